This design comes from an exercise in tuning for small area on the open sky130 flow, not from production work.
At most, simulation tests tie the RTL to the original design; equivalence was not proved.
The runs stand in the order in which they began. Some may have run side by side, so a run need not build on the results above it, and the first need not be the original design.
The series may have gaps, and a smaller design here may also do less where the tests do not look.
No functional check of the RTL was part of run 1.
The clock cells of runs 5 to 13 come from the design's own scripts or RTL, not from TritonCTS.
The flow treats the clock pin as an ideal source. Dropping or thinning the clock tree relies on that and would not hold on a real chip.
Power figures rest on the tool's default switching activity, not on a simulated workload.

**flow/design.v**
```verilog
module some_registers
  (
   input wire        pclk,
   input wire        preset_n,
   input wire        penable,
   input wire [7:0]  paddr,
   input wire        pwrite,
   input wire [31:0] pwdata,
   input wire [3:0]  pstrb,
   input wire [2:0]  pprot,
   input wire        psel,
   output reg [31:0] prdata,
   output reg        pready
);
   wire [1:0]        wordaddr;
   reg [31:0]        registers[3:0];  
   assign wordaddr = paddr[3:2];
   always @(posedge pclk or negedge preset_n)
     if(!preset_n) begin
        pready <= 1'b0;
     end else begin
        if (psel & !penable) begin
           pready <= 1'b1;
        end else begin 
           pready <= 1'b0;
        end
     end
   always @(posedge pclk)
     if (preset_n & psel & !penable) begin
        if (pwrite) begin
           if (pstrb[0]) registers[wordaddr][7:0] <= pwdata[7:0];
           if (pstrb[1]) registers[wordaddr][15:8] <= pwdata[15:8];
           if (pstrb[2]) registers[wordaddr][23:16] <= pwdata[23:16];
           if (pstrb[3]) registers[wordaddr][31:24] <= pwdata[31:24];
        end else begin
           prdata <= registers[wordaddr];
        end
     end
endmodule
module pwm_controller
  #(parameter WIDTH = 16)
  (
   input wire        pclk,
   input wire        preset_n,
   input wire        penable,
   input wire [7:0]  paddr,
   input wire        pwrite,
   input wire [31:0] pwdata,
   input wire [3:0]  pstrb,
   input wire [2:0]  pprot,
   input wire        psel,
   output reg [31:0] prdata,
   output reg        pready,
   output wire       pwm_out
);
   reg [WIDTH-1:0]   counter;
   reg [WIDTH-1:0]   counter_limit;  
   reg [WIDTH-1:0]   on_limit;       
   assign pwm_out = counter < on_limit;
   always @(posedge pclk or negedge preset_n)
     if(!preset_n) begin
        pready <= 1'b0;
        counter <= {WIDTH{1'b0}};
        counter_limit <= {WIDTH{1'b0}};
        on_limit <= {WIDTH{1'b0}};
     end else begin
        if (psel & !penable) begin
           if (pwrite) begin
              if (paddr == 8'h0)
                counter_limit <= pwdata[WIDTH-1:0];
              else
                on_limit <= pwdata[WIDTH-1:0];
           end
           pready <= 1'b1;
        end else begin 
           pready <= 1'b0;
        end
        if (counter >= counter_limit)
          counter <= {WIDTH{1'b0}};
        else
          counter <= counter + 1'b1;
     end
   always @(posedge pclk)
     if (preset_n & psel & !penable & !pwrite) begin
        if (paddr == 8'h0)
          prdata <= {{(32-WIDTH){1'b0}}, counter_limit};
        else
          prdata <= {{(32-WIDTH){1'b0}}, on_limit};
     end
endmodule
module apb_periph
  (
   input wire        pclk,
   input wire        preset_n,
   input wire        penable,
   input wire [7:0]  paddr,
   input wire        pwrite,
   input wire [31:0] pwdata,
   input wire [3:0]  pstrb,
   input wire [2:0]  pprot,
   input wire        psel1,
   output wire [31:0] prdata1,
   output wire       pready1,
   input wire        psel2,
   output wire [31:0] prdata2,
   output wire       pready2,
   output wire       led
);
   some_registers some_registers0
     (
      .pclk(pclk),
      .preset_n(preset_n),
      .penable(penable),
      .paddr(paddr),
      .pwrite(pwrite),
      .pwdata(pwdata),
      .pstrb(pstrb),
      .pprot(pprot),
      .psel(psel1),
      .prdata(prdata1),
      .pready(pready1)
      );
   pwm_controller pwm_controller0
     (
      .pclk(pclk),
      .preset_n(preset_n),
      .penable(penable),
      .paddr(paddr),
      .pwrite(pwrite),
      .pwdata(pwdata),
      .pstrb(pstrb),
      .pprot(pprot),
      .psel(psel2),
      .prdata(prdata2),
      .pready(pready2),
      .pwm_out(led)
      );
endmodule
```
**flow/run.sh**
```bash
#!/bin/bash
# synth_recipe.tcl (not shown) runs the flow's synth.tcl, then flattens the netlist and writes it again
# the make line also repeats each setting of config.mk as NAME=value (left out here)
make -C /OpenROAD-flow-scripts/flow DESIGN_CONFIG=/design/flow/config.mk WORK_HOME=/design/flow/orfs CLKGATE_MAP_FILE= SYNTH_SCRIPT=/design/flow/synth_recipe.tcl finish
```
**flow/config.mk**
```make
export PLATFORM = sky130hd
export DESIGN_NAME = apb_periph
export DESIGN_NICKNAME = apb_periph
export VERILOG_FILES = /design/flow/design.v
export SDC_FILE = /design/flow/constraint.sdc
export NUM_CORES = 4
export LEC_CHECK = 0
export CAP_MARGIN = 20
export CORE_MARGIN = 2
export CORE_UTILIZATION = 40
export SLEW_MARGIN = 20
```
**flow/constraint.sdc**
```tcl
create_clock -name core_clock -period 5.0 [get_ports {pclk}]
set_input_delay 1.0000 -clock core_clock [delete_from_list [all_inputs] [get_ports {pclk}]]
set_output_delay 1.0000 -clock core_clock [all_outputs]
set_load 0.01 [all_outputs]
```
==> results of run 1 <==
[layout by cell type, fill, tap and decap left out, types with 3 or more instances in the layout]
cell and n:
a21o_1 3, a21oi_1 9, and3_1 3, buf_2 3, buf_4 10, clkbuf_1 6, clkbuf_16 25, clkdlybuf4s50_1 97
clkinv_1 9, clkinv_2 3, conb_1 16, dfrtp_1 50, edfxtp_1 176, ha_1 32, inv_1 35, mux2_2 18
mux4_2 32, nand2_1 49, nand2b_1 3, nand3_1 9, nand4_1 6, nor2_1 34, nor3_1 7, o21ai_0 35
xnor2_1 4, xor2_1 10
[cell type report]
type / instances / area (um^2)
clock buffers: 31 / 648
clock inverters: 13 / 78.8
repair buffers: 110 / 1060
multi-input cells: 287 / 2370
inverters: 35 / 131
flip-flops and latches: 226 / 6540
well taps: 285 / 357
fillers: 1909 / 11400
[sequential cells by signal, indices dropped and copies added (netlist names)]
| register | cells |
|---|---|
| some_registers0.registers | 128 |
| some_registers0.prdata | 32 |
| pwm_controller0.counter | 16 |
| pwm_controller0.counter_limit | 16 |
| pwm_controller0.on_limit | 16 |
| pwm_controller0.prdata | 16 |
| pwm_controller0.pready | 1 |
| some_registers0.pready | 1 |
[metal layers]
metal  global-route usage [%]  vias up  part of all wire, %
met1                     19.1     2449                   43
met5                        0        -                    0
met3                     2.72       28                  5.0
li1                         -     2319                    -
met2                     26.5      131                   50
met4                     4.19        0                  2.0
[worst register-to-register path, stage by stage (launching register included)]
cell and delay, ns:
dfrtp_1 0.43, ha_1 0.34, nand4_1 0.17, or3_1 0.44, a221oi_1 0.41, or3_1 0.55, nor2_1 0.12
[power breakdown]
group | leakage [nW] | internal (mW) | switching, mW
Combinational | 1.49 | 0.111 | 0.150
Clock | 0.355 | 0.959 | 0.676
Sequential | 2.26 | 2.08 | 0.0221
Total | 4.10 | 3.15 | 0.848
[per-stage QoR]
step / total power, mW / setup slack (ns) / std cells / util [%] / cell area, um^2
final: 3.99 / 0.988 / 987 / 49.5 / 11200
after detailed placement: 2.40 / 1.57 / 943 / 46.3 / 10500
after global routing: 4.14 / 0.755 / 987 / 49.5 / 11200
after CTS: 4.04 / 0.983 / 987 / 49.5 / 11200
after global placement: 2.39 / 1.52 / 943 / 46.3 / 10500
after floorplan: 2.29 / 2.23 / 582 / - / 9240
[worst max-delay path by stage]
| stage | endpoint | slack [ns] |
|---|---|---|
| CTS | led | 0.98 |
| floorplan | led | 2.23 |
| detailed placement | led | 1.57 |
| global route | led | 0.76 |
| global placement | led | 1.52 |
| finish | led | 0.99 |
[cell families (layout without fill, tap and decap cells)]
logic type	count (synthesis)	after routing	share of synthesized area, %
AND/OR/NAND/NOR	122	122	6.14
buffers and inverters	69	189	3.68
AO/OA/AOI/OAI	53	53	3.25
XOR/XNOR	14	14	1.33
flip-flops	226	226	71.1
other	1	16	0.0408
adder cells (fa/ha/maj)	32	32	4.36
multiplexers	50	50	10.1
==> results.json, run 1 <==
{
  "run_status": "complete, no violations",
  "post_cts_resize_count": 0,
  "worst_path_class_setup": "reg2out",
  "crit_buf_inv": 1,
  "routed-via-count": 4927,
  "final.setup_skew_ns": 0.00494,
  "num_antenna_cells": 0,
  "cpMaxStageDelayCell": "clkdlybuf4s50_1",
  "syn_inst": 567,
  "final-hold-violation-count": 0,
  "ant_nets": 0,
  "post_drt_wl_per_cell_um": 18.1,
  "worst_r2r_endpoint": "pwm_controller0.counter[15]",
  "startpoint_type": "flip-flop",
  "post_synth_instance_area_mm2": 0.00919,
  "yosysMostFrequentCell": "edfxtp_1",
  "grt_setup_unrepaired": "false",
  "timing.critical_path.from": "pwm_controller0.counter[9]",
  "synth-edff-count": 176,
  "clock_sinks": 226,
  "critical_path_required_ns": 4.00,
  "critPathMaxFanout": 5,
  "clock_path_buffers": 3,
  "leakage_nw": 4.10,
  "syn_avg_cell_area_um2": 16.2,
  "cts_hold_buffers": 0,
  "core_area_mm2": 0.0226,
  "wire_length_of_the_first_global_routing_pass_mm": 27.8,
  "track_usage_pct": 15.0,
  "final_max_tran_viols": 0,
  "chipWidth_um": 156,
  "timing.critical_path.cells": "ha_1 -> a21oi_1 -> nor2_1 -> a211oi_1 -> o21ai_0 -> a2111oi_0 -> clkdlybuf4s50_1",
  "warnings_from_yosys": 2,
  "cpPeakStageDelay_ns": 0.65,
  "place.gp.congestion": 0.821,
  "yosysUniqueCellTypes": 36,
  "cap_viol_max_count": 0,
  "die_area_mm2": 0.0242,
  "synth_top_cell_by_area": "edfxtp_1",
  "route.final.wire_length_mm": 17.9,
  "area.growth.synth_to_final_pct": 21.7,
  "num-nets-final": 769,
  "number_of_design_rule_violations_left_after_detail_routing": 0,
  "yosys_register_bits": 226,
  "cts_htree_levels": 1,
  "cts_buffers": 24,
  "synth_sequential_area_ratio_pct": 71.1,
  "worst_pin_slew_ns": 0.932,
  "worst_r2r_path_depth": 6,
  "path_clk_slew_ns": 0.06,
  "initial_antenna_violation_count": 0,
  "setup_violations": 0,
  "crit_family": "compound AO/OA/AOI/OAI gates",
  "fin_crit_sh_pct": 80.2,
  "root_cell_of_the_clock_tree": "clkbuf_16",
  "first_global_vias": 5188,
  "synth_top_area_share_pct": 57.5,
  "ios": 120,
  "die-height_um": 156,
  "crit_cells": 7,
  "tritoncts_clock_tree": "yes",
  "vias_per_instance": 4.99,
  "endpoint_kind": "output port",
  "detailedRoute.firstPassIterationCount": 4,
  "std_cell_rows": 55,
  "min_path_type": "in2async",
  "cp.arrival_ns": 3.01,
  "final.min_clock_period_ns": 4.01,
  "place_hpwl_mm": 12.2,
  "largest_net_degree_at_the_start_of_global_routing": 40,
  "synth.area.top_cells": "edfxtp_1 58%, dfrtp_1 14%, mux4_2 7.8%, ha_1 4.4%, mux2_2 2.2%",
  "clock_insertion_delay_at_the_later_pin_of_the_skew_report_ns": 0.50,
  "tns_ns": 0,
  "r2r_start": "pwm_controller0.counter[14]",
  "max_slew_margin_pct": 37.9,
  "synth.top_cells.by_count": "176 x edfxtp_1, 50 x dfrtp_1, 49 x nand2_1",
  "finalHoldWorstSlack_ns": 0.431,
  "globalRouteOverflowTotal": 0,
  "power.density_cell_area_mw_per_mm2": 357,
  "cts_setup_buffers": 0,
  "yosys_most_used_dff": "edfxtp_1",
  "maximum_vdd_drop_mv": 0.205,
  "drive_gt1_share_pct": 13.7,
  "number_of_drc_violations_after_detailed_routing_iteration_0": 277,
  "initial_util_pct": 40.7,
  "number_of_port_buffers": 100,
  "fmax_ghz": 0.249,
  "worst-r2r-setup-slack_ns": 2.40,
  "synthArstFlopShare_pct": 22.1
}
==> run 2: changes to the inputs <==
--- a/flow/design.v
+++ b/flow/design.v
@@ -11,4 +11,4 @@
    input wire        psel,
-   output reg [31:0] prdata,
-   output reg        pready
+   output wire [31:0] prdata,
+   output wire       pready
 );
@@ -17,22 +17,10 @@
    assign wordaddr = paddr[3:2];
-   always @(posedge pclk or negedge preset_n)
-     if(!preset_n) begin
-        pready <= 1'b0;
-     end else begin
-        if (psel & !penable) begin
-           pready <= 1'b1;
-        end else begin 
-           pready <= 1'b0;
-        end
-     end
+   assign pready = penable;
+   assign prdata = registers[wordaddr];
    always @(posedge pclk)
-     if (preset_n & psel & !penable) begin
-        if (pwrite) begin
-           if (pstrb[0]) registers[wordaddr][7:0] <= pwdata[7:0];
-           if (pstrb[1]) registers[wordaddr][15:8] <= pwdata[15:8];
-           if (pstrb[2]) registers[wordaddr][23:16] <= pwdata[23:16];
-           if (pstrb[3]) registers[wordaddr][31:24] <= pwdata[31:24];
-        end else begin
-           prdata <= registers[wordaddr];
-        end
+     if (preset_n & psel & !penable & pwrite) begin
+        if (pstrb[0]) registers[wordaddr][7:0] <= pwdata[7:0];
+        if (pstrb[1]) registers[wordaddr][15:8] <= pwdata[15:8];
+        if (pstrb[2]) registers[wordaddr][23:16] <= pwdata[23:16];
+        if (pstrb[3]) registers[wordaddr][31:24] <= pwdata[31:24];
      end
@@ -51,4 +39,4 @@
    input wire        psel,
-   output reg [31:0] prdata,
-   output reg        pready,
+   output wire [31:0] prdata,
+   output wire       pready,
    output wire       pwm_out
@@ -58,6 +46,8 @@
    reg [WIDTH-1:0]   on_limit;       
+   wire              addr0 = (paddr == 8'h0);
    assign pwm_out = counter < on_limit;
+   assign pready = penable;
+   assign prdata = {{(32-WIDTH){1'b0}}, addr0 ? counter_limit : on_limit};
    always @(posedge pclk or negedge preset_n)
      if(!preset_n) begin
-        pready <= 1'b0;
         counter <= {WIDTH{1'b0}};
@@ -66,12 +56,7 @@
      end else begin
-        if (psel & !penable) begin
-           if (pwrite) begin
-              if (paddr == 8'h0)
-                counter_limit <= pwdata[WIDTH-1:0];
-              else
-                on_limit <= pwdata[WIDTH-1:0];
-           end
-           pready <= 1'b1;
-        end else begin 
-           pready <= 1'b0;
+        if (psel & !penable & pwrite) begin
+           if (addr0)
+             counter_limit <= pwdata[WIDTH-1:0];
+           else
+             on_limit <= pwdata[WIDTH-1:0];
         end
@@ -81,9 +66,2 @@
           counter <= counter + 1'b1;
-     end
-   always @(posedge pclk)
-     if (preset_n & psel & !penable & !pwrite) begin
-        if (paddr == 8'h0)
-          prdata <= {{(32-WIDTH){1'b0}}, counter_limit};
-        else
-          prdata <= {{(32-WIDTH){1'b0}}, on_limit};
      end
==> run 2 against run 1 <==
Cell count down 12%. Register-to-register slack worse by 0.05 ns. Count of clock-buffer cells in the layout down 14. Sequential power shrank 23%. Clock power shrank 24%. Via count decreased by 11%. Non-clock buffer count up 1. Clock skew is 0.0036 ns higher. Sequential cell count down 50. First-iteration DRC count fell by 10%. Synthesized cell count decreased by 8.8%. Highest routed layer unchanged. Still clean.
==> results.json, run 2 <==
{
  "run_status": "complete, no violations",
  "globalRouteOverflowTotal": 0,
  "placed_cells_incl_taps": 841,
  "min_path_type": "reg2reg",
  "min_path_cells": 1,
  "worst_r2r_path_depth": 6,
  "chipWidth_um": 143,
  "drive_gt1_share_pct": 15.0,
  "finalNonFillerCells": 873,
  "worst_pin_slew_ns": 1.03,
  "post_synth_instance_area_mm2": 0.00768,
  "warnings_from_yosys": 2,
  "syn_inst": 517,
  "ant_nets": 0,
  "cts_hold_buffers": 0,
  "met2_length_mm": 7.78,
  "multi_input_comb_area_mm2": 0.00234,
  "power.density_cell_area_mw_per_mm2": 340,
  "clock_insertion_delay_at_the_later_pin_of_the_skew_report_ns": 0.42,
  "timing.hold.worst_endpoint": "pwm_controller0.counter_limit[3]",
  "synth-edff-count": 128,
  "met3RoutedLength_um": 642,
  "post_drt_wl_per_cell_um": 17.6,
  "track_usage_pct": 15.9,
  "initial_util_pct": 40.9,
  "final.setup_skew_ns": 0.00850,
  "synth_sequential_area_ratio_pct": 65.7,
  "largest_register": "some_registers0.registers",
  "r2r_start": "pwm_controller0.counter[13]",
  "synth_top_cell_by_area": "edfxtp_1",
  "setup_violations": 0,
  "final.min_clock_period_ns": 4.07,
  "yosysUniqueCellTypes": 38,
  "final-hold-violation-count": 0,
  "endpoint_kind": "output port",
  "cts_setup_buffers": 0,
  "route.final.wire_length_mm": 15.4,
  "yosys_register_bits": 176,
  "yosys_most_used_dff": "edfxtp_1",
  "final_common_cell": "edfxtp_1",
  "max_slew_margin_pct": 31.2,
  "fillCellCount": 1613,
  "place_hpwl_mm": 10.7,
  "ios": 120,
  "grt_setup_unrepaired": "false",
  "core_area_mm2": 0.0188,
  "number_of_design_rule_violations_left_after_detail_routing": 0,
  "final_max_tran_viols": 0,
  "yosysMostFrequentCell": "edfxtp_1",
  "path_clk_slew_ns": 0.07,
  "most-common-layout-cells": "128 x edfxtp_1, 97 x clkdlybuf4s50_1, 48 x dfrtp_1, 47 x nand2_1, 37 x inv_1",
  "num_antenna_cells": 0,
  "clock_sinks": 176,
  "wire_length_of_the_first_global_routing_pass_mm": 24.3,
  "cap_viol_max_count": 0,
  "largest_net_degree_at_the_start_of_global_routing": 49,
  "vias_per_instance": 5.04,
  "syn_avg_cell_area_um2": 14.9,
  "detailedRoute.firstPassIterationCount": 4,
  "maximum_vdd_drop_mv": 0.234,
  "largest_register_ffs": 128,
  "synth.top_cells.by_count": "128 x edfxtp_1, 48 x dfrtp_1, 47 x nand2_1",
  "post_cts_resize_count": 0,
  "cpMaxStageDelayCell": "clkdlybuf4s50_1",
  "clock_path_buffers": 2,
  "fin_crit_sh_pct": 81.5,
  "timing.critical_path.cells": "clkdlybuf4s50_1 -> nor4_1 -> buf_4 -> nand2_1 -> buf_4 -> o21ai_0 -> clkdlybuf4s50_1",
  "initial_antenna_violation_count": 0,
  "tritoncts_clock_tree": "yes",
  "worst-r2r-setup-slack_ns": 2.35,
  "cp.arrival_ns": 3.07,
  "top_layer": "met4",
  "die_area_mm2": 0.0203,
  "synth.area.top_cells": "edfxtp_1 50%, dfrtp_1 16%, mux4_2 9.4%, ha_1 5.2%, mux2_2 2.6%",
  "number_of_drc_violations_after_detailed_routing_iteration_0": 248,
  "first_global_vias": 4698,
  "area.growth.synth_to_final_pct": 23.0,
  "routed-via-count": 4398,
  "cts_buffers": 17,
  "crit_family": "buffers and inverters",
  "cts_htree_levels": 4,
  "num-nets-final": 711,
  "worst_r2r_endpoint": "pwm_controller0.counter[5]",
  "leakage_nw": 3.53,
  "die-height_um": 143,
  "worst_path_class_setup": "in2out",
  "synthArstFlopShare_pct": 27.3,
  "tns_ns": 0,
  "std_cell_rows": 50,
  "crit_buf_inv": 4,
  "number_of_port_buffers": 100,
  "synth_top_area_share_pct": 50.1,
  "routedLengthMet1_mm": 6.83,
  "layout.area.seq_mm2": 0.00504,
  "root_cell_of_the_clock_tree": "clkbuf_16",
  "critical_path_required_ns": 4.00,
  "hold_start": "pwm_controller0.counter_limit[3]",
  "critPathMaxFanout": 15,
  "cpPeakStageDelay_ns": 0.61,
  "startpoint_type": "primary input",
  "fmax_ghz": 0.246,
  "place.gp.congestion": 0.837
}
-- run 2: changes by cell type in the layout (fill, tap and decap cells not counted), moves of 3 or more --
cell       before  now
edfxtp_1      176  128
clkbuf_16      25   17
clkbuf_1        6    0
clkinv_1        9    3
xor2_1         10    4
clkinv_4        0    5
xnor2_1         4    9
inv_6           0    4
clkinv_2        3    0
nand3_1         9    6
-- run 2: kinds of logic (layout without fill, tap and decap cells) --
family | after synthesis | in the layout | synth area share (%)
flip-flops | 176 | 176 | 65.7
AND/OR/NAND/NOR | 116 | 116 | 6.75
buffers and inverters | 73 | 180 | 4.61
AO/OA/AOI/OAI | 56 | 56 | 4.17
multiplexers | 50 | 50 | 12.0
adder cells (fa/ha/maj) | 32 | 32 | 5.21
XOR/XNOR | 13 | 13 | 1.48
other | 1 | 16 | 0.0488
-- run 2: worst register-to-register path, delay by kind of cell (launching register included) --
kind,cells,cell delay (ns)
compound gates,1,0.57
fa+ha+maj,1,0.33
flops,1,0.44
simple gates,4,1.18
-- run 2: how the worst max path moves through the flow --
stage               slack, ns      from     endpoint  cells past startpoint
floorplan                1.83  paddr[2]  prdata1[18]                      3
detailed placement       0.95  paddr[7]   prdata2[6]                      7
global route             0.76  paddr[7]   prdata2[6]                      7
global placement         0.93  paddr[7]   prdata2[5]                      7
CTS                      0.92  paddr[7]   prdata2[6]                      7
finish                   0.93  paddr[7]   prdata2[6]                      7
-- run 2: stage by stage --
step / instance area [um^2] / worst slack (ns) / util (%) / hold slack [ns] / power, mW
after global routing: 9440 / 0.760 / 50.3 / 0.521 / 3.34
after floorplan: 7730 / 1.83 / - / 0.479 / 1.83
after CTS: 9440 / 0.919 / 50.3 / 0.509 / 3.25
after global placement: 8880 / 0.929 / 47.3 / 0.488 / 1.99
final: 9440 / 0.927 / 50.3 / 0.508 / 3.21
after detailed placement: 8880 / 0.949 / 47.3 / 0.494 / 1.99
-- run 2: layer usage --
layer	vias to the layer above	global-route usage, %
met5	-	0
li1	2091	-
met3	12	3.70
met1	2196	20.0
met4	0	4.06
met2	99	27.8
-- run 2: final cells by class --
type | count | share of cell area [%]
sequential | 176 | 53.4
tap | 234 | 3.10
clock inverter | 15 | 1.43
timing repair buffer | 111 | 11.3
clock buffer | 17 | 4.51
inverter | 37 | 1.47
multi-input combinational | 283 | 24.7
-- run 2: report_power, final --
group          switching, mW  internal (mW)
registers             0.0212           1.60
logic                  0.169          0.166
clock network          0.557          0.690
==> run 3: changes to the inputs <==
--- a/flow/design.v
+++ b/flow/design.v
@@ -15,13 +15,29 @@
    wire [1:0]        wordaddr;
-   reg [31:0]        registers[3:0];  
+   reg               phase;            
+   reg [31:0]        slot0 [1:0];      
+   reg [31:0]        slot1 [1:0];      
    assign wordaddr = paddr[3:2];
-   assign pready = penable;
-   assign prdata = registers[wordaddr];
-   always @(posedge pclk)
-     if (preset_n & psel & !penable & pwrite) begin
-        if (pstrb[0]) registers[wordaddr][7:0] <= pwdata[7:0];
-        if (pstrb[1]) registers[wordaddr][15:8] <= pwdata[15:8];
-        if (pstrb[2]) registers[wordaddr][23:16] <= pwdata[23:16];
-        if (pstrb[3]) registers[wordaddr][31:24] <= pwdata[31:24];
-     end
+   assign pready = 1'b1;
+   wire              rslot = wordaddr[0] ^ phase;
+   assign prdata = rslot ? slot1[wordaddr[1]] : slot0[wordaddr[1]];
+   wire              wr = psel & pwrite & rslot;
+   always @(posedge pclk or negedge preset_n)
+     if (!preset_n)
+       phase <= 1'b0;
+     else
+       phase <= !phase;
+   genvar            p, b;
+   generate
+      for (p = 0; p < 2; p = p + 1) begin : pair
+         for (b = 0; b < 4; b = b + 1) begin : lane
+            always @(posedge pclk) begin
+               if (wr & (wordaddr[1] == p) & pstrb[b])
+                 slot0[p][8*b +: 8] <= pwdata[8*b +: 8];
+               else
+                 slot0[p][8*b +: 8] <= slot1[p][8*b +: 8];
+               slot1[p][8*b +: 8] <= slot0[p][8*b +: 8];
+            end
+         end
+      end
+   endgenerate
 endmodule
@@ -44,8 +60,26 @@
    reg [WIDTH-1:0]   counter;
-   reg [WIDTH-1:0]   counter_limit;  
-   reg [WIDTH-1:0]   on_limit;       
+   reg [WIDTH-1:0]   climit_n;       
+   reg [WIDTH-1:0]   onlimit_n;      
+   reg               climit_set;
+   reg               onlimit_set;
    wire              addr0 = (paddr == 8'h0);
-   assign pwm_out = counter < on_limit;
-   assign pready = penable;
-   assign prdata = {{(32-WIDTH){1'b0}}, addr0 ? counter_limit : on_limit};
+   wire              wr = psel & !penable & pwrite;
+   function automatic ge_n;
+      input [WIDTH-1:0] a;
+      input [WIDTH-1:0] b_n;
+      integer i;
+      reg c;
+      begin
+         c = 1'b1;
+         for (i = 0; i < WIDTH; i = i + 1)
+           c = (a[i] & b_n[i]) | (a[i] & c) | (b_n[i] & c);
+         ge_n = c;
+      end
+   endfunction
+   assign pwm_out = onlimit_set & !ge_n(counter, onlimit_n);
+   assign pready = 1'b1;
+   wire              rd_c = addr0 & climit_set;
+   wire              rd_o = !addr0 & onlimit_set;
+   assign prdata = {{(32-WIDTH){1'b0}},
+                    ~(({WIDTH{!rd_c}} | climit_n) & ({WIDTH{!rd_o}} | onlimit_n))};
    always @(posedge pclk or negedge preset_n)
@@ -53,12 +87,12 @@
         counter <= {WIDTH{1'b0}};
-        counter_limit <= {WIDTH{1'b0}};
-        on_limit <= {WIDTH{1'b0}};
+        climit_set <= 1'b0;
+        onlimit_set <= 1'b0;
      end else begin
-        if (psel & !penable & pwrite) begin
+        if (wr) begin
            if (addr0)
-             counter_limit <= pwdata[WIDTH-1:0];
+             climit_set <= 1'b1;
            else
-             on_limit <= pwdata[WIDTH-1:0];
+             onlimit_set <= 1'b1;
         end
-        if (counter >= counter_limit)
+        if (!climit_set || ge_n(counter, climit_n))
           counter <= {WIDTH{1'b0}};
@@ -66,2 +100,9 @@
           counter <= counter + 1'b1;
+     end
+   always @(posedge pclk)
+     if (wr) begin
+        if (addr0)
+          climit_n <= ~pwdata[WIDTH-1:0];
+        else
+          onlimit_n <= ~pwdata[WIDTH-1:0];
      end
==> flow/flow/run.sh (new file) <==
#!/bin/bash
# Standard ORFS layout with these changes:
#  - synthesis maps logic with an area-oriented ABC script (flow/abc.script)
#    in place of ORFS's speed script; everything else in synthesis, and so
#    every register, is as the standard synthesis makes it;
#  - ports are buffered with the smallest buffer (buf_1);
#  - clock tree synthesis uses clkbuf_8 and inserts no dummy loads.
set -euo pipefail
W=$(pwd)
rm -rf "$W/scripts_abc"
cp -r "$FLOW_HOME/scripts" "$W/scripts_abc"
cp "$W/flow/abc.script" "$W/scripts_abc/abc_speed.script"
bash standard.sh "SCRIPTS_DIR=$W/scripts_abc" synth > synth.log 2>&1
bash standard.sh \
  "BUFFER_PORTS_ARGS=-buffer_cell sky130_fd_sc_hd__buf_1" \
  "CTS_ARGS=-sink_clustering_enable -repair_clock_nets -dont_use_dummy_load -buf_list sky130_fd_sc_hd__clkbuf_8" \
  finish > layout.log 2>&1
==> flow/flow/abc.script (new file) <==
strash
&get -n
&st
&synch2
&dch -f
&nf -R 1000
&put
==> flow/standard.sh (new file) <==
#!/bin/bash
# synth_recipe.tcl (not shown) runs the flow's synth.tcl, then flattens the netlist and writes it again
# the make line also repeats each setting of config.mk as NAME=value (left out here)
make -C /OpenROAD-flow-scripts/flow DESIGN_CONFIG=/design/flow/config.mk WORK_HOME=/design/flow/orfs CLKGATE_MAP_FILE= SYNTH_SCRIPT=/design/flow/synth_recipe.tcl "${@:-finish}"
removed: flow/run.sh
==> run 3 against run 2 <==
Sequential share of layout area increased by 1.9 points. Cell count down 6.2%. Critical path depth is 6 higher. Hold slack worse by 0.17 ns.
==> results.json, run 3 <==
{
  "synth_compound_gate_area_share_pct": 8.37,
  "internal-power_mw": 2.11,
  "critical_path_required_ns": 4.00,
  "min_path_cells": 0,
  "multi_input_comb_area_mm2": 0.00225,
  "yosys.area_share.simple_pct": 6.41,
  "cpMaxStageDelayCell": "dfrtp_1",
  "worst-r2r-setup-slack_ns": 1.92,
  "run_status": "complete, no violations",
  "final.min_clock_period_ns": 3.91,
  "synthXorXnorAreaFrac_pct": 1.92,
  "number_of_design_rule_violations_left_after_detail_routing": 0,
  "endpoint_kind": "output port",
  "final_common_cell": "dfxtp_1",
  "drive_gt1_share_pct": 9.29,
  "path_clk_slew_ns": 0.09,
  "yosysUniqueCellTypes": 31,
  "synth_sequential_area_ratio_pct": 62.7,
  "initial_antenna_violation_count": 0,
  "final-hold-violation-count": 0,
  "clock_path_buffers": 2,
  "worst_pin_slew_ns": 0.687,
  "min_path_type": "reg2reg",
  "cts_buffers": 17,
  "clock_sinks": 179,
  "syn_avg_cell_area_um2": 13.1,
  "ios": 120,
  "power.switching_uw": 660,
  "syn_inst": 486,
  "first_global_vias": 4226,
  "tns_ns": 0,
  "timing.hold.worst_endpoint": "some_registers0.slot1[0][21]",
  "largest_family_of_logic_cells_by_synthesized_area": "multiplexers",
  "largest_net_degree_at_the_start_of_global_routing": 35,
  "power_switching_share_pct": 23.8,
  "num-nets-final": 659,
  "critPathMaxFanout": 8,
  "fmax_ghz": 0.256,
  "leakage_nw": 2.63,
  "synth.mux.area_fraction_pct": 16.9,
  "post_drt_wl_per_cell_um": 16.4,
  "worst_r2r_endpoint": "pwm_controller0.counter[3]",
  "yosysMostFrequentCell": "dfxtp_1",
  "yosys_most_used_dff": "dfxtp_1",
  "die-height_um": 130,
  "initial_util_pct": 40.6,
  "fin_crit_sh_pct": 78.2,
  "std_cell_rows": 46,
  "place_hpwl_mm": 9.40,
  "worst_r2r_path_depth": 15,
  "placed_cells_incl_taps": 802,
  "number_of_drc_violations_after_detailed_routing_iteration_0": 284,
  "wire_length_of_the_first_global_routing_pass_mm": 21.1,
  "core_area_mm2": 0.0157,
  "fillCellCount": 1476,
  "root_cell_of_the_clock_tree": "clkbuf_8",
  "clock_insertion_delay_at_the_later_pin_of_the_skew_report_ns": 0.44,
  "cts_htree_levels": 4,
  "r2r_start": "pwm_controller0.counter[1]",
  "cts_hold_buffers": 0,
  "yosys_register_bits": 179,
  "maximum_vdd_drop_mv": 0.262,
  "synth.top_cells.by_count": "128 x dfxtp_1, 50 x nand2_1, 38 x o21ai_0",
  "route.final.wire_length_mm": 13.4,
  "pwr-share-comb_pct": 11.2,
  "finalHoldWorstSlack_ns": 0.335,
  "startpoint_type": "flip-flop",
  "largest_registers": "some_registers0.slot0: 64 flops, some_registers0.slot1: 64 flops",
  "max_slew_margin_pct": 54.2,
  "cp.arrival_ns": 2.91,
  "cap_viol_max_count": 0,
  "hold_start": "some_registers0.slot0[0][21]",
  "track_usage_pct": 16.5,
  "warnings_from_yosys": 4,
  "ant_nets": 0,
  "setup_violations": 0,
  "vias_per_instance": 5.06,
  "post_synth_instance_area_mm2": 0.00638,
  "final.setup_skew_ns": 0.0209,
  "cts_setup_buffers": 0,
  "synth_top_area_share_pct": 40.2,
  "synthArstFlopShare_pct": 10.6,
  "synth-edff-count": 32,
  "power.density_cell_area_mw_per_mm2": 383,
  "detailedRoute.firstPassIterationCount": 5,
  "chipWidth_um": 130,
  "worst_path_class_setup": "reg2out",
  "layout.area.seq_mm2": 0.00400,
  "die_area_mm2": 0.0170,
  "timing.critical_path.cells": "a22oi_1 -> a21oi_1 -> a221oi_1 -> o21ai_0 -> o221ai_1 -> a21oi_1 -> a221oi_1 -> o21ai_0 -> o221ai_1 -> a21oi_1 -> a221oi_1 -> o21a_1 -> buf_1",
  "p_clk_share_pct": 26.0,
  "area.growth.synth_to_final_pct": 13.3,
  "finalNonFillerCells": 819,
  "pwr-share-seq_pct": 62.9,
  "routed-via-count": 4144,
  "number_of_port_buffers": 98,
  "synth.area.top_cells": "dfxtp_1 40%, edfxtp_1 15%, mux4_2 11%, dfrtp_1 7.5%, mux2_1 5.6%",
  "cpPeakStageDelay_ns": 0.47,
  "yosys.area_share.adder_pct": 0.196,
  "final_max_tran_viols": 0,
  "place.gp.congestion": 0.776,
  "synth_top_cell_by_area": "dfxtp_1",
  "most-common-layout-cells": "128 x dfxtp_1, 96 x buf_1, 50 x nand2_1, 38 x o21ai_0",
  "grt_setup_unrepaired": "false",
  "tritoncts_clock_tree": "yes",
  "num_antenna_cells": 0,
  "post_cts_resize_count": 0,
  "globalRouteOverflowTotal": 0
}
[run 3: metrics by stage]
stage          area (um^2)  utilization (%)  setup WS, ns  power (mW)
2_1_floorplan         6440                -         0.957        1.96
3_3_place_gp          6990             44.5          1.42        2.06
3_5_place_dp          6990             44.5          1.41        2.08
4_1_cts               7230             46.0          1.10        2.80
5_1_grt               7230             46.0         0.705        2.91
6_report              7230             46.0          1.09        2.77
[run 3: logic make-up (layout without fill, tap and decap cells)]
group           after synthesis  count (layout)
fa+ha+maj                     1               1
buf+inv                      39             140
compound gates               89              89
xor+xnor                     14              14
other cells                   2              18
mux                          64              64
flops                       179             179
simple gates                 98              98
[run 3: cell type report]
type / instances / share of cell area (%)
Timing Repair Buffer: 102 / 5.54
Multi-Input combinational cell: 284 / 31.1
Inverter: 21 / 1.09
Clock buffer: 17 / 3.24
Sequential cell: 179 / 55.3
Tap cell: 216 / 3.74
[run 3: how the worst max path moves through the flow]
stage	from	end	slack, ns	depth (start not counted)
after floorplan	paddr[2]	prdata1[0]	0.96	2
after global placement	paddr[3]	prdata1[8]	1.42	4
after detailed placement	paddr[3]	prdata1[6]	1.41	4
after CTS	pwm_controller0.counter[2]	led	1.10	13
after global routing	pwm_controller0.counter[2]	led	0.70	13
final	pwm_controller0.counter[2]	led	1.09	13
[run 3: worst max-delay path: cells and delay by family, from the launching register on]
family,cells,cell delay (ns)
compound gates,12,1.88
buf+inv,1,0.15
flops,1,0.47
[run 3: routing by layer]
layer  up-vias  GRT usage (%)  part of all wire (%)
li1       1969              -                     -
met1      2042           20.7                    44
met2       126           26.6                    46
met3         7           7.01                   9.0
met4         0           3.98                  0.73
met5         -              0                     0
[run 3: power groups by stage]
stage	sequential (mW)	clock (mW)	combinational [mW]
global route	1.76	0.802	0.344
detailed placement	1.77	0	0.313
global placement	1.76	0	0.304
finish	1.74	0.719	0.309
floorplan	1.74	0	0.217
CTS	1.74	0.744	0.316
==> run 4: changes to the inputs <==
--- a/flow/design.v
+++ b/flow/design.v
@@ -65,3 +65,3 @@
    wire              addr0 = (paddr == 8'h0);
-   wire              wr = psel & !penable & pwrite;
+   wire              wr = psel & pwrite;
    function automatic ge_n;
@@ -86,3 +86,2 @@
      if(!preset_n) begin
-        counter <= {WIDTH{1'b0}};
         climit_set <= 1'b0;
@@ -96,7 +95,8 @@
         end
-        if (!climit_set || ge_n(counter, climit_n))
-          counter <= {WIDTH{1'b0}};
-        else
-          counter <= counter + 1'b1;
      end
+   always @(posedge pclk)
+     if (!climit_set || ge_n(counter, climit_n))
+       counter <= {WIDTH{1'b0}};
+     else
+       counter <= counter + 1'b1;
    always @(posedge pclk)
==> run 4 against run 3 <==
Still clean. Clock power down 0.6%. Sequential power about the same. Non-clock buffer count down 3. Global-route usage up 0.29 points. Via count down 0.31%. Routed wire length up 0.96%. Critical endpoint unchanged. Highest routed layer unchanged.
==> results.json, run 4 <==
{
  "run_status": "complete, no violations",
  "post_drt_wl_per_cell_um": 16.8,
  "power_switching_share_pct": 23.8,
  "synth_top_cell_by_area": "dfxtp_1",
  "die-height_um": 130,
  "worst_r2r_path_depth": 14,
  "yosysMostFrequentCell": "dfxtp_1",
  "pwr-share-seq_pct": 63.0,
  "synthXorXnorAreaFrac_pct": 1.94,
  "synth.area.top_cells": "dfxtp_1 46%, edfxtp_1 15%, mux4_2 11%, mux2_1 5.7%, o21ai_0 2.9%",
  "first_global_vias": 4186,
  "clock_sinks": 179,
  "worst_r2r_endpoint": "pwm_controller0.counter[7]",
  "fillCellCount": 1440,
  "r2r_start": "pwm_controller0.counter[2]",
  "path_clk_slew_ns": 0.09,
  "ios": 120,
  "worst-r2r-setup-slack_ns": 1.75,
  "cap_viol_max_count": 0,
  "grt_setup_unrepaired": "false",
  "warnings_from_yosys": 4,
  "synthArstFlopShare_pct": 1.68,
  "yosys.area_share.simple_pct": 6.56,
  "tritoncts_clock_tree": "yes",
  "fin_crit_sh_pct": 77.0,
  "number_of_drc_violations_after_detailed_routing_iteration_0": 313,
  "pwr-share-comb_pct": 11.2,
  "vias_per_instance": 5.11,
  "endpoint_kind": "output port",
  "track_usage_pct": 16.8,
  "largest_net_degree_at_the_start_of_global_routing": 34,
  "worst_path_class_setup": "reg2out",
  "initial_util_pct": 41.2,
  "power.density_cell_area_mw_per_mm2": 389,
  "p_clk_share_pct": 25.8,
  "num_antenna_cells": 0,
  "drive_gt1_share_pct": 8.88,
  "wire_length_of_the_first_global_routing_pass_mm": 21.5,
  "post_cts_resize_count": 0,
  "critical_path_required_ns": 4.00,
  "synth_compound_gate_area_share_pct": 8.56,
  "place_hpwl_mm": 9.49,
  "synth.top_cells.by_count": "144 x dfxtp_1, 45 x nand2_1, 37 x o21ai_0",
  "min_path_type": "reg2reg",
  "timing.hold.worst_endpoint": "some_registers0.slot1[0][25]",
  "synth.mux.area_fraction_pct": 17.1,
  "maximum_vdd_drop_mv": 0.311,
  "most-common-layout-cells": "144 x dfxtp_1, 96 x buf_1, 45 x nand2_1, 37 x o21ai_0",
  "timing.critical_path.from": "pwm_controller0.onlimit_n[2]",
  "ant_nets": 0,
  "detailedRoute.firstPassIterationCount": 6,
  "chipWidth_um": 130,
  "routed-via-count": 4131,
  "final_util_pct": 46.6,
  "post_synth_instance_area_mm2": 0.00631,
  "largest_registers": "some_registers0.slot0: 64 flops, some_registers0.slot1: 64 flops",
  "synth_sequential_area_ratio_pct": 62.1,
  "critPathMaxFanout": 3,
  "max_slew_margin_pct": 45.4,
  "leakage_nw": 2.56,
  "syn_inst": 483,
  "number_of_port_buffers": 97,
  "internal-power_mw": 2.12,
  "cts_htree_levels": 4,
  "final.setup_skew_ns": 0.0208,
  "setup_violations": 0,
  "cts_hold_buffers": 0,
  "finalInstanceArea_mm2": 0.00714,
  "number_of_design_rule_violations_left_after_detail_routing": 0,
  "cts_setup_buffers": 0,
  "worst_pin_slew_ns": 0.819,
  "hold_start": "some_registers0.slot0[0][25]",
  "std_cell_rows": 45,
  "yosys_register_bits": 179,
  "synth-edff-count": 32,
  "placedInstanceArea_mm2": 0.00690,
  "die_area_mm2": 0.0168,
  "placed_cells_incl_taps": 791,
  "core_area_mm2": 0.0153,
  "globalRouteOverflowTotal": 0,
  "cp.arrival_ns": 2.85,
  "syn_avg_cell_area_um2": 13.1,
  "min_path_cells": 0,
  "clock_insertion_delay_at_the_later_pin_of_the_skew_report_ns": 0.43,
  "yosysUniqueCellTypes": 36,
  "power.switching_uw": 660,
  "fmax_ghz": 0.260,
  "worst_slack_ns": 1.15,
  "area.growth.synth_to_final_pct": 13.0,
  "final_max_tran_viols": 0,
  "final_common_cell": "dfxtp_1",
  "yosys_most_used_dff": "dfxtp_1",
  "yosys.area_share.adder_pct": 0.198,
  "post-place-ws_ns": 1.22,
  "final-hold-violation-count": 0,
  "clock_path_buffers": 2,
  "tns_ns": 0,
  "cts_buffers": 17,
  "root_cell_of_the_clock_tree": "clkbuf_8",
  "route.final.wire_length_mm": 13.5,
  "final.min_clock_period_ns": 3.85,
  "num-nets-final": 653,
  "largest_family_of_logic_cells_by_synthesized_area": "multiplexers",
  "place.gp.congestion": 0.729,
  "synth_top_area_share_pct": 45.7,
  "finalNonFillerCells": 808,
  "initial_antenna_violation_count": 0,
  "startpoint_type": "flip-flop"
}
-- run 4: cell types whose count changed in the layout (fill, tap and decap cells not counted), moves of 4 or more --
cell / previous run / this run
dfrtp_1: 19 / 3
nor2_1: 29 / 24
dfxtp_1: 128 / 144
a21oi_1: 7 / 3
nand2_1: 50 / 45
-- run 4: power by group through the flow --
stage	sequential, mW	clock, mW	combinational (mW)
3_5_place_dp	1.78	0	0.317
3_3_place_gp	1.76	0	0.309
4_1_cts	1.75	0.748	0.320
2_1_floorplan	1.74	0	0.223
6_report	1.75	0.715	0.312
5_1_grt	1.77	0.807	0.347
-- run 4: routing by layer --
layer / global-route usage, % / up-vias / routed length [um]
met3: 6.65 / 6 / 1190
met1: 22.0 / 2001 / 6010
li1: - / 1962 / -
met2: 26.4 / 162 / 6260
met4: 3.98 / 0 / 87
met5: 0 / - / 0
-- run 4: final cells by class --
cell class	instances	area (um^2)	area share [%]
clock buffer	17	234	3.28
inverter	22	82.6	1.16
multi-input combinational	280	2260	31.6
sequential	179	3920	54.9
tap	211	264	3.70
timing repair buffer	99	380	5.33
-- run 4: worst max-delay path by stage --
stage	endpoint	cells after the start
detailed placement	prdata1[6]	4
global route	led	13
CTS	led	13
global placement	prdata1[6]	4
finish	led	13
floorplan	prdata1[0]	2
-- run 4: logic make-up (layout without fill, tap and decap cells) --
| family | Yosys count | count (layout) |
|---|---|---|
| AOI/OAI and AO/OA | 88 | 88 |
| xor gates and xnor gates | 14 | 14 |
| adders and majority gates | 1 | 1 |
| buffers and inverters | 40 | 138 |
| DFF | 179 | 179 |
| muxes | 64 | 64 |
| other | 2 | 18 |
| and+or+nand+nor | 95 | 95 |
-- run 4: through the flow --
stage               total power [mW]  hold slack [ns]
CTS                             2.81            0.345
global route                    2.92            0.343
detailed placement              2.09            0.335
global placement                2.07            0.328
floorplan                       1.97            0.326
finish                          2.77            0.343
-- run 4: worst max-delay path, stage by stage, from the launching register on --
cell,delay [ns]
edfxtp_1,0.41
a22oi_1,0.19
a21oi_1,0.09
a221oi_1,0.25
o21ai_0,0.16
a222oi_1,0.33
nor3_1,0.12
a211oi_1,0.21
o22ai_1,0.15
o221ai_1,0.09
nand3_1,0.09
o21ai_0,0.07
and2_0,0.13
buf_1,0.15
==> run 5: changes to the inputs <==
--- a/flow/flow/run.sh
+++ b/flow/flow/run.sh
@@ -6,3 +6,6 @@
 #  - ports are buffered with the smallest buffer (buf_1);
-#  - clock tree synthesis uses clkbuf_8 and inserts no dummy loads.
+#  - after clock tree synthesis, flow/myclk.tcl replaces the tree with a
+#    two-level inverter tree: the clock port drives one root inverter,
+#    which drives 8 leaf inverters, each driving the clock pins of one
+#    spatial group of about 22 registers.
 set -euo pipefail
@@ -13,2 +16,4 @@
 bash standard.sh "SCRIPTS_DIR=$W/scripts_abc" synth > synth.log 2>&1
+export MYCLK_NLEAF=8 MYCLK_NX=4
+export MYCLK_CELL=sky130_fd_sc_hd__inv_12 MYCLK_ROOT=sky130_fd_sc_hd__inv_8
 bash standard.sh \
@@ -16,2 +21,3 @@
   "CTS_ARGS=-sink_clustering_enable -repair_clock_nets -dont_use_dummy_load -buf_list sky130_fd_sc_hd__clkbuf_8" \
+  "POST_CTS_TCL=$W/flow/myclk.tcl" \
   finish > layout.log 2>&1
==> flow/flow/myclk.tcl (new file) <==
# Replace the clock tree that CTS built (run as ORFS's POST_CTS_TCL hook).
# The clock port drives one root cell (MYCLK_ROOT, if set; else the port
# drives the leaves directly), which drives MYCLK_NLEAF leaf cells
# (MYCLK_CELL), each driving the clock pins of one spatial group of
# registers and placed at the group's centroid.  The groups are
# MYCLK_NX columns by x, each split into rows by y, with equal counts.
# Root and leaf are both inverters or both buffers, so the registers see
# the clock with its own polarity.

proc outpin {inst} {
  set t [$inst findITerm X]
  if {$t eq "NULL" || $t eq ""} { set t [$inst findITerm Y] }
  return $t
}
set nleaf [expr {[info exists ::env(MYCLK_NLEAF)] ? $::env(MYCLK_NLEAF) : 4}]
set leafcell [expr {[info exists ::env(MYCLK_CELL)] ? $::env(MYCLK_CELL) : "sky130_fd_sc_hd__clkbuf_16"}]
set block [ord::get_db_block]
set db [ord::get_db]
set clknet [$block findNet pclk]
# 1. remove the buffers CTS inserted, moving their loads to their input net
set changed 1
while {$changed} {
  set changed 0
  foreach inst [$block getInsts] {
    set mname [[$inst getMaster] getName]
    if {![string match "clkbuf_*" [$inst getName]] || ![string match "sky130_fd_sc_hd__clkbuf_*" $mname]} continue
    set in [[$inst findITerm A] getNet]
    set out [[$inst findITerm X] getNet]
    foreach it [$out getITerms] {
      if {[$it getInst] eq $inst} continue
      $it disconnect
      $it connect $in
    }
    [$inst findITerm A] disconnect
    [$inst findITerm X] disconnect
    odb::dbInst_destroy $inst
    odb::dbNet_destroy $out
    set changed 1
    break
  }
}
# 2. the clock pins now on the port's net
set sinks {}
foreach it [$clknet getITerms] {
  set inst [$it getInst]
  set bb [$inst getBBox]
  lappend sinks [list $it [expr {([$bb xMin]+[$bb xMax])/2}] [expr {([$bb yMin]+[$bb yMax])/2}]]
}
puts "myclk: [llength $sinks] sinks on pclk"
# 3. split into groups: by x into nx columns, each by y into ny rows
proc split_by {lst idx n} {
  set s [lsort -integer -index $idx $lst]
  set out {}
  set len [llength $s]
  for {set i 0} {$i < $n} {incr i} {
    lappend out [lrange $s [expr {$i*$len/$n}] [expr {($i+1)*$len/$n - 1}]]
  }
  return $out
}
set nx [expr {[info exists ::env(MYCLK_NX)] ? $::env(MYCLK_NX) : 2}]
set ny [expr {$nleaf / $nx}]
set rootcell [expr {[info exists ::env(MYCLK_ROOT)] ? $::env(MYCLK_ROOT) : ""}]
set srcnet $clknet
if {$rootcell ne ""} {
  set rm [$db findMaster $rootcell]
  set die [$block getDieArea]
  set root [odb::dbInst_create $block $rm "clkbuf_root_my"]
  $root setLocation [expr {([$die xMin]+[$die xMax])/2}] [expr {([$die yMin]+[$die yMax])/2}]
  $root setPlacementStatus PLACED
  set srcnet [odb::dbNet_create $block "clknet_my_root"]
  $srcnet setSigType CLOCK
  [$root findITerm A] connect $clknet
  [outpin $root] connect $srcnet
}
set groups {}
foreach col [split_by $sinks 1 $nx] { foreach g [split_by $col 2 $ny] { lappend groups $g } }
set master [$db findMaster $leafcell]
set k 0
foreach g $groups {
  set sx 0; set sy 0
  foreach s $g { set sx [expr {$sx + [lindex $s 1]}]; set sy [expr {$sy + [lindex $s 2]}] }
  set cx [expr {$sx / [llength $g]}]; set cy [expr {$sy / [llength $g]}]
  set buf [odb::dbInst_create $block $master "clkbuf_leaf_my_$k"]
  $buf setLocation [expr {$cx - [$master getWidth]/2}] [expr {$cy - [$master getHeight]/2}]
  $buf setPlacementStatus PLACED
  set net [odb::dbNet_create $block "clknet_my_$k"]
  $net setSigType CLOCK
  foreach s $g { set it [lindex $s 0]; $it disconnect; $it connect $net }
  [outpin $buf] connect $net
  [$buf findITerm A] connect $srcnet
  puts "myclk: leaf $k [llength $g] sinks at $cx $cy"
  incr k
}
detailed_placement
estimate_parasitics -placement
==> run 5 against run 4 <==
Largest power group unchanged. Global-route usage decreased by 0.72 points. Highest routed layer unchanged. Combinational power about the same. Still clean. Register-to-register slack about the same. Critical path depth unchanged. Cell count decreased by 0.99%. Final area decreased by 1.3%. Hold slack improved by 0.0047 ns. Clock skew decreased by 0.012 ns.
==> results.json, run 5 <==
{
  "run_status": "complete, no violations",
  "min_path_type": "reg2reg",
  "fin_crit_sh_pct": 75.3,
  "top_layer": "met4",
  "final.min_clock_period_ns": 3.76,
  "route.final.wire_length_mm": 13.5,
  "met2_length_mm": 6.31,
  "report.power.total_mw": 2.66,
  "worst_r2r_endpoint": "pwm_controller0.counter[7]",
  "number_of_drc_violations_after_detailed_routing_iteration_0": 298,
  "critPathMaxFanout": 3,
  "die-height_um": 130,
  "finalInstanceArea_mm2": 0.00704,
  "track_usage_pct": 16.1,
  "largest_net_degree_at_the_start_of_global_routing": 34,
  "clock_sinks": 179,
  "synth-edff-count": 32,
  "crit_family": "compound AO/OA/AOI/OAI gates",
  "yosysMostFrequentCell": "dfxtp_1",
  "die_area_mm2": 0.0168,
  "post_drt_wl_per_cell_um": 16.9,
  "final_common_cell": "dfxtp_1",
  "crit_buf_inv": 1,
  "setup_violations": 0,
  "globalRouteOverflowTotal": 0,
  "synth_sequential_area_ratio_pct": 62.1,
  "fmax_ghz": 0.266,
  "synth_top_cell_by_area": "dfxtp_1",
  "maximum_vdd_drop_mv": 0.277,
  "place_hpwl_mm": 9.49,
  "core_area_mm2": 0.0153,
  "area.growth.synth_to_final_pct": 11.6,
  "synth_top_area_share_pct": 45.7,
  "crit_cells": 13,
  "critPathMostFrequentCell": "o21ai_0",
  "met3RoutedLength_mm": 1.13,
  "synth.area.top_cells": "dfxtp_1 46%, edfxtp_1 15%, mux4_2 11%, mux2_1 5.7%, o21ai_0 2.9%",
  "post_synth_instance_area_mm2": 0.00631,
  "worst_path_class_setup": "reg2out",
  "number_of_design_rule_violations_left_after_detail_routing": 0,
  "yosys_register_bits": 179,
  "most-common-layout-cells": "144 x dfxtp_1, 96 x buf_1, 45 x nand2_1, 37 x o21ai_0",
  "cpMaxStageDelayCell": "edfxtp_1",
  "synthArstFlopShare_pct": 1.68,
  "cp-endpoint": "led",
  "yosys_most_used_dff": "dfxtp_1",
  "worst_pin_slew_ns": 0.811,
  "vias_per_instance": 5.15,
  "num_antenna_cells": 0,
  "warnings_from_yosys": 4,
  "chipWidth_um": 130,
  "timing.critical_path.cells": "a22oi_1 -> a21oi_1 -> a221oi_1 -> o21ai_0 -> a222oi_1 -> nor3_1 -> a211oi_1 -> o22ai_1 -> o221ai_1 -> nand3_1 -> o21ai_0 -> and2_0 -> buf_1",
  "largest_registers": "some_registers0.slot0: 64 flops, some_registers0.slot1: 64 flops",
  "leakage_nw": 2.51,
  "finalNonFillerCells": 800,
  "cp.arrival_ns": 2.76,
  "wire_length_of_the_first_global_routing_pass_mm": 21.4,
  "endpoint_kind": "output port",
  "startpoint_type": "flip-flop",
  "worst-r2r-setup-slack_ns": 1.74,
  "final_util_pct": 46.0,
  "num-nets-final": 645,
  "worst_slack_ns": 1.24,
  "grt_setup_unrepaired": "false",
  "layout.area.seq_mm2": 0.00392,
  "tns_ns": 0,
  "multi_input_comb_area_mm2": 0.00226,
  "placedInstanceArea_mm2": 0.00690,
  "ios": 120,
  "syn_inst": 483,
  "power.density_cell_area_mw_per_mm2": 377,
  "worst_r2r_path_depth": 14,
  "routed-via-count": 4121,
  "critical_path_required_ns": 4.00,
  "cap_viol_max_count": 0,
  "placed_cells_incl_taps": 791,
  "initial_antenna_violation_count": 0,
  "max_slew_margin_pct": 46.0,
  "fillCellCount": 1428,
  "place.gp.congestion": 0.729,
  "synth.top_cells.by_count": "144 x dfxtp_1, 45 x nand2_1, 37 x o21ai_0",
  "post-place-ws_ns": 1.22,
  "detailedRoute.firstPassIterationCount": 5,
  "yosysUniqueCellTypes": 36,
  "final_max_tran_viols": 0,
  "final.setup_skew_ns": 0.00927,
  "final-hold-violation-count": 0,
  "r2r_start": "pwm_controller0.counter[2]",
  "timing.critical_path.from": "pwm_controller0.onlimit_n[2]",
  "cpPeakStageDelay_ns": 0.43,
  "number_of_port_buffers": 97,
  "first_global_vias": 4170,
  "clock_insertion_delay_at_the_later_pin_of_the_skew_report_ns": 0.25,
  "drive_gt1_share_pct": 7.64,
  "std_cell_rows": 45,
  "ant_nets": 0,
  "initial_util_pct": 41.2,
  "syn_avg_cell_area_um2": 13.1,
  "path_clk_slew_ns": 0.09,
  "finalHoldWorstSlack_ns": 0.348,
  "routedLengthMet1_mm": 5.94
}
==> run 5: metal layers <==
metal  vias up  GRT usage (%)
met2       144           27.0
met4         0           2.09
met3        10           4.50
met1      2012           21.4
li1       1955              -
met5         -              0
==> run 5: area by class of cell <==
class	count	area share (%)
repair buffers	99	5.40
multi-input cells	280	32.0
flip-flops and latches	179	55.6
well taps	211	3.75
inverters	31	3.18
==> run 5: where the power goes <==
group	switching (mW)	leakage [nW]	internal, mW
logic	0.155	0.919	0.157
registers	0.0916	1.52	1.66
clock network	0.508	0.0644	0.0902
==> run 5: worst register-to-register path, delay by kind of cell (launching register included) <==
family,cells,cell delay (ns)
compound gates,10,1.45
simple gates,4,1.20
flops,1,0.49
==> run 5: worst min-delay path by stage <==
stage | startpoint | cells past startpoint | endpoint | slack (ns)
global route | some_registers0.slot0[1][18] | 0 | some_registers0.slot1[1][18] | 0.35
finish | some_registers0.slot0[1][18] | 0 | some_registers0.slot1[1][18] | 0.35
floorplan | some_registers0.slot0[1][0] | 0 | some_registers0.slot1[1][0] | 0.33
detailed placement | some_registers0.slot0[0][28] | 0 | some_registers0.slot1[0][28] | 0.34
global placement | some_registers0.slot0[0][21] | 0 | some_registers0.slot1[0][21] | 0.33
==> run 5: kinds of logic (layout without fill, tap and decap cells) <==
kind of cell,Yosys count,in the layout,share of synthesized area (%)
fa+ha+maj,1,1,0.198
compound gates,88,88,8.56
flops,179,179,62.1
buf+inv,40,130,3.45
xor+xnor,14,14,1.94
mux,64,64,17.1
simple gates,95,95,6.56
other cells,2,18,0.119
==> run 6: changes to the inputs <==
--- a/flow/flow/run.sh
+++ b/flow/flow/run.sh
@@ -8,4 +8,4 @@
 #    two-level inverter tree: the clock port drives one root inverter,
-#    which drives 8 leaf inverters, each driving the clock pins of one
-#    spatial group of about 22 registers.
+#    which drives 10 leaf inverters, each driving the clock pins of one
+#    spatial group of about 18 registers.
 set -euo pipefail
@@ -16,4 +16,4 @@
 bash standard.sh "SCRIPTS_DIR=$W/scripts_abc" synth > synth.log 2>&1
-export MYCLK_NLEAF=8 MYCLK_NX=4
-export MYCLK_CELL=sky130_fd_sc_hd__inv_12 MYCLK_ROOT=sky130_fd_sc_hd__inv_8
+export MYCLK_NLEAF=10 MYCLK_NX=5
+export MYCLK_CELL=sky130_fd_sc_hd__inv_8 MYCLK_ROOT=sky130_fd_sc_hd__inv_8
 bash standard.sh \
==> flow/flow/abc.script (replaced) <==
strash
&get -n
&st
&syn3
&dch -f
&nf -R 1000
&put
==> run 6 against run 5 <==
Largest cell class unchanged. Clock skew up 0.0026 ns. Critical path depth unchanged. Utilization down 0.16 points. Largest power group unchanged. Die area decreased by 0.62%. Area after synthesis fell by 0.63%. Register-to-register slack better by 0.35 ns.
==> results.json, run 6 <==
{
  "syn_inst": 477,
  "final.setup_skew_ns": 0.0118,
  "internal-power_mw": 1.89,
  "timing.critical_path.cells": "o22ai_1 -> a21oi_1 -> a221oi_1 -> o21ai_0 -> o221ai_1 -> a21oi_1 -> a221oi_1 -> nor2_1 -> a221oi_1 -> o21ai_0 -> o221ai_1 -> and3_1 -> buf_1",
  "chipWidth_um": 129,
  "number_of_drc_violations_after_detailed_routing_iteration_0": 142,
  "largest_registers": "some_registers0.slot0: 64 flops, some_registers0.slot1: 64 flops",
  "first_global_vias": 4155,
  "number_of_design_rule_violations_left_after_detail_routing": 0,
  "most-common-layout-cells": "144 x dfxtp_1, 96 x buf_1, 49 x nand2_1, 36 x o21ai_0",
  "maximum_vdd_drop_mv": 0.259,
  "run_status": "complete, no violations",
  "synth.top_cells.by_count": "144 x dfxtp_1, 49 x nand2_1, 36 x o21ai_0",
  "track_usage_pct": 15.4,
  "min_path_type": "reg2reg",
  "worst_path_class_setup": "reg2out",
  "fillCellCount": 1426,
  "cpMaxStageDelayCell": "edfxtp_1",
  "worst_r2r_path_depth": 13,
  "cp-endpoint": "led",
  "max_slew_margin_pct": 50.9,
  "place_hpwl_mm": 9.24,
  "worst_slack_ns": 1.39,
  "die_area_mm2": 0.0167,
  "area.growth.synth_to_final_pct": 11.5,
  "largest_net_degree_at_the_start_of_global_routing": 34,
  "post_drt_wl_per_cell_um": 16.2,
  "synth_sequential_area_ratio_pct": 62.5,
  "worst_pin_slew_ns": 0.736,
  "placedInstanceArea_mm2": 0.00687,
  "vias_per_instance": 5.08,
  "placed_cells_incl_taps": 786,
  "final-hold-violation-count": 0,
  "finalNonFillerCells": 797,
  "yosys_most_used_dff": "dfxtp_1",
  "num_antenna_cells": 0,
  "tns_ns": 0,
  "p_clk_share_pct": 21.6,
  "place.gp.congestion": 0.743,
  "routed-via-count": 4045,
  "endpoint_kind": "output port",
  "power.density_cell_area_mw_per_mm2": 376,
  "final_common_cell": "dfxtp_1",
  "timing.critical_path.from": "pwm_controller0.onlimit_n[1]",
  "worst_r2r_endpoint": "pwm_controller0.counter[3]",
  "number_of_port_buffers": 97,
  "clock_insertion_delay_at_the_later_pin_of_the_skew_report_ns": 0.24,
  "route.final.wire_length_mm": 12.9,
  "cpPeakStageDelay_ns": 0.43,
  "worst-r2r-setup-slack_ns": 2.09,
  "critPathMostFrequentCell": "a221oi_1",
  "leakage_nw": 2.50,
  "detailedRoute.firstPassIterationCount": 5,
  "num-nets-final": 642,
  "warnings_from_yosys": 4,
  "std_cell_rows": 45,
  "post-place-ws_ns": 1.58,
  "critPathMaxFanout": 3,
  "grt_setup_unrepaired": "false",
  "initial_util_pct": 41.1,
  "r2r_start": "pwm_controller0.climit_n[2]",
  "synth_top_cell_by_area": "dfxtp_1",
  "final_max_tran_viols": 0,
  "cap_viol_max_count": 0,
  "yosysMostFrequentCell": "dfxtp_1",
  "clock_sinks": 179,
  "core_area_mm2": 0.0153,
  "synth_top_area_share_pct": 45.9,
  "wire_length_of_the_first_global_routing_pass_mm": 20.6,
  "power.switching_uw": 735,
  "die-height_um": 129,
  "pwr-share-comb_pct": 12.0,
  "power_switching_share_pct": 28.0,
  "post_synth_instance_area_mm2": 0.00627,
  "ios": 120,
  "synth.area.top_cells": "dfxtp_1 46%, edfxtp_1 15%, mux4_2 11%, mux2_1 5.7%, nand2_1 2.9%",
  "drive_gt1_share_pct": 8.19,
  "critical_path_required_ns": 4.00,
  "pwr-share-seq_pct": 66.4,
  "finalInstanceArea_mm2": 0.00699,
  "final.min_clock_period_ns": 3.61,
  "fmax_ghz": 0.277,
  "initial_antenna_violation_count": 0,
  "synthArstFlopShare_pct": 1.68,
  "fin_crit_sh_pct": 72.2,
  "cp.arrival_ns": 2.61,
  "globalRouteOverflowTotal": 0,
  "synth-edff-count": 32,
  "setup_violations": 0,
  "ant_nets": 0,
  "yosys_register_bits": 179,
  "syn_avg_cell_area_um2": 13.2,
  "startpoint_type": "flip-flop",
  "yosysUniqueCellTypes": 27,
  "path_clk_slew_ns": 0.09
}
==> run 6: changes by cell type in the layout (fill, tap and decap cells not counted), moves of 4 or more <==
cell     previous run  this run
inv_12              8         0
inv_8               1        11
nand2_1            45        49
nor2_1             24        20
xnor2_1             9         4
xor2_1              4         9
==> run 6: kinds of logic after synthesis <==
| kind of cell | Yosys count | synth area share [%] |
|---|---|---|
| DFF | 179 | 62.5 |
| and+or+nand+nor | 91 | 6.20 |
| AOI/OAI and AO/OA | 87 | 8.43 |
| muxes | 64 | 17.2 |
| buffers and inverters | 39 | 3.41 |
| xor gates and xnor gates | 14 | 1.95 |
| other | 2 | 0.120 |
| adders and majority gates | 1 | 0.199 |
==> run 6: worst min path at each step <==
stage / start / end / cells past startpoint / slack (ns)
3_3_place_gp: some_registers0.slot0[1][25] / some_registers0.slot1[1][25] / 0 / 0.33
3_5_place_dp: some_registers0.slot0[0][3] / some_registers0.slot1[0][3] / 0 / 0.34
5_1_grt: some_registers0.slot0[0][20] / some_registers0.slot1[0][20] / 0 / 0.36
2_1_floorplan: some_registers0.slot0[1][0] / some_registers0.slot1[1][0] / 0 / 0.33
6_report: some_registers0.slot0[0][22] / some_registers0.slot1[0][22] / 0 / 0.35
==> run 6: per-layer routing <==
metal  GRT usage (%)  share of wire (%)  wire, um
met1            19.3                 43      5560
met2            27.2                 49      6260
met3            4.34                7.5       970
met4            2.11               0.89       115
met5               0                  0         0
==> run 6: through the flow <==
step                power [mW]  utilization, %  hold slack, ns
detailed placement        2.09            45.0           0.337
floorplan                 1.97               -           0.326
global placement          2.07            45.0           0.329
global route              2.77            45.8           0.358
finish                    2.63            45.8           0.349
==> run 6: layout make-up <==
cell class	count	area (um^2)	share of cell area, %
multi-input combinational	275	2220	31.8
tap	211	264	3.77
inverter	32	203	2.90
sequential	179	3920	56.0
timing repair buffer	100	388	5.55
==> run 6: critical path, delay by kind of cell (launching register included) <==
| kind | cells | cell delay [ns] |
|---|---|---|
| flip-flops | 1 | 0.43 |
| buffers and inverters | 1 | 0.15 |
| AO/OA/AOI/OAI | 10 | 1.53 |
| AND/OR/NAND/NOR | 2 | 0.27 |
==> run 6: power by group through the flow <==
stage	Sequential (mW)	Clock, mW	Combinational [mW]
3_3_place_gp	1.76	0	0.310
2_1_floorplan	1.74	0	0.222
5_1_grt	1.77	0.650	0.350
3_5_place_dp	1.77	0	0.320
6_report	1.75	0.566	0.315
==> run 7: changes to the inputs <==
--- a/flow/flow/run.sh
+++ b/flow/flow/run.sh
@@ -9,3 +9,7 @@
 #    which drives 10 leaf inverters, each driving the clock pins of one
-#    spatial group of about 18 registers.
+#    spatial group of about 18 registers;
+#  - the tie cells that synthesis makes for constant outputs are not
+#    duplicated per port (SKIP_REPAIR_TIE_FANOUT): one tie cell drives the
+#    constant-0 outputs (prdata2[31:16]) and one the constant-1 outputs
+#    (pready1, pready2).
 set -euo pipefail
@@ -22,2 +26,3 @@
   "POST_CTS_TCL=$W/flow/myclk.tcl" \
+  "SKIP_REPAIR_TIE_FANOUT=1" \
   finish > layout.log 2>&1
==> run 7 against run 6 <==
Still clean on timing, DRC and antenna. Setup slack got worse by 0.060 ns. Hold slack improved by 0.0024 ns. Global-route usage fell by 0.26 points. Combinational power barely moved. Power fell by 0.51%. Cell count fell by 2.1%. Clock power fell by 2%. First-iteration DRC count rose by 39%. Routed wire length fell by 1.4%. Via count fell by 1.1%. Largest cell class unchanged. Highest routed layer unchanged.
==> results.json, run 7 <==
{
  "vias_per_instance": 5.13,
  "initial_util_pct": 41.1,
  "warnings_from_yosys": 4,
  "fillCellCount": 1392,
  "wire_length_of_the_first_global_routing_pass_mm": 20.2,
  "place_hpwl_mm": 9.00,
  "ios": 120,
  "post_synth_instance_area_mm2": 0.00627,
  "most-common-layout-cells": "144 x dfxtp_1, 96 x buf_1, 49 x nand2_1, 36 x o21ai_0",
  "synth.area.top_cells": "dfxtp_1 46%, edfxtp_1 15%, mux4_2 11%, mux2_1 5.7%, nand2_1 2.9%",
  "largest_registers": "some_registers0.slot0: 64 flops, some_registers0.slot1: 64 flops",
  "yosysUniqueCellTypes": 27,
  "final.min_clock_period_ns": 3.67,
  "area.growth.synth_to_final_pct": 10.4,
  "critical_path_required_ns": 4.00,
  "die-height_um": 129,
  "number_of_drc_violations_after_detailed_routing_iteration_0": 197,
  "multi_input_comb_area_mm2": 0.00216,
  "syn_avg_cell_area_um2": 13.2,
  "drive_gt1_share_pct": 8.26,
  "clock_sinks": 179,
  "post_drt_wl_per_cell_um": 16.3,
  "track_usage_pct": 15.1,
  "path_clk_slew_ns": 0.09,
  "cpPeakStageDelay_ns": 0.43,
  "cpMaxStageDelayCell": "edfxtp_1",
  "worst_path_class_setup": "reg2out",
  "timing.critical_path.cells": "a22oi_1 -> a21oi_1 -> a221oi_1 -> o21ai_0 -> o221ai_1 -> a21oi_1 -> a221oi_1 -> nor2_1 -> a221oi_1 -> o21ai_0 -> o221ai_1 -> and3_1 -> buf_1",
  "detailedRoute.firstPassIterationCount": 4,
  "synth.top_cells.by_count": "144 x dfxtp_1, 49 x nand2_1, 36 x o21ai_0",
  "grt_setup_unrepaired": "false",
  "routed-via-count": 4002,
  "first_global_vias": 4100,
  "final_common_cell": "dfxtp_1",
  "maximum_vdd_drop_mv": 0.252,
  "num-nets-final": 625,
  "cap_viol_max_count": 0,
  "place.gp.congestion": 0.769,
  "cp.arrival_ns": 2.67,
  "largest_net_degree_at_the_start_of_global_routing": 35,
  "run_status": "complete, no violations",
  "worst-r2r-setup-slack_ns": 2.06,
  "max_slew_margin_pct": 51.2,
  "ant_nets": 0,
  "num_antenna_cells": 0,
  "yosys_most_used_dff": "dfxtp_1",
  "power.density_cell_area_mw_per_mm2": 377,
  "placedInstanceArea_mm2": 0.00680,
  "finalInstanceArea_mm2": 0.00693,
  "setup_violations": 0,
  "tns_ns": 0,
  "yosysMostFrequentCell": "dfxtp_1",
  "fin_crit_sh_pct": 73.4,
  "route.final.wire_length_mm": 12.7,
  "synth_sequential_area_ratio_pct": 62.5,
  "synthArstFlopShare_pct": 1.68,
  "min_path_type": "reg2reg",
  "chipWidth_um": 129,
  "layout.area.seq_mm2": 0.00392,
  "std_cell_rows": 45,
  "core_area_mm2": 0.0153,
  "final_max_tran_viols": 0,
  "startpoint_type": "flip-flop",
  "number_of_port_buffers": 97,
  "die_area_mm2": 0.0167,
  "worst_pin_slew_ns": 0.732,
  "critPathMaxFanout": 3,
  "final.setup_skew_ns": 0.0105,
  "yosys_register_bits": 179,
  "critPathMostFrequentCell": "a221oi_1",
  "number_of_design_rule_violations_left_after_detail_routing": 0,
  "initial_antenna_violation_count": 0,
  "fmax_ghz": 0.272,
  "synth-edff-count": 32,
  "syn_inst": 477,
  "endpoint_kind": "output port",
  "synth_top_cell_by_area": "dfxtp_1",
  "leakage_nw": 2.44,
  "synth_top_area_share_pct": 45.9,
  "clock_insertion_delay_at_the_later_pin_of_the_skew_report_ns": 0.23,
  "final-hold-violation-count": 0,
  "globalRouteOverflowTotal": 0
}
[run 7: cell type report]
cell class | instances | area share (%)
well taps | 211 | 3.81
flip-flops and latches | 179 | 56.6
repair buffers | 99 | 5.49
multi-input cells | 259 | 31.2
inverters | 32 | 2.93
[run 7: worst paths after layout]
path,start,cells past startpoint,endpoint
min in group asynchronous,preset_n,1,pwm_controller0.climit_set
max in group asynchronous,preset_n,1,some_registers0.phase
max,pwm_controller0.onlimit_n[2],13,led
min reg2reg,some_registers0.slot0[1][21],0,some_registers0.slot1[1][21]
max reg2reg,pwm_controller0.climit_n[2],13,pwm_controller0.counter[3]
min,some_registers0.slot0[1][21],0,some_registers0.slot1[1][21]
[run 7: cells by family after synthesis]
group,count (synthesis),share of synthesized area (%)
AO/OA/AOI/OAI,87,8.43
XOR/XNOR,14,1.95
adder cells (fa/ha/maj),1,0.199
buffers and inverters,39,3.41
flip-flops,179,62.5
multiplexers,64,17.2
other,2,0.120
AND/OR/NAND/NOR,91,6.20
[run 7: power by group]
part | switching [mW] | internal (mW) | total [mW]
sequential | 0.0892 | 1.66 | 1.74
clock | 0.479 | 0.0771 | 0.556
combinational | 0.155 | 0.157 | 0.313
total | 0.723 | 1.89 | 2.61
[run 7: per-stage QoR]
step           worst slack (ns)  power [mW]  hold WS [ns]  utilization, %  cells
3_3_place_gp               1.46        2.07         0.327            44.6    769
3_5_place_dp               1.46        2.09         0.336            44.6    769
6_report                   1.33        2.61         0.351            45.4    780
2_1_floorplan             0.944        1.97         0.326               -    477
5_1_grt                    1.09        2.75         0.358            45.4    780
[run 7: critical path: cells and delay by family, from the launching register on]
kind	cells	cell delay, ns
AOI/OAI and AO/OA	10	1.57
DFF	1	0.43
and+or+nand+nor	2	0.27
buffers and inverters	1	0.16
[run 7: metal layers]
layer  track usage (%)  part of all wire [%]
met2              26.3                    48
met3              4.50                   7.9
met5                 0                     0
met1              18.8                    43
met4              2.81                   1.1
==> run 8: changes to the inputs <==
--- a/flow/design.v
+++ b/flow/design.v
@@ -21,3 +21,10 @@
    wire              rslot = wordaddr[0] ^ phase;
-   assign prdata = rslot ? slot1[wordaddr[1]] : slot0[wordaddr[1]];
+   wire [3:0]        rsel;
+   assign rsel[0] = !wordaddr[1] & !rslot;
+   assign rsel[1] = !wordaddr[1] & rslot;
+   assign rsel[2] = wordaddr[1] & !rslot;
+   assign rsel[3] = wordaddr[1] & rslot;
+   rmux rmux0
+     (.sel(rsel), .d0(slot0[0]), .d1(slot1[0]), .d2(slot0[1]), .d3(slot1[1]),
+      .q(prdata));
    wire              wr = psel & pwrite & rslot;
@@ -31,11 +38,38 @@
       for (p = 0; p < 2; p = p + 1) begin : pair
+         wire [31:0] next0;
+         wire [3:0]  load;
          for (b = 0; b < 4; b = b + 1) begin : lane
-            always @(posedge pclk) begin
-               if (wr & (wordaddr[1] == p) & pstrb[b])
-                 slot0[p][8*b +: 8] <= pwdata[8*b +: 8];
-               else
-                 slot0[p][8*b +: 8] <= slot1[p][8*b +: 8];
-               slot1[p][8*b +: 8] <= slot0[p][8*b +: 8];
-            end
+            assign load[b] = wr & (wordaddr[1] == p) & pstrb[b];
          end
+         wmux wmux0 (.load(load), .d(pwdata), .keep(slot1[p]), .q(next0));
+         always @(posedge pclk) begin
+            slot0[p] <= next0;
+            slot1[p] <= slot0[p];
+         end
+      end
+   endgenerate
+endmodule
+module rmux
+  (
+   input wire [3:0]  sel,
+   input wire [31:0] d0,
+   input wire [31:0] d1,
+   input wire [31:0] d2,
+   input wire [31:0] d3,
+   output wire [31:0] q
+);
+   assign q = ({32{sel[0]}} & d0) | ({32{sel[1]}} & d1)
+            | ({32{sel[2]}} & d2) | ({32{sel[3]}} & d3);
+endmodule
+module wmux
+  (
+   input wire [3:0]  load,
+   input wire [31:0] d,
+   input wire [31:0] keep,
+   output wire [31:0] q
+);
+   genvar            b;
+   generate
+      for (b = 0; b < 4; b = b + 1) begin : lane
+         assign q[8*b +: 8] = ({8{load[b]}} & d[8*b +: 8]) | ({8{!load[b]}} & keep[8*b +: 8]);
       end
--- a/flow/flow/run.sh
+++ b/flow/flow/run.sh
@@ -4,3 +4,6 @@
 #    in place of ORFS's speed script; everything else in synthesis, and so
-#    every register, is as the standard synthesis makes it;
+#    every register, is as the standard synthesis makes it; the register
+#    file's read mux (module rmux, which holds no registers) is kept as a
+#    module until the end of synthesis (SYNTH_KEEP_MODULES), so it is
+#    mapped on its own as an AND-OR of its one-hot select;
 #  - ports are buffered with the smallest buffer (buf_1);
@@ -19,3 +22,3 @@
 cp "$W/flow/abc.script" "$W/scripts_abc/abc_speed.script"
-bash standard.sh "SCRIPTS_DIR=$W/scripts_abc" synth > synth.log 2>&1
+bash standard.sh "SCRIPTS_DIR=$W/scripts_abc" "SYNTH_KEEP_MODULES=rmux" synth > synth.log 2>&1
 export MYCLK_NLEAF=10 MYCLK_NX=5
==> run 8 against run 7 <==
Still clean. Utilization shrank 0.51 points. Clock skew grew 0.00071 ns. Synthesized cell count grew 14%. Cell count grew 6.0%. Maximum frequency grew 0.13%. Clock power is essentially flat. Routed wire length grew 11%. Area after synthesis shrank 1.6%. Sequential share of layout area grew 1.1 points. Sequential power is essentially flat. Register-to-register slack gained 0.10 ns. Largest power group unchanged.
==> results.json, run 8 <==
{
  "synth_top_area_share_pct": 46.7,
  "worst_path_class_setup": "reg2out",
  "vias_per_instance": 5.36,
  "number_of_design_rule_violations_left_after_detail_routing": 0,
  "final_max_tran_viols": 0,
  "fin_crit_sh_pct": 73.3,
  "track_usage_pct": 17.1,
  "critPathMaxFanout": 3,
  "post-place-ws_ns": 1.45,
  "power.density_cell_area_mw_per_mm2": 381,
  "die-height_um": 128,
  "worst_r2r_path_depth": 13,
  "final.min_clock_period_ns": 3.67,
  "warnings_from_yosys": 6,
  "tns_ns": 0,
  "synth-edff-count": 32,
  "synth.top_cells.by_count": "144 x dfxtp_1, 81 x nand2_1, 72 x a22oi_1",
  "yosysUniqueCellTypes": 27,
  "crit_family": "compound AO/OA/AOI/OAI gates",
  "worst-r2r-setup-slack_ns": 2.16,
  "fmax_ghz": 0.273,
  "setup_violations": 0,
  "final_common_cell": "dfxtp_1",
  "synth_sequential_area_ratio_pct": 63.5,
  "leakage_nw": 2.50,
  "syn_inst": 545,
  "wire_length_of_the_first_global_routing_pass_mm": 22.8,
  "first_global_vias": 4487,
  "yosys_register_bits": 179,
  "die_area_mm2": 0.0164,
  "std_cell_rows": 45,
  "critPathMostFrequentCell": "a221oi_1",
  "area.growth.synth_to_final_pct": 10.1,
  "crit_buf_inv": 1,
  "routed-via-count": 4435,
  "initial_util_pct": 40.8,
  "ant_nets": 0,
  "timing.critical_path.cells": "a22oi_1 -> a21oi_1 -> a221oi_1 -> o21ai_0 -> o221ai_1 -> a21oi_1 -> a221oi_1 -> nor2_1 -> a221oi_1 -> o21ai_0 -> o221ai_1 -> and3_1 -> buf_1",
  "crit_cells": 13,
  "maximum_vdd_drop_mv": 0.287,
  "report.power.total_mw": 2.59,
  "synth.area.top_cells": "dfxtp_1 47%, edfxtp_1 16%, a22oi_1 8.8%, mux2_1 5.8%, nand2_1 4.9%",
  "worst_slack_ns": 1.33,
  "synthArstFlopShare_pct": 1.68,
  "min_path_type": "reg2reg",
  "number_of_drc_violations_after_detailed_routing_iteration_0": 189,
  "final-hold-violation-count": 0,
  "ios": 120,
  "clock_sinks": 179,
  "run_status": "complete, no violations",
  "drive_gt1_share_pct": 2.66,
  "place_hpwl_mm": 9.74,
  "grt_setup_unrepaired": "false",
  "post_drt_wl_per_cell_um": 17.1,
  "yosys_most_used_dff": "dfxtp_1",
  "largest_net_degree_at_the_start_of_global_routing": 33,
  "final.setup_skew_ns": 0.0112,
  "worst_pin_slew_ns": 0.749,
  "most-common-layout-cells": "144 x dfxtp_1, 97 x buf_1, 81 x nand2_1, 72 x a22oi_1, 36 x o21ai_0",
  "num_antenna_cells": 0,
  "startpoint_type": "flip-flop",
  "post_synth_instance_area_mm2": 0.00617,
  "synth_top_cell_by_area": "dfxtp_1",
  "place.gp.congestion": 0.723,
  "largest_registers": "some_registers0.slot0: 64 flops, some_registers0.slot1: 64 flops",
  "endpoint_kind": "output port",
  "min_path_cells": 0,
  "fillCellCount": 1431,
  "globalRouteOverflowTotal": 0,
  "max_slew_margin_pct": 50.1,
  "core_area_mm2": 0.0151,
  "yosysMostFrequentCell": "dfxtp_1",
  "num-nets-final": 695,
  "route.final.wire_length_mm": 14.2,
  "cap_viol_max_count": 0,
  "cpMaxStageDelayCell": "edfxtp_1",
  "number_of_port_buffers": 97,
  "path_clk_slew_ns": 0.09,
  "initial_antenna_violation_count": 0,
  "critical_path_required_ns": 4.00,
  "clock_insertion_delay_at_the_later_pin_of_the_skew_report_ns": 0.24,
  "cpPeakStageDelay_ns": 0.43,
  "cp.arrival_ns": 2.67,
  "syn_avg_cell_area_um2": 11.3,
  "chipWidth_um": 128,
  "final_util_pct": 44.9,
  "detailedRoute.firstPassIterationCount": 4
}
[run 8: power by group]
part | switching, mW | internal [mW]
Combinational | 0.168 | 0.111
Clock | 0.480 | 0.0772
Sequential | 0.0985 | 1.66
Total | 0.746 | 1.84
[run 8: path summary, 6_finish.rpt]
kind | from | to
setup / recovery | pwm_controller0.onlimit_n[2] | led
hold / removal | some_registers0.slot0[0][24] | some_registers0.slot1[0][24]
setup reg to reg | pwm_controller0.climit_n[2] | pwm_controller0.counter[3]
hold reg to reg | some_registers0.slot0[0][24] | some_registers0.slot1[0][24]
max in group asynchronous | preset_n | some_registers0.phase
min in group asynchronous | preset_n | pwm_controller0.climit_set
[run 8: logic make-up (layout without fill, tap and decap cells)]
logic type	count (synthesis)	after routing	synth area share (%)
fa+ha+maj	1	1	0.203
mux	32	32	5.84
buf+inv	39	133	3.47
simple gates	127	127	8.57
flops	179	179	63.5
compound gates	151	151	16.4
xor+xnor	14	14	1.99
other cells	2	2	0.122
[run 8: area by class of cell]
type	instances	area (um^2)	share of cell area (%)
multi-input combinational	327	2050	30.1
sequential	179	3920	57.6
inverter	32	203	2.98
timing repair buffer	101	394	5.80
tap	188	235	3.46
[run 8: metrics by stage]
step / hold WS, ns / instance area, um^2 / cells
finish: 0.349 / 6800 / 827
global route: 0.359 / 6800 / 827
detailed placement: 0.339 / 6670 / 816
global placement: 0.334 / 6670 / 816
floorplan: 0.331 / 6170 / 545
[run 8: layer usage]
| metal | up-vias | wire [um] | part of all wire, % | track usage (%) |
|---|---|---|---|---|
| met5 | - | 0 | 0 | 0 |
| met4 | 0 | 216 | 1.5 | 3.36 |
| met3 | 15 | 1010 | 7.2 | 4.22 |
| met2 | 116 | 6880 | 49 | 30.4 |
| met1 | 2135 | 6050 | 43 | 21.2 |
| li1 | 2169 | - | - | - |
[run 8: per-module statistics from Yosys (local to each module, per instance)]
module,cell area (um^2),flops+latches,cells inside,times used
apb_periph,5570,179,449,1
rmux,601,0,96,1
==> run 9: changes to the inputs <==
--- a/flow/flow/run.sh
+++ b/flow/flow/run.sh
@@ -7,3 +7,6 @@
 #    module until the end of synthesis (SYNTH_KEEP_MODULES), so it is
-#    mapped on its own as an AND-OR of its one-hot select;
+#    mapped on its own as an AND-OR of its one-hot select; the write
+#    muxes of the register file's slots (module wmux, no registers) are
+#    kept as well and mapped first with ABC's area mapper amap
+#    (flow/abc_wmux.script, hooked in by flow/abc_modules.py);
 #  - ports are buffered with the smallest buffer (buf_1);
@@ -22,3 +25,5 @@
 cp "$W/flow/abc.script" "$W/scripts_abc/abc_speed.script"
-bash standard.sh "SCRIPTS_DIR=$W/scripts_abc" "SYNTH_KEEP_MODULES=rmux" synth > synth.log 2>&1
+python3 "$W/flow/abc_modules.py" "$W/scripts_abc/synth.tcl"
+bash standard.sh "SCRIPTS_DIR=$W/scripts_abc" "SYNTH_KEEP_MODULES=rmux wmux" \
+  "ABC_MODULE_SCRIPTS=wmux $W/flow/abc_wmux.script" synth > synth.log 2>&1
 export MYCLK_NLEAF=10 MYCLK_NX=5
==> flow/flow/abc_modules.py (new file) <==
# Patch the copied ORFS synth.tcl so that, before its abc call maps the
# whole design, the modules named in ABC_MODULE_SCRIPTS ("module script"
# pairs) are mapped with their own ABC scripts; the main abc call then
# leaves their already mapped cells alone.
import sys
p = sys.argv[1]
s = open(p).read()
old = "  log_cmd abc {*}$abc_args\n"
new = """  if { [env_var_exists_and_non_empty ABC_MODULE_SCRIPTS] } {
    foreach {m script} $::env(ABC_MODULE_SCRIPTS) {
      set margs $abc_args
      lset margs 1 $script
      log_cmd abc {*}$margs $m
    }
  }
  log_cmd abc {*}$abc_args
"""
assert s.count(old) == 1, "abc call not found"
open(p, "w").write(s.replace(old, new))
==> flow/flow/abc_wmux.script (new file) <==
strash
dch -f
amap
topo
==> run 9 against run 8 <==
First-iteration DRC count decreased by 2.6%. Cell count decreased by 2.8%. Clock skew about the same. Clock power increased by 2%. Die area decreased by 0.48%. Highest routed layer unchanged. Maximum frequency decreased by 8.1%. Still clean on timing, DRC and antenna. Synthesized cell count decreased by 4.4%. Final area decreased by 0.33%. Setup slack got worse by 0.32 ns. Sequential share of layout area increased by 0.19 points.
==> results.json, run 9 <==
{
  "report.power.total_mw": 2.75,
  "post_synth_instance_area_mm2": 0.00614,
  "min_path_type": "reg2reg",
  "fin_crit_sh_pct": 79.8,
  "track_usage_pct": 17.6,
  "num-nets-final": 672,
  "final_common_cell": "dfxtp_1",
  "synth.top_cells.by_count": "144 x dfxtp_1, 72 x a22oi_1, 64 x o22a_1",
  "yosys_register_bits": 179,
  "yosysMostFrequentCell": "dfxtp_1",
  "syn_inst": 521,
  "number_of_port_buffers": 97,
  "hold_start": "some_registers0.slot0[0][13]",
  "synthArstFlopShare_pct": 1.68,
  "routed-via-count": 4451,
  "grtUsageMet1_pct": 22.4,
  "initial_util_pct": 40.7,
  "final.setup_skew_ns": 0.0116,
  "yosys_most_used_dff": "dfxtp_1",
  "synth_sequential_area_ratio_pct": 63.8,
  "setup_violations": 0,
  "core_area_mm2": 0.0151,
  "leakage_nw": 2.38,
  "worst_path_class_setup": "in2out",
  "synth-edff-count": 32,
  "yosysUniqueCellTypes": 27,
  "area.growth.synth_to_final_pct": 10.3,
  "critPathMaxFanout": 18,
  "die_area_mm2": 0.0164,
  "synth_top_cell_by_area": "dfxtp_1",
  "first_global_vias": 4557,
  "number_of_design_rule_violations_left_after_detail_routing": 0,
  "initial_antenna_violation_count": 0,
  "largest_registers": "some_registers0.slot0: 64 flops, some_registers0.slot1: 64 flops",
  "run_status": "complete, no violations",
  "grt_setup_unrepaired": "false",
  "post_drt_wl_per_cell_um": 18.1,
  "ant_nets": 0,
  "critical_path_required_ns": 4.00,
  "place.gp.congestion": 0.765,
  "num_antenna_cells": 0,
  "fillCellCount": 1442,
  "cp.arrival_ns": 2.99,
  "endpoint_kind": "output port",
  "finalNonFillerCells": 804,
  "clock_sinks": 179,
  "synth.area.top_cells": "dfxtp_1 47%, edfxtp_1 16%, o22a_1 9.1%, a22oi_1 8.8%, o22ai_1 2.9%",
  "clock_insertion_delay_at_the_later_pin_of_the_skew_report_ns": 0.24,
  "tns_ns": 0,
  "layout.area.seq_mm2": 0.00392,
  "wire_length_of_the_first_global_routing_pass_mm": 23.4,
  "largest_net_degree_at_the_start_of_global_routing": 33,
  "syn_avg_cell_area_um2": 11.8,
  "grt_most_used_layer": "met2",
  "std_cell_rows": 45,
  "maximum_vdd_drop_mv": 0.257,
  "place_hpwl_mm": 10.0,
  "cap_viol_max_count": 0,
  "die-height_um": 128,
  "timing.critical_path.from": "paddr[2]",
  "grt_util_met2_pct": 31.3,
  "final.min_clock_period_ns": 3.99,
  "worst_pin_slew_ns": 0.939,
  "placed_cells_incl_taps": 793,
  "ios": 120,
  "vias_per_instance": 5.54,
  "warnings_from_yosys": 6,
  "fmax_ghz": 0.251,
  "number_of_drc_violations_after_detailed_routing_iteration_0": 184,
  "multi_input_comb_area_mm2": 0.00199,
  "path_clk_slew_ns": 0.10,
  "final_max_tran_viols": 0,
  "chipWidth_um": 128,
  "power.density_cell_area_mw_per_mm2": 407,
  "startpoint_type": "primary input",
  "most-common-layout-cells": "144 x dfxtp_1, 97 x buf_1, 72 x a22oi_1, 64 x o22a_1, 41 x nand2_1",
  "max_slew_margin_pct": 37.4,
  "drive_gt1_share_pct": 2.92,
  "final-hold-violation-count": 0,
  "met3_usage_grt_pct": 3.63,
  "r2r_start": "pwm_controller0.climit_n[2]",
  "route.final.wire_length_mm": 14.6,
  "synth_top_area_share_pct": 46.9,
  "globalRouteOverflowTotal": 0,
  "detailedRoute.firstPassIterationCount": 5
}
[run 9: path summary, 6_finish.rpt]
check | endpoint | slack [ns] | cells past startpoint
hold reg to reg | some_registers0.slot1[0][13] | 0.35 | 0
setup reg to reg | pwm_controller0.counter[3] | 2.10 | 13
max in group asynchronous | pwm_controller0.onlimit_set | 4.29 | 1
min in group asynchronous | some_registers0.phase | 0.55 | 1
hold / removal | some_registers0.slot1[0][13] | 0.35 | 0
setup / recovery | prdata1[6] | 1.01 | 7
[run 9: area by class of cell]
cell class / count / share of cell area (%)
tap: 188 / 3.47
sequential: 179 / 57.8
timing repair buffer: 102 / 5.93
inverter: 40 / 3.43
multi-input combinational: 295 / 29.3
[run 9: per-layer routing]
metal  up-vias  share of wire (%)  wire (um)
met5         -                  0          0
li1       2148                  -          -
met2       121                 49       7140
met1      2162                 43       6260
met3        20                6.5        954
met4         0                1.6        230
[run 9: kinds of logic after synthesis]
logic type                 share of synthesized area (%)
adders and majority gates                          0.204
and+or+nand+nor                                     6.98
xor gates and xnor gates                            2.00
DFF                                                 63.8
other                                              0.122
buffers and inverters                               3.97
AOI/OAI and AO/OA                                   22.9
[run 9: power by group]
| group | switching, mW | total, mW | leakage (nW) | internal (mW) |
|---|---|---|---|---|
| sequential | 0.126 | 1.83 | 1.53 | 1.71 |
| combinational | 0.183 | 0.352 | 0.784 | 0.169 |
| clock | 0.492 | 0.569 | 0.0666 | 0.0773 |
[run 9: metrics by stage]
step           area [um^2]  utilization, %  hold WS [ns]  setup WS, ns
6_report              6780            44.9         0.349          1.01
5_1_grt               6780            44.9         0.358         0.874
3_5_place_dp          6650            44.1         0.337          1.04
3_3_place_gp          6650            44.1         0.333          1.00
2_1_floorplan         6140               -         0.331          1.41
[run 9: worst max-delay path: stages]
cell	delay [ns]
buf_1	0.11
xor2_1	0.35
and2_1	0.81
buf_4	0.32
a22oi_1	0.10
nand2_1	0.13
buf_1	0.16
[run 9: modules after synthesis, one instance, submodules excluded]
module,copies in the design,cells inside,flops+latches
apb_periph,1,353,179
rmux,1,96,0
wmux,2,36,0
==> run 10: changes to the inputs <==
--- a/flow/design.v
+++ b/flow/design.v
@@ -60,4 +60,5 @@
 );
-   assign q = ({32{sel[0]}} & d0) | ({32{sel[1]}} & d1)
-            | ({32{sel[2]}} & d2) | ({32{sel[3]}} & d3);
+   wire [31:0]       n012;            
+   rmux_aoi3 aoi (.sel(sel[2:0]), .d0(d0), .d1(d1), .d2(d2), .y(n012));
+   rmux_fin fin (.n012(n012), .sel3(sel[3]), .d3(d3), .q(q));
 endmodule
@@ -76,2 +77,21 @@
    endgenerate
+endmodule
+module rmux_aoi3
+  (
+   input wire [2:0]  sel,
+   input wire [31:0] d0,
+   input wire [31:0] d1,
+   input wire [31:0] d2,
+   output wire [31:0] y
+);
+   assign y = ~(({32{sel[0]}} & d0) | ({32{sel[1]}} & d1) | ({32{sel[2]}} & d2));
+endmodule
+module rmux_fin
+  (
+   input wire [31:0] n012,
+   input wire        sel3,
+   input wire [31:0] d3,
+   output wire [31:0] q
+);
+   assign q = ~(n012 & ~({32{sel3}} & d3));
 endmodule
--- a/flow/flow/run.sh
+++ b/flow/flow/run.sh
@@ -4,6 +4,7 @@
 #    in place of ORFS's speed script; everything else in synthesis, and so
-#    every register, is as the standard synthesis makes it; the register
-#    file's read mux (module rmux, which holds no registers) is kept as a
-#    module until the end of synthesis (SYNTH_KEEP_MODULES), so it is
-#    mapped on its own as an AND-OR of its one-hot select; the write
+#    every register, is as the standard synthesis makes it; the two
+#    halves of the register file's read mux (modules rmux_aoi3 and
+#    rmux_fin, which hold no registers) are kept as modules until the end
+#    of synthesis (SYNTH_KEEP_MODULES), so they are mapped on their own as
+#    an AND-OR of the one-hot select; the write
 #    muxes of the register file's slots (module wmux, no registers) are
@@ -26,3 +27,3 @@
 python3 "$W/flow/abc_modules.py" "$W/scripts_abc/synth.tcl"
-bash standard.sh "SCRIPTS_DIR=$W/scripts_abc" "SYNTH_KEEP_MODULES=rmux wmux" \
+bash standard.sh "SCRIPTS_DIR=$W/scripts_abc" "SYNTH_KEEP_MODULES=rmux_aoi3 rmux_fin wmux" \
   "ABC_MODULE_SCRIPTS=wmux $W/flow/abc_wmux.script" synth > synth.log 2>&1
==> run 10 against run 9 <==
Global-route usage is 0.19 points lower. Combinational power barely moved. Clock skew hardly changed. Power barely moved. Setup slack gained 0.33 ns. Cell count decreased by 0.12%. Clock power is 0.9% higher. Utilization decreased by 0.11 points. Critical endpoint is now prdata1[10]. Area after synthesis is 0.65% lower. First-iteration DRC count grew 89%. Hold slack worse by 0.00089 ns.
==> results.json, run 10 <==
{
  "ant_nets": 0,
  "min_path_type": "reg2reg",
  "run_status": "complete, no violations",
  "place_hpwl_mm": 9.66,
  "synth_sequential_area_ratio_pct": 64.2,
  "syn_inst": 521,
  "worst_slack_ns": 1.34,
  "initial_antenna_violation_count": 0,
  "most-common-layout-cells": "144 x dfxtp_1, 97 x buf_1, 73 x nand2_1, 64 x o22a_1",
  "path_clk_slew_ns": 0.10,
  "tns_ns": 0,
  "layout.area.seq_mm2": 0.00392,
  "critical_path_required_ns": 4.00,
  "yosys_most_used_dff": "dfxtp_1",
  "drive_gt1_share_pct": 2.76,
  "largest_net_degree_at_the_start_of_global_routing": 33,
  "syn_avg_cell_area_um2": 11.7,
  "synth-edff-count": 32,
  "synth_top_area_share_pct": 47.2,
  "synth_top_cell_by_area": "dfxtp_1",
  "die-height_um": 128,
  "num-nets-final": 671,
  "multi_input_comb_area_mm2": 0.00195,
  "place.gp.congestion": 0.787,
  "final.min_clock_period_ns": 3.66,
  "synth.top_cells.by_count": "144 x dfxtp_1, 73 x nand2_1, 64 x o22a_1",
  "route.final.wire_length_mm": 14.5,
  "setup_violations": 0,
  "die_area_mm2": 0.0163,
  "fillCellCount": 1405,
  "critPathMaxFanout": 32,
  "number_of_design_rule_violations_left_after_detail_routing": 0,
  "area.growth.synth_to_final_pct": 10.3,
  "yosysMostFrequentCell": "dfxtp_1",
  "startpoint_type": "primary input",
  "wire_length_of_the_first_global_routing_pass_mm": 23.0,
  "fin_crit_sh_pct": 73.2,
  "cp.arrival_ns": 2.66,
  "first_global_vias": 4541,
  "vias_per_instance": 5.60,
  "worst_pin_slew_ns": 0.940,
  "routed-via-count": 4497,
  "final_common_cell": "dfxtp_1",
  "final_max_tran_viols": 0,
  "clock_insertion_delay_at_the_later_pin_of_the_skew_report_ns": 0.24,
  "yosysUniqueCellTypes": 28,
  "warnings_from_yosys": 6,
  "num_antenna_cells": 0,
  "std_cell_rows": 45,
  "power.density_cell_area_mw_per_mm2": 409,
  "endpoint_kind": "output port",
  "max_slew_margin_pct": 37.2,
  "cap_viol_max_count": 0,
  "synthArstFlopShare_pct": 1.68,
  "number_of_drc_violations_after_detailed_routing_iteration_0": 347,
  "largest_registers": "some_registers0.slot0: 64 flops, some_registers0.slot1: 64 flops",
  "leakage_nw": 2.38,
  "grt_setup_unrepaired": "false",
  "finalHoldWorstSlack_ns": 0.348,
  "initial_util_pct": 40.6,
  "post-place-ws_ns": 1.38,
  "globalRouteOverflowTotal": 0,
  "core_area_mm2": 0.0150,
  "maximum_vdd_drop_mv": 0.272,
  "detailedRoute.firstPassIterationCount": 5,
  "chipWidth_um": 128,
  "worst_path_class_setup": "in2out",
  "track_usage_pct": 17.4,
  "post_drt_wl_per_cell_um": 18.0,
  "clock_sinks": 179,
  "number_of_port_buffers": 97,
  "synth.area.top_cells": "dfxtp_1 47%, edfxtp_1 16%, o22a_1 9.2%, a222oi_1 5.2%, nand2_1 4.5%",
  "final-hold-violation-count": 0,
  "yosys_register_bits": 179,
  "final.setup_skew_ns": 0.0118,
  "report.power.total_mw": 2.75,
  "ios": 120,
  "fmax_ghz": 0.273,
  "post_synth_instance_area_mm2": 0.00610
}
==> run 10: area by class of cell <==
type | count | share of cell area (%)
Tap cell | 188 | 3.49
Inverter | 40 | 3.46
Timing Repair Buffer | 101 | 5.85
Multi-Input combinational cell | 295 | 29.0
Sequential cell | 179 | 58.2
==> run 10: worst max-delay path, stage by stage <==
cell and delay [ns]:
buf_1 0.09, xor2_1 0.22, nor2_4 0.74, a222oi_1 0.25, nand2_1 0.11, buf_1 0.22
==> run 10: kinds of logic after synthesis <==
logic type	synth area share, %
other cells	0.123
simple gates	9.00
xor+xnor	2.01
flops	64.2
fa+ha+maj	0.205
compound gates	20.5
buf+inv	4.00
==> run 10: routing by layer <==
metal | global-route usage (%) | routed length [um] | up-vias
met1 | 21.7 | 6170 | 2180
met5 | 0 | 0 | -
met2 | 31.6 | 7120 | 142
li1 | - | - | 2156
met4 | 3.68 | 206 | 0
met3 | 3.27 | 971 | 19
==> run 10: report_power, final <==
group | internal, mW | leakage, nW | switching (mW)
combinational | 0.168 | 0.779 | 0.182
clock | 0.0775 | 0.0666 | 0.496
sequential | 1.71 | 1.53 | 0.123
==> run 10: through the flow <==
stage	utilization (%)	area, um^2	instances
5_1_grt	44.8	6730	803
3_5_place_dp	44.0	6610	792
2_1_floorplan	-	6100	521
6_report	44.8	6730	803
3_3_place_gp	44.0	6610	792
==> run 10: path summary, 6_finish.rpt <==
kind	slack [ns]	cells after the start	startpoint	endpoint
min in group asynchronous	0.54	1	preset_n	some_registers0.phase
max	1.34	6	paddr[2]	prdata1[10]
min reg2reg	0.35	0	some_registers0.slot0[0][13]	some_registers0.slot1[0][13]
min	0.35	0	some_registers0.slot0[0][13]	some_registers0.slot1[0][13]
max in group asynchronous	4.31	1	preset_n	pwm_controller0.onlimit_set
max reg2reg	2.15	6	some_registers0.phase	some_registers0.slot0[1][0]
==> run 10: per-module statistics from Yosys, one instance, submodules excluded <==
| module | flip-flops and latches | times used |
|---|---|---|
| rmux_fin | 0 | 1 |
| wmux | 0 | 2 |
| apb_periph | 179 | 1 |
| rmux_aoi3 | 0 | 1 |
==> run 11: changes to the inputs <==
--- a/flow/flow/run.sh
+++ b/flow/flow/run.sh
@@ -16,7 +16,3 @@
 #    which drives 10 leaf inverters, each driving the clock pins of one
-#    spatial group of about 18 registers;
-#  - the tie cells that synthesis makes for constant outputs are not
-#    duplicated per port (SKIP_REPAIR_TIE_FANOUT): one tie cell drives the
-#    constant-0 outputs (prdata2[31:16]) and one the constant-1 outputs
-#    (pready1, pready2).
+#    spatial group of about 18 registers.
 set -euo pipefail
@@ -35,3 +31,2 @@
   "POST_CTS_TCL=$W/flow/myclk.tcl" \
-  "SKIP_REPAIR_TIE_FANOUT=1" \
   finish > layout.log 2>&1
==> run 11 against run 10 <==
Still clean. Setup slack got worse by 0.14 ns. Sequential power barely moved. Synthesized cell count did not move. Critical path depth did not move. Global-route usage barely moved. First-iteration DRC count fell by 13%. Routed wire length rose by 0.73%. Area after synthesis did not move. Sequential cell count did not move. Utilization rose by 0.33 points. Critical path type unchanged. Highest routed layer unchanged.
==> results.json, run 11 <==
{
  "fin_crit_sh_pct": 76.1,
  "power.switching_uw": 801,
  "route.final.wire_length_mm": 14.6,
  "leakage_nw": 2.42,
  "worst_r2r_path_depth": 6,
  "detailedRoute.firstPassIterationCount": 5,
  "area.growth.synth_to_final_pct": 11.1,
  "warnings_from_yosys": 6,
  "place.gp.congestion": 0.802,
  "critical_path_required_ns": 4.00,
  "timing.critical_path.from": "paddr[3]",
  "number_of_design_rule_violations_left_after_detail_routing": 0,
  "wire_length_of_the_first_global_routing_pass_mm": 23.0,
  "endpoint_kind": "output port",
  "syn_avg_cell_area_um2": 11.7,
  "core_area_mm2": 0.0150,
  "cp.arrival_ns": 2.80,
  "pwr-share-comb_pct": 12.7,
  "die-height_um": 128,
  "fillCellCount": 1444,
  "ant_nets": 0,
  "worst_path_class_setup": "in2out",
  "synthArstFlopShare_pct": 1.68,
  "yosysMostFrequentCell": "dfxtp_1",
  "initial_util_pct": 40.6,
  "first_global_vias": 4524,
  "yosys_register_bits": 179,
  "chipWidth_um": 128,
  "worst_r2r_endpoint": "some_registers0.slot0[1][10]",
  "finalInstanceArea_mm2": 0.00678,
  "path_clk_slew_ns": 0.10,
  "post_synth_instance_area_mm2": 0.00610,
  "std_cell_rows": 45,
  "final_util_pct": 45.1,
  "drive_gt1_share_pct": 2.38,
  "post_drt_wl_per_cell_um": 17.8,
  "min_path_type": "reg2reg",
  "final.min_clock_period_ns": 3.80,
  "largest_registers": "some_registers0.slot0: 64 flops, some_registers0.slot1: 64 flops",
  "most-common-layout-cells": "144 x dfxtp_1, 97 x buf_1, 73 x nand2_1, 64 x o22a_1",
  "grt_setup_unrepaired": "false",
  "cp-endpoint": "prdata1[30]",
  "synth_sequential_area_ratio_pct": 64.2,
  "synth.top_cells.by_count": "144 x dfxtp_1, 73 x nand2_1, 64 x o22a_1",
  "num-nets-final": 685,
  "vias_per_instance": 5.60,
  "yosys_most_used_dff": "dfxtp_1",
  "maximum_vdd_drop_mv": 0.272,
  "final_max_tran_viols": 0,
  "globalRouteOverflowTotal": 0,
  "clock_insertion_delay_at_the_later_pin_of_the_skew_report_ns": 0.24,
  "report.power.total_mw": 2.75,
  "run_status": "complete, no violations",
  "critPathMaxFanout": 32,
  "die_area_mm2": 0.0163,
  "internal-power_mw": 1.95,
  "place_hpwl_mm": 9.86,
  "finalHoldWorstSlack_ns": 0.350,
  "synth-edff-count": 32,
  "power_switching_share_pct": 29.1,
  "placedInstanceArea_mm2": 0.00666,
  "pwr-share-seq_pct": 66.5,
  "synth_top_cell_by_area": "dfxtp_1",
  "ios": 120,
  "routed-via-count": 4576,
  "worst-r2r-setup-slack_ns": 2.03,
  "clock_sinks": 179,
  "final_common_cell": "dfxtp_1",
  "tns_ns": 0,
  "number_of_drc_violations_after_detailed_routing_iteration_0": 302,
  "power.density_cell_area_mw_per_mm2": 406,
  "max_slew_margin_pct": 35.4,
  "initial_antenna_violation_count": 0,
  "synth.area.top_cells": "dfxtp_1 47%, edfxtp_1 16%, o22a_1 9.2%, a222oi_1 5.2%, nand2_1 4.5%",
  "fmax_ghz": 0.263,
  "p_clk_share_pct": 20.8,
  "number_of_port_buffers": 97,
  "final-hold-violation-count": 0,
  "track_usage_pct": 17.4,
  "setup_violations": 0,
  "r2r_start": "some_registers0.phase",
  "synth_top_area_share_pct": 47.2,
  "final.setup_skew_ns": 0.00974,
  "yosysUniqueCellTypes": 28,
  "largest_net_degree_at_the_start_of_global_routing": 33,
  "num_antenna_cells": 0,
  "startpoint_type": "primary input",
  "worst_pin_slew_ns": 0.966,
  "cap_viol_max_count": 0,
  "syn_inst": 521
}
## run 11: cell types whose count changed in the layout (fill, tap and decap cells not counted), sizes merged
cell | before | now
conb | 2 | 18
buf | 101 | 99
## run 11: power groups by stage
stage / Clock [mW] / Combinational, mW / Sequential, mW
6_report: 0.572 / 0.351 / 1.83
2_1_floorplan: 0 / 0.246 / 1.82
3_3_place_gp: 0 / 0.343 / 1.84
3_5_place_dp: 0 / 0.353 / 1.86
5_1_grt: 0.652 / 0.390 / 1.86
## run 11: worst max-delay path, stage by stage
cell      delay [ns]
buf_1           0.27
clkinv_1        0.21
nor2_4          0.79
a222oi_1        0.21
nand2_1         0.16
buf_1           0.16
## run 11: kinds of logic after synthesis
group	count (synthesis)	share of synthesized area [%]
flip-flops	179	64.2
AO/OA/AOI/OAI	151	20.5
AND/OR/NAND/NOR	127	9.00
buffers and inverters	47	4.00
XOR/XNOR	14	2.01
other	2	0.123
adder cells (fa/ha/maj)	1	0.205
## run 11: worst min-delay path by stage
| stage | startpoint | slack, ns | end | cells past startpoint |
|---|---|---|---|---|
| 6_report | some_registers0.slot0[1][2] | 0.35 | some_registers0.slot1[1][2] | 0 |
| 5_1_grt | some_registers0.slot0[1][29] | 0.35 | some_registers0.slot1[1][29] | 0 |
| 3_5_place_dp | some_registers0.slot0[0][7] | 0.33 | some_registers0.slot1[0][7] | 0 |
| 2_1_floorplan | some_registers0.slot0[0][30] | 0.33 | some_registers0.slot1[0][30] | 0 |
| 3_3_place_gp | some_registers0.slot0[1][19] | 0.33 | some_registers0.slot1[1][19] | 0 |
## run 11: Yosys stat by module, one instance, submodules excluded
module	cells	area (um^2)	flip-flops and latches
wmux	36	295	0
apb_periph	353	4950	179
rmux_fin	64	240	0
rmux_aoi3	32	320	0
## run 11: layout make-up
type	count	area [um^2]	share of cell area, %
inverters	40	233	3.43
multi-input cells	311	2020	29.7
flip-flops and latches	179	3920	57.8
well taps	188	235	3.47
repair buffers	99	379	5.59
## run 11: routing by layer
metal | GRT usage [%] | part of all wire [%] | vias to the layer above | routed length (um)
met5 | 0 | 0 | - | 0
met4 | 3.62 | 1.2 | 0 | 171
met3 | 4.40 | 9.0 | 15 | 1320
met2 | 29.8 | 47 | 189 | 6910
met1 | 22.5 | 42 | 2202 | 6180
li1 | - | - | 2170 | -
## run 11: metrics by stage
stage | instances | worst slack [ns]
floorplan | 537 | 1.41
global placement | 806 | 1.24
detailed placement | 806 | 1.24
global route | 817 | 1.09
finish | 817 | 1.20
==> run 12: changes to the inputs <==
--- a/flow/design.v
+++ b/flow/design.v
@@ -113,5 +113,5 @@
 );
-   reg [WIDTH-1:0]   counter;
-   reg [WIDTH-1:0]   climit_n;       
-   reg [WIDTH-1:0]   onlimit_n;      
+   reg [WIDTH-1:0]   counter_n;      
+   reg [WIDTH-1:0]   climit_val;     
+   reg [WIDTH-1:0]   onlimit_val;    
    reg               climit_set;
@@ -120,5 +120,5 @@
    wire              wr = psel & pwrite;
-   function automatic ge_n;
-      input [WIDTH-1:0] a;
-      input [WIDTH-1:0] b_n;
+   function automatic lt_n;
+      input [WIDTH-1:0] a_n;
+      input [WIDTH-1:0] b;
       integer i;
@@ -126,9 +126,9 @@
       begin
-         c = 1'b1;
+         c = 1'b0;
          for (i = 0; i < WIDTH; i = i + 1)
-           c = (a[i] & b_n[i]) | (a[i] & c) | (b_n[i] & c);
-         ge_n = c;
+           c = (a_n[i] & b[i]) | (a_n[i] & c) | (b[i] & c);
+         lt_n = c;
       end
    endfunction
-   assign pwm_out = onlimit_set & !ge_n(counter, onlimit_n);
+   assign pwm_out = onlimit_set & lt_n(counter_n, onlimit_val);
    assign pready = 1'b1;
@@ -137,3 +137,3 @@
    assign prdata = {{(32-WIDTH){1'b0}},
-                    ~(({WIDTH{!rd_c}} | climit_n) & ({WIDTH{!rd_o}} | onlimit_n))};
+                    ({WIDTH{rd_c}} & climit_val) | ({WIDTH{rd_o}} & onlimit_val)};
    always @(posedge pclk or negedge preset_n)
@@ -151,6 +151,6 @@
    always @(posedge pclk)
-     if (!climit_set || ge_n(counter, climit_n))
-       counter <= {WIDTH{1'b0}};
+     if (!climit_set || !lt_n(counter_n, climit_val))
+       counter_n <= {WIDTH{1'b1}};
      else
-       counter <= counter + 1'b1;
+       counter_n <= counter_n - 1'b1;
    always @(posedge pclk)
@@ -158,5 +158,5 @@
         if (addr0)
-          climit_n <= ~pwdata[WIDTH-1:0];
+          climit_val <= pwdata[WIDTH-1:0];
         else
-          onlimit_n <= ~pwdata[WIDTH-1:0];
+          onlimit_val <= pwdata[WIDTH-1:0];
      end
--- a/flow/flow/run.sh
+++ b/flow/flow/run.sh
@@ -16,3 +16,7 @@
 #    which drives 10 leaf inverters, each driving the clock pins of one
-#    spatial group of about 18 registers.
+#    spatial group of about 18 registers;
+#  - the tie cells that synthesis makes for constant outputs are not
+#    duplicated per port (SKIP_REPAIR_TIE_FANOUT): one tie cell drives the
+#    constant-0 outputs (prdata2[31:16]) and one the constant-1 outputs
+#    (pready1, pready2).
 set -euo pipefail
@@ -31,2 +35,3 @@
   "POST_CTS_TCL=$W/flow/myclk.tcl" \
+  "SKIP_REPAIR_TIE_FANOUT=1" \
   finish > layout.log 2>&1
==> run 12 against run 11 <==
Area after synthesis is 0.49% lower. Clock power fell by 2%. Global-route usage shrank 0.52 points. Critical path type unchanged. Still clean. Cell count fell by 3.8%. Routed wire length decreased by 3.8%. Largest cell class unchanged.
==> results.json, run 12 <==
{
  "run_status": "complete, no violations",
  "synth.area.top_cells": "dfxtp_1 47%, edfxtp_1 16%, o22a_1 9.2%, a222oi_1 5.3%, nand2_1 4.7%",
  "number_of_port_buffers": 97,
  "placed_cells_incl_taps": 775,
  "area.growth.synth_to_final_pct": 10.6,
  "post_drt_wl_per_cell_um": 17.9,
  "yosys_most_used_dff": "dfxtp_1",
  "clock_insertion_delay_at_the_later_pin_of_the_skew_report_ns": 0.23,
  "r2r_start": "pwm_controller0.counter_n[2]",
  "final_max_tran_viols": 0,
  "largest_registers": "some_registers0.slot0: 64 flops, some_registers0.slot1: 64 flops",
  "initial_antenna_violation_count": 0,
  "timing.critical_path.from": "paddr[3]",
  "yosysUniqueCellTypes": 32,
  "synth_top_area_share_pct": 47.5,
  "synth_compound_gate_area_share_pct": 22.3,
  "core_area_mm2": 0.0150,
  "yosys_register_bits": 179,
  "finalHoldWorstSlack_ns": 0.348,
  "ant_nets": 0,
  "hold_start": "some_registers0.slot0[0][21]",
  "power.density_cell_area_mw_per_mm2": 409,
  "fmax_ghz": 0.267,
  "place_hpwl_mm": 9.35,
  "cap_viol_max_count": 0,
  "yosysMostFrequentCell": "dfxtp_1",
  "fin_crit_sh_pct": 74.8,
  "first_global_vias": 4322,
  "synth-edff-count": 32,
  "tns_ns": 0,
  "std_cell_rows": 45,
  "final_util_pct": 44.7,
  "drive_gt1_share_pct": 3.18,
  "route.final.wire_length_mm": 14.0,
  "largest_family_of_logic_cells_by_synthesized_area": "compound AO/OA/AOI/OAI gates",
  "final-hold-violation-count": 0,
  "worst_pin_slew_ns": 1.00,
  "min_path_type": "reg2reg",
  "leakage_nw": 2.42,
  "vias_per_instance": 5.61,
  "yosys.area_share.simple_pct": 8.71,
  "post_synth_instance_area_mm2": 0.00607,
  "initial_util_pct": 40.4,
  "critical_path_required_ns": 4.00,
  "clock_sinks": 179,
  "syn_inst": 503,
  "largest_net_degree_at_the_start_of_global_routing": 33,
  "maximum_vdd_drop_mv": 0.292,
  "die-height_um": 127,
  "most-common-layout-cells": "144 x dfxtp_1, 97 x buf_1, 76 x nand2_1, 64 x o22a_1",
  "ios": 120,
  "num-nets-final": 654,
  "synth_top_cell_by_area": "dfxtp_1",
  "globalRouteOverflowTotal": 0,
  "grt_setup_unrepaired": "false",
  "warnings_from_yosys": 6,
  "startpoint_type": "primary input",
  "place.gp.congestion": 0.759,
  "die_area_mm2": 0.0162,
  "synthXorXnorAreaFrac_pct": 1.15,
  "path_clk_slew_ns": 0.09,
  "wire_length_of_the_first_global_routing_pass_mm": 22.2,
  "num_antenna_cells": 0,
  "synthArstFlopShare_pct": 1.68,
  "finalNonFillerCells": 786,
  "worst_path_class_setup": "in2out",
  "setup_violations": 0,
  "synth_sequential_area_ratio_pct": 64.5,
  "final.min_clock_period_ns": 3.74,
  "routed-via-count": 4413,
  "final_common_cell": "dfxtp_1",
  "syn_avg_cell_area_um2": 12.1,
  "chipWidth_um": 127,
  "cp.arrival_ns": 2.74,
  "endpoint_kind": "output port",
  "worst_r2r_path_depth": 8,
  "min_path_cells": 0,
  "critPathMaxFanout": 32,
  "synth.mux.area_fraction_pct": 0,
  "detailedRoute.firstPassIterationCount": 5,
  "synth.top_cells.by_count": "144 x dfxtp_1, 76 x nand2_1, 64 x o22a_1",
  "number_of_design_rule_violations_left_after_detail_routing": 0,
  "number_of_drc_violations_after_detailed_routing_iteration_0": 315,
  "final.setup_skew_ns": 0.0120,
  "track_usage_pct": 16.9,
  "report.power.total_mw": 2.75,
  "yosys.area_share.adder_pct": 0.206,
  "max_slew_margin_pct": 33.0
}
run 12: per-layer routing:
layer  share of wire [%]  track usage (%)  routed length, um
met1                  43             21.8               6040
met2                  48             28.5               6680
met3                 6.8             3.48                956
met4                 2.5             5.75                355
met5                   0                0                  0
run 12: worst paths after layout:
check	endpoint	slack, ns
worst max-delay path	prdata1[5]	1.26
worst min-delay path	some_registers0.slot1[0][21]	0.35
worst max register to register	pwm_controller0.counter_n[15]	1.87
worst min register to register	some_registers0.slot1[0][21]	0.35
max in group asynchronous	pwm_controller0.climit_set	4.30
min in group asynchronous	some_registers0.phase	0.55
run 12: cell type report:
class | instances | area (um^2)
multi-input cells | 293 | 1990
fillers | 1432 | 8310
well taps | 188 | 235
repair buffers | 102 | 402
inverters | 24 | 173
flip-flops and latches | 179 | 3920
run 12: kinds of logic after synthesis:
logic type                 count (synthesis)
xor gates and xnor gates                   8
AOI/OAI and AO/OA                        162
and+or+nand+nor                          120
buffers and inverters                     31
DFF                                      179
other                                      2
adders and majority gates                  1
run 12: per-stage QoR:
stage               cell area, um^2  worst slack, ns
floorplan                      6070             1.41
global placement               6590             1.35
detailed placement             6590             1.31
global route                   6720             1.18
finish                         6720             1.26
run 12: power breakdown:
part           leakage, nW  switching [mW]  internal, mW
registers             1.53           0.123          1.71
clock network       0.0666           0.486        0.0772
logic                0.820           0.179         0.173
run 12: Yosys stat by module (local to each module, per instance):
module      cell area, um^2  cells inside  flops+latches
apb_periph             4920           335            179
rmux_fin                240            64              0
wmux                    295            36              0
rmux_aoi3               320            32              0
run 12: critical path, cell delays in order:
cell and delay (ns):
buf_1 0.22, clkinv_1 0.19, nor2_4 0.81, a222oi_1 0.17
nand2_1 0.17, buf_1 0.17
==> run 13: changes to the inputs <==
--- a/flow/flow/run.sh
+++ b/flow/flow/run.sh
@@ -16,7 +16,3 @@
 #    which drives 10 leaf inverters, each driving the clock pins of one
-#    spatial group of about 18 registers;
-#  - the tie cells that synthesis makes for constant outputs are not
-#    duplicated per port (SKIP_REPAIR_TIE_FANOUT): one tie cell drives the
-#    constant-0 outputs (prdata2[31:16]) and one the constant-1 outputs
-#    (pready1, pready2).
+#    spatial group of about 18 registers.
 set -euo pipefail
@@ -35,3 +31,2 @@
   "POST_CTS_TCL=$W/flow/myclk.tcl" \
-  "SKIP_REPAIR_TIE_FANOUT=1" \
   finish > layout.log 2>&1
==> run 13 against run 12 <==
Still clean. Die area did not move. Sequential share of layout area fell by 0.60 points. Area after synthesis did not move. Sequential cell count did not move. Clock power barely moved. Cell count rose by 2.3%. Hold slack barely moved. Power barely moved. Critical path type unchanged. Largest power group unchanged.
==> results.json, run 13 <==
{
  "run_status": "complete, no violations",
  "track_usage_pct": 17.3,
  "placedInstanceArea_mm2": 0.00666,
  "first_global_vias": 4503,
  "initial_antenna_violation_count": 0,
  "place.gp.congestion": 0.767,
  "synth.top_cells.by_count": "144 x dfxtp_1, 76 x nand2_1, 64 x o22a_1",
  "yosys_register_bits": 179,
  "setup_violations": 0,
  "synthArstFlopShare_pct": 1.68,
  "final_max_tran_viols": 0,
  "critical_path_required_ns": 4.00,
  "tns_ns": 0,
  "cp.arrival_ns": 2.64,
  "drive_gt1_share_pct": 3.41,
  "cap_viol_max_count": 0,
  "num_antenna_cells": 0,
  "endpoint_kind": "output port",
  "yosysUniqueCellTypes": 32,
  "leakage_nw": 2.48,
  "warnings_from_yosys": 6,
  "vias_per_instance": 5.52,
  "hold_start": "some_registers0.slot0[1][25]",
  "clock_insertion_delay_at_the_later_pin_of_the_skew_report_ns": 0.23,
  "wire_length_of_the_first_global_routing_pass_mm": 22.9,
  "synth-edff-count": 32,
  "most-common-layout-cells": "144 x dfxtp_1, 97 x buf_1, 76 x nand2_1, 64 x o22a_1",
  "fin_crit_sh_pct": 72.7,
  "max_slew_margin_pct": 38.6,
  "route.final.wire_length_mm": 14.1,
  "finalNonFillerCells": 804,
  "synth_sequential_area_ratio_pct": 64.5,
  "chipWidth_um": 127,
  "ant_nets": 0,
  "fmax_ghz": 0.275,
  "post_drt_wl_per_cell_um": 17.5,
  "final.setup_skew_ns": 0.00926,
  "placed_cells_incl_taps": 793,
  "syn_inst": 503,
  "final_util_pct": 45.2,
  "r2r_start": "pwm_controller0.counter_n[2]",
  "largest_registers": "some_registers0.slot0: 64 flops, some_registers0.slot1: 64 flops",
  "finalHoldWorstSlack_ns": 0.349,
  "number_of_port_buffers": 97,
  "finalInstanceArea_mm2": 0.00679,
  "routed-via-count": 4437,
  "power.density_cell_area_mw_per_mm2": 405,
  "timing.critical_path.from": "paddr[2]",
  "timing.critical_path.cells": "buf_1 -> xor2_1 -> nor2_4 -> a222oi_1 -> nand2_1 -> buf_1",
  "initial_util_pct": 40.4,
  "startpoint_type": "primary input",
  "core_area_mm2": 0.0150,
  "std_cell_rows": 45,
  "grt_setup_unrepaired": "false",
  "crit_buf_inv": 2,
  "syn_avg_cell_area_um2": 12.1,
  "largest_net_degree_at_the_start_of_global_routing": 33,
  "die_area_mm2": 0.0162,
  "num-nets-final": 672,
  "area.growth.synth_to_final_pct": 11.8,
  "number_of_design_rule_violations_left_after_detail_routing": 0,
  "ios": 120,
  "final_common_cell": "dfxtp_1",
  "final.min_clock_period_ns": 3.64,
  "number_of_drc_violations_after_detailed_routing_iteration_0": 262,
  "maximum_vdd_drop_mv": 0.262,
  "synth.area.top_cells": "dfxtp_1 47%, edfxtp_1 16%, o22a_1 9.2%, a222oi_1 5.3%, nand2_1 4.7%",
  "detailedRoute.firstPassIterationCount": 5,
  "path_clk_slew_ns": 0.09,
  "worst_path_class_setup": "in2out",
  "cpMaxStageDelayCell": "nor2_4",
  "place_hpwl_mm": 9.44,
  "clock_sinks": 179,
  "synth_top_area_share_pct": 47.5,
  "globalRouteOverflowTotal": 0,
  "post_synth_instance_area_mm2": 0.00607,
  "min_path_type": "reg2reg",
  "crit_family": "simple AND/OR/NAND/NOR gates",
  "synth_top_cell_by_area": "dfxtp_1",
  "critPathMaxFanout": 32,
  "worst_pin_slew_ns": 0.918,
  "cpPeakStageDelay_ns": 0.73,
  "yosysMostFrequentCell": "dfxtp_1",
  "final-hold-violation-count": 0,
  "yosys_most_used_dff": "dfxtp_1",
  "critPathMostFrequentCell": "buf_1",
  "die-height_um": 127
}
-- run 13: cell counts after synthesis --
No cell type changed its count.
-- run 13: per-layer routing --
layer	part of all wire [%]	vias to the layer above	wire length, um	global-route usage, %
li1	-	2141	-	-
met1	42	2116	5980	22.0
met2	49	160	6900	30.4
met3	7.0	20	991	3.69
met4	1.4	0	203	3.94
met5	0	-	0	0
-- run 13: cell type report --
| class | count | area (um^2) |
|---|---|---|
| Multi-Input combinational cell | 309 | 2050 |
| Timing Repair Buffer | 104 | 417 |
| Inverter | 24 | 173 |
| Fill cell | 1409 | 8240 |
| Tap cell | 188 | 235 |
| Sequential cell | 179 | 3920 |
-- run 13: worst paths after layout --
path / end / depth (start not counted) / slack, ns
setup / recovery: prdata1[12] / 6 / 1.36
hold / removal: some_registers0.slot1[1][25] / 0 / 0.35
setup reg to reg: pwm_controller0.counter_n[15] / 8 / 1.92
hold reg to reg: some_registers0.slot1[1][25] / 0 / 0.35
max in group asynchronous: some_registers0.phase / 1 / 4.30
min in group asynchronous: pwm_controller0.onlimit_set / 1 / 0.55
-- run 13: stage by stage --
stage          worst slack [ns]  total power [mW]
3_3_place_gp               1.38              2.19
6_report                   1.36              2.75
2_1_floorplan              1.41              2.07
3_5_place_dp               1.36              2.22
5_1_grt                    1.16              2.89
-- run 13: per-module statistics from Yosys, one instance, submodules excluded --
module | cell area (um^2) | cells inside
apb_periph | 4920 | 335
wmux | 295 | 36
rmux_aoi3 | 320 | 32
rmux_fin | 240 | 64
-- run 13: cells by family (layout without fill, tap and decap cells) --
logic type	after synthesis	after routing	synth area share, %
xor gates and xnor gates	8	8	1.15
adders and majority gates	1	1	0.206
AOI/OAI and AO/OA	162	162	22.3
buffers and inverters	31	128	3.03
DFF	179	179	64.5
other	2	18	0.124
and+or+nand+nor	120	120	8.71
-- run 13: worst reg2reg max path: cells and delay by family (launching register included) --
family	cells	cell delay, ns
and+or+nand+nor	7	2.40
DFF	1	0.39
xor gates and xnor gates	1	0.15
-- run 13: report_power, final --
group	switching, mW	internal (mW)	total (mW)
clock network	0.484	0.0773	0.562
logic	0.180	0.174	0.353
registers	0.124	1.71	1.83
total	0.788	1.96	2.75

==> static timing again, ports no longer ideal <==
The results above use ideal ports. As a check the final layouts listed here were re-extracted and re-timed, cells and wires unchanged.
Step 1, drivers: a clkbuf_16 drives pclk and a buf_2 each remaining input, both assumed.
Step 2 adds t to the input delays and takes it off the output delays; t is the mean of the earliest and latest rising clock arrival at the registers after step 1. Input paths then give back, and output paths get back, about the clock's delay inside the block.
a / b / c = ideal ports / drivers / drivers and shift; a / b = the first two.
run	shift t [ns]	setup WS [ns]	latest minus earliest clock arrival (ns)
run 1	0.537	0.988 / 0.945 / 1.482	0.007 / 0.006
run 2	0.456	0.927 / 0.902 / 0.902	0.009 / 0.010
run 3	0.464	1.090 / 1.058 / 1.435	0.026 / 0.026
run 4	0.454	1.149 / 1.114 / 1.276	0.027 / 0.027
run 5	0.299	1.237 / 1.183 / 1.272	0.011 / 0.011
run 6	0.284	1.389 / 1.337 / 1.545	0.013 / 0.013
run 7	0.276	1.329 / 1.278 / 1.489	0.013 / 0.014
run 8	0.284	1.334 / 1.281 / 1.430	0.015 / 0.014
run 9	0.285	1.012 / 0.986 / 0.986	0.012 / 0.012
run 10	0.290	1.338 / 1.313 / 1.318	0.013 / 0.012
run 11	0.290	1.196 / 1.167 / 1.167	0.010 / 0.010
run 12	0.279	1.258 / 1.237 / 1.237	0.013 / 0.013
run 13	0.283	1.363 / 1.341 / 1.341	0.011 / 0.012
After both steps setup and hold are still met in every run listed. The setup slack of run 11, which loses most, moves by -0.029 ns with the drivers and by -0.029 ns with both steps.
